Background: an optimization exercise with open tools, aiming at small area. Do not read the settings as production practice.
RTL that was checked went through simulation tests only; none was proved equivalent to the original.
The runs stand in the order in which they began. Some may have run side by side, so a run need not build on the results above it, and the first need not be the original design.
The series may have gaps, and a smaller design here may also do less where the tests do not look.
The RTL of runs 1 to 4 was laid out without a check of its function.
No driver is modelled on the clock port, so clocking that relies on it looks cheaper here than on a real chip.
Power is estimated from default activity; no workload was simulated.

==> flow/design.v <==
module sseg_driver(
    input [2:0] k,
    input [3:0] money,    
    input [3:0] change,   
    output [0:7] AN,
    output reg [6:0] sseg,
    output DP
    );
    reg [2:0] dig;
    always @(*) begin
        case (k)
            3'd0: dig = money[0] ? 3'd5 : 3'd0;
            3'd1: dig = money[3:1];
            3'd4: dig = change[0] ? 3'd5 : 3'd0;
            3'd5: dig = change[3:1];
            default: dig = 3'd0;
        endcase
        case (dig)  
            3'd1: sseg = 7'b1111001;
            3'd2: sseg = 7'b0100100;
            3'd3: sseg = 7'b0110000;
            3'd4: sseg = 7'b0011001;
            3'd5: sseg = 7'b0010010;
            default: sseg = 7'b1000000;
        endcase
    end
    assign AN = ~(8'b1000_0000 >> k) | 8'b0001_0001;
    assign DP = 1'b1;
endmodule
module rgb_driver(
    input clk,
    input reset_n,
    input [1:0] t4,
    input dispense,
    output reg red_LED, green_LED,
    output blue_LED
    );
    reg [5:0] r;
    wire end49 = (r[4:2] == 3'b101) & r[0];
    wire tick = (t4 == 2'd3) & end49;
    always @(posedge clk) begin
        r <= (~reset_n | end49) ? 6'd1 : {~r[4:0], r[5] ^ r[4]};
        if (~reset_n) begin
            red_LED <= 1'b0;
            green_LED <= 1'b0;
        end else if (tick) begin
            red_LED <= ~dispense;
            green_LED <= dispense;
        end
    end
    assign blue_LED = 1'b0;
endmodule
module debouncer_delayed(
    input clk, reset_n,
    input noisy,
    output reg debounced,
    output reg p_edge
    );
    localparam [14:0] K = 15'd9823;
    localparam [14:0] T = 15'd24189;
    localparam [14:0] M = 15'b000101111111111;
    reg [14:0] c;
    wire eq   = ~(noisy ^ debounced);
    wire done = ((c ^ T) & M) == 15'd0;
    wire clr  = ~reset_n | eq | done;
    always @(posedge clk) begin
        c <= clr ? K : {~c[13:0], c[14] ^ c[13]};
        debounced <= reset_n & (debounced ^ (done & ~eq));
        p_edge <= reset_n & ~debounced & done & noisy;
    end
endmodule
module button(
    input clk, reset_n,
    input noisy,
    output debounced,
    output p_edge
    );
    debouncer_delayed DD0(
        .clk(clk),
        .reset_n(reset_n),
        .noisy(noisy),
        .debounced(debounced),
        .p_edge(p_edge)
    );
endmodule
module money_counter(
    input clk,
    input reset_n,
    input clr,
    input c5, c10, c25,
    output [3:0] money,
    output [3:0] change
    );
    reg [3:0] m;
    wire one = (c5 | c10 | c25) & ~(c5 & c10) & ~(c5 & c25) & ~(c10 & c25);
    wire [3:0] inc = c5 ? 4'd1 : c10 ? 4'd2 : 4'd5;
    always @(posedge clk) begin
        if (~reset_n | clr)
            m <= 4'd0;
        else if (one & (m < 4'd5))
            m <= m + inc;
    end
    assign money  = clr ? 4'd0 : m;
    assign change = (money >= 4'd5) ? money - 4'd5 : 4'd0;
endmodule
module vending_machine_fsm(
    input clk,
    input reset_n,
    input [3:0] x,    
    output r5, r10, r20, dispense
    );
    reg [3:0] s;
    wire p5 = x[3], p10 = x[2], p25 = x[1], it = x[0];
    wire one = (p5 | p10 | p25) & ~(p5 & p10) & ~(p5 & p25) & ~(p10 & p25);
    wire [3:0] inc = p5 ? 4'd1 : p10 ? 4'd2 : 4'd5;
    always @(posedge clk) begin
        if (~reset_n)
            s <= 4'd0;
        else if (s < 4'd5) begin
            if (one & ~it)
                s <= s + inc;
        end else if (~p5 & ~p10 & ~p25 & it)
            s <= 4'd0;
    end
    assign dispense = s >= 4'd5;
    assign r5  = (s == 4'd6) | (s == 4'd8);
    assign r10 = (s == 4'd7) | (s == 4'd8);
    assign r20 = (s == 4'd9);
endmodule
module vending_machine_controller(
    input clk,
    input reset_n,
    input c5, c10, c25, item_taken,
    output [6:0]sseg,
    output [0:7]AN,
    output DP,
    output r5, r10, r20,
    output rgb_red, rgb_green, rgb_blue
    );
    wire c5_pedge, c10_pedge, c25_pedge, item_level;
    wire dispense;
    wire [3:0] money, change;
    reg [10:0] t;
    button B0(.clk(clk), .reset_n(reset_n), .noisy(c5),  .debounced(), .p_edge(c5_pedge));
    button B1(.clk(clk), .reset_n(reset_n), .noisy(c10), .debounced(), .p_edge(c10_pedge));
    button B2(.clk(clk), .reset_n(reset_n), .noisy(c25), .debounced(), .p_edge(c25_pedge));
    button B3(.clk(clk), .reset_n(reset_n), .noisy(item_taken), .debounced(item_level), .p_edge());
    vending_machine_fsm VMF0(
        .clk(clk),
        .reset_n(reset_n),
        .x({c5_pedge, c10_pedge, c25_pedge, item_level}),
        .r5(r5), .r10(r10), .r20(r20),
        .dispense(dispense)
    );
    money_counter MC0(
        .clk(clk),
        .reset_n(reset_n),
        .clr(item_level & dispense),
        .c5(c5_pedge), .c10(c10_pedge), .c25(c25_pedge),
        .money(money),
        .change(change)
    );
    always @(posedge clk)
        t <= reset_n ? t + 11'd1 : 11'd0;
    sseg_driver SSD0(
        .k(t[10:8]),
        .money(money),
        .change(change),
        .AN(AN),
        .sseg(sseg),
        .DP(DP)
    );
    rgb_driver RGB0(
        .clk(clk),
        .reset_n(reset_n),
        .t4(t[1:0]),
        .dispense(dispense),
        .red_LED(rgb_red),
        .green_LED(rgb_green),
        .blue_LED(rgb_blue)
    );
endmodule
==> flow/run.sh <==
#!/bin/bash
# synth_recipe.tcl (not shown) runs the flow's synth.tcl, then flattens the netlist and writes it again
# the make line also repeats each setting of config.mk as NAME=value (left out here)
make -C /OpenROAD-flow-scripts/flow DESIGN_CONFIG=/design/flow/config.mk WORK_HOME=/design/flow/orfs CLKGATE_MAP_FILE= SYNTH_SCRIPT=/design/flow/synth_recipe.tcl finish
==> flow/config.mk <==
export PLATFORM = sky130hd
export DESIGN_NAME = vending_machine_controller
export DESIGN_NICKNAME = vending_machine_controller
export VERILOG_FILES = /design/flow/design.v
export SDC_FILE = /design/flow/constraint.sdc
export NUM_CORES = 4
export LEC_CHECK = 0
export CAP_MARGIN = 20
export CORE_MARGIN = 2
export CORE_UTILIZATION = 40
export SLEW_MARGIN = 20
==> flow/constraint.sdc <==
create_clock -name core_clock -period 10.0 [get_ports {clk}]
set_input_delay 2.0000 -clock core_clock [delete_from_list [all_inputs] [get_ports {clk}]]
set_output_delay 2.0000 -clock core_clock [all_outputs]
set_load 0.01 [all_outputs]
==> notes.md, run 1 <==
status complete, no violations; Yosys warnings 6; diodes inserted 0; Worst-Skew Late Latency ~0.35 ns; HP Class flop to flop; clock sink count 94; Layout area overhead 13.3%; detailed-route via count 2454; required time of the critical path 8.00 ns; Post-Syn Area 3550 um^2; largest net degree at the start of global routing 22; clock slew at reported path FFs 0.09 ns; CP endpoint kind output pin; fmax 0.193 GHz; initial antenna violation count 0; Finish-stage setup viols 0; Yosys reg bits 94; Slew HR 48.4%; first-pass GRT wire length 9800 um; initial core utilization roughly 40%; Leak 1.56 nW; CP arrival 3.18 ns; # hold bufs at CTS 0; CORE AREA 8680 um^2; number of library cell types mapped by synthesis 52; Die H 98.2 um; CTS tree built; fin area ~4000 um^2; Pre-Repair DR Iteration Count 4; row count 34; Max H-tree Level 3; Mean Syn Cell Area 9.54 um^2; VDD IR-drop max 0.0756 mV; post-synthesis cell count 372; post-layout net count 406; DRT Wirelength 5780 um; Post-CTS Repair Setup Buffers 0; DRC Markers 0; die area slightly below 10000 um^2; max_cap viols 0; reg2reg setup slack a little over 8 ns; hold slack approximately 0.37 ns; RSZ-0062 raised after global routing false; WL/cell 11.5 um; routability cong. 0.830; post-cts repair resize count 0; Tcrit/Tclk final 51.8%; worst r2r src B0.DD0.p_edge$_DFF_P_; DP Wirelength slightly above 4000 um; DR iter-0 viols between 50 and 60; EDFF count, synth 0; Worst Max-Slew Pin Slew 0.771 ns; Main synth FF type dfxtp_1; Critical R2R Capture VMF0.s[3]$_SDFFE_PN0P_; CP Max Fanout 7; Seq/Total Area, Yosys 53.0%; fin. max-slew vios 0; Top Ports 28; Final ANT Viol Nets 0; die width 98.2 um; Synth async-reset ratio 0%; worst setup path startpoint VMF0.s[0]$_SDFFE_PN0P_; Worst setup SP type flop; vias in the first global route between 2000 and 2500; share of layout cells above drive strength 1 7.85%; pwr/cell area 163 nW/um^2; setup_tns 0 ns; WS Path Type flop to output pin; final hold vios 0; Placement Cell Area 3830 um^2; grt total ovfl 0; number of port buffers 23; CTS Buf Count 9; Max clock buf depth 2; Min Clock Period, post-route between 5 and 6 ns; GRT Overall Usage between 10% and 20%; CTS root buf clkbuf_8; Setup Skew 0.0128 ns; vias per inst 4.88; cell depth of the worst flop-to-flop path 7; critical path endpoint sseg[3]
## sequential cells by signal, summed over array words and instances (netlist names), 4 cells and up
register / count
B1.DD0.c: 15
B0.DD0.c: 15
VMF0.s: 4
t: 11
B2.DD0.c: 15
RGB0.r: 6
MC0.m: 4
B3.DD0.c: 15
## logic make-up (layout without fill, tap and decap cells)
kind of cell             count (synthesis)  after routing  synth area share [%]
XOR/XNOR                                21             21                  5.18
multiplexers                             8              8                  2.26
AO/OA/AOI/OAI                           41             41                  8.53
buffers and inverters                   24             45                  3.31
adder cells (fa/ha/maj)                 10             10                  3.95
flip-flops                              94             94                  53.0
other                                    2              4                 0.212
AND/OR/NAND/NOR                        172            172                  23.5
## area by class of cell
cell class,instances,area (um^2)
clock buffers,13,149
flip-flops and latches,94,1880
repair buffers,23,230
fillers,843,4660
inverters,6,22.5
well taps,108,135
clock inverters,3,43.8
multi-input cells,256,1560
## cells in the final DEF (no fill, tap or decap), types with 4 or more instances in the layout
cell type,count
ha_1,8
and3_1,8
o21ai_0,9
dfxtp_1,94
nand4b_1,8
nor2_1,55
inv_1,6
nand2_1,55
xor2_1,13
xnor2_1,8
conb_1,4
nand2b_1,4
a21oi_1,7
clkdlybuf4s50_1,23
nand3_1,14
clkbuf_8,10
nand4_1,4
mux2i_1,8
## cells in the mapped netlist, types with 3 or more instances
cell type / instances / share of area [%]
a21oi_1: 7 / 0.99
a31oi_1: 3 / 0.53
and3_1: 8 / 1.4
buf_2: 7 / 0.99
buf_4: 5 / 1.1
clkbuf_1: 6 / 0.63
dfxtp_1: 94 / 53
ha_1: 8 / 2.8
inv_1: 6 / 0.63
mux2i_1: 8 / 2.3
nand2_1: 55 / 5.8
nand2b_1: 4 / 0.71
nand3_1: 14 / 2.0
nand4_1: 4 / 0.71
nand4b_1: 8 / 2.0
nor2_1: 55 / 5.8
nor3_1: 3 / 0.42
nor4_1: 3 / 0.53
o21a_1: 3 / 0.63
o21ai_0: 9 / 1.3
or4_4: 3 / 0.95
xnor2_1: 8 / 2.0
xor2_1: 13 / 3.2
## layer usage
metal | share of wire [%] | track usage, %
met5 | 0 | 0
met4 | 1.5 | 6.43
met3 | 4.0 | 3.58
met2 | 44 | 19.2
met1 | 51 | 16.0
## how the worst min path moves through the flow
stage,cells past startpoint,slack (ns),end,start
5_1_grt,1,0.39,B1.DD0.c[13]$_SDFF_PP1_,B1.DD0.c[12]$_SDFF_PP0_
4_1_cts,1,0.37,B0.DD0.c[13]$_SDFF_PP1_,B0.DD0.c[12]$_SDFF_PP0_
2_1_floorplan,1,0.34,B0.DD0.c[13]$_SDFF_PP1_,B0.DD0.c[12]$_SDFF_PP0_
3_5_place_dp,1,0.35,B0.DD0.c[13]$_SDFF_PP1_,B0.DD0.c[12]$_SDFF_PP0_
3_3_place_gp,1,0.35,B1.DD0.c[13]$_SDFF_PP1_,B1.DD0.c[12]$_SDFF_PP0_
6_report,1,0.37,B1.DD0.c[13]$_SDFF_PP1_,B1.DD0.c[12]$_SDFF_PP0_
## stage by stage
step	power (W)	setup slack, ns	utilization, %	instances
finish	0.000657	4.82	46.3	503
global route	0.000689	4.66	46.3	503
CTS	0.000667	4.79	46.3	503
detailed placement	0.000422	5.19	44.1	487
global placement	0.000422	5.31	44.1	487
floorplan	0.000416	5.71	-	374
## worst max-delay path: stages (launching register included)
cell,delay (ns)
dfxtp_1,0.38
o21a_2,0.27
o21ai_2,0.24
and2_2,0.19
ha_1,0.25
and3_1,0.20
a31oi_2,0.14
or3_1,0.40
a21boi_1,0.19
clkdlybuf4s50_1,0.56
## power by group
| group | switching [W] | total [W] | internal (W) |
|---|---|---|---|
| registers | 0.00000623 | 0.000392 | 0.000386 |
| clock network | 0.000121 | 0.000244 | 0.000123 |
| logic | 0.0000130 | 0.0000211 | 0.00000813 |
==> inputs of run 2 (changes only) <==
--- a/flow/config.mk
+++ b/flow/config.mk
@@ -8,4 +8,7 @@
 export CAP_MARGIN = 20
 export CORE_MARGIN = 2
 export CORE_UTILIZATION = 40
+export CTS_BUF_LIST = sky130_fd_sc_hd__clkbuf_16
+export CTS_CLUSTER_DIAMETER = 500
+export CTS_CLUSTER_SIZE = 100
 export SLEW_MARGIN = 20
==> notes.md, run 2 <==
CTS root buf clkbuf_16; clock sink count 94; die width between 90 and 100 um; DRT Wirelength 5850 um; Top Ports 28; Max clock buf depth 2; post-synthesis cell count 372; Yosys reg bits 94; routability cong. about 0.83; DR iter-0 viols between 50 and 60; die area 9640 um^2; grt total ovfl 0; initial antenna violation count 0; Seq/Total Area, Yosys 53.0%; top post-synthesis cells by area dfxtp_1 53%, nand2_1 5.8%, nor2_1 5.8%, xor2_1 3.2%, ha_1 2.8%; met1 wire length 2960 um; vias per inst 4.87; setup_tns 0 ns; CP endpoint kind output pin; Max H-tree Level 3; post-layout net count 406; top-count cell post-synth dfxtp_1; GRT Overall Usage 12.6%; Post-Syn Area between 3000 and 4000 um^2; Synth area leader dfxtp_1; total power draw 0.000735 W; number of port buffers 23; Max Used Layer met4; CTS Buf Count 9; share of the synthesized area in the top cell type 53.0%; HP Class flop to flop; diodes inserted 0; VDD IR-drop max 0.101 mV; final hold vios 0; commonest cells in the netlist 94 x dfxtp_1, 55 x nand2_1, 55 x nor2_1, 14 x nand3_1, 13 x xor2_1; # hold bufs at CTS 0; clock slew at reported path FFs roughly 0.06 ns; Slew HR between 40% and 50%; Synth async-reset ratio 0%; Yosys warnings 6; pwr/cell area 179 nW/um^2; max_cap viols 0; final core occ 47.4%; Worst-Skew Late Latency 0.33 ns; Mean Syn Cell Area ~9.5 um^2; Min Clock Period, post-route 5.15 ns; CORE AREA 8680 um^2; commonest non-fill, non-tap cell in the layout dfxtp_1; Worst Max-Slew Pin Slew between 0.7 and 0.8 ns; worst setup path startpoint VMF0.s[0]$_SDFFE_PN0P_; share of layout cells above drive strength 1 7.59%; status complete, no violations; vias in the first global route roughly 2200; WS Path Type flop to output pin; CP Max Fanout 7; EDFF count, synth 0; required time of the critical path roughly 8.0 ns; power share of the clock group 43.8%; first-pass GRT wire length 9890 um; Internal Power slightly below 0.0006 W; Switching Power 0.000151 W; DRC Markers 0; Gate power share just under 3%; number of fill cells between 800 and 900; WL/cell roughly 12 um; worst r2r src B0.DD0.p_edge$_DFF_P_; sw frac between 20% and 30%; detailed-route via count 2451; initial core utilization roughly 40%; cell depth of the worst flop-to-flop path 7; Finish-stage setup viols 0; hold_sp B0.DD0.c[12]$_SDFF_PP0_; row count 34; largest net degree at the start of global routing 22; number of library cell types mapped by synthesis 52; Main synth FF type dfxtp_1; Pre-Repair DR Iteration Count 4; commonest non-fill, non-tap cells in the layout 94 x dfxtp_1, 55 x nor2_1, 55 x nand2_1; critical path endpoint sseg[3]; reg2reg setup slack 8.23 ns; routed wl met2 roughly 2600 um; Post-CTS Repair Setup Buffers 0; Setup Skew 0.00553 ns; DP Wirelength 4140 um; Leak around 1.6 nW; RSZ-0062 raised after global routing false; fmax roughly 0.19 GHz; met3 wire length 226 um; Layout area overhead 15.8%; CTS tree built; Tcrit/Tclk final between 50% and 60%; Critical R2R Capture VMF0.s[3]$_SDFFE_PN0P_; Worst setup SP type flop; CP arrival 3.15 ns; Final ANT Viol Nets 0; Die H 98.2 um; fin. max-slew vios 0; post-cts repair resize count 0; Flop pwr share between 50 and 60%
[run 2: cell counts after synthesis]
No cell type changed its count.
[run 2: worst max-delay path, cell delays in order, from the launching register on]
cell and delay, ns:
dfxtp_1 0.37, o21a_2 0.27, o21ai_2 0.25, and2_2 0.19, ha_1 0.25, and3_1 0.20
a31oi_2 0.14, or3_1 0.40, a21boi_1 0.19, clkdlybuf4s50_1 0.56
[run 2: how the worst min path moves through the flow]
| stage | end | slack [ns] | cells past startpoint |
|---|---|---|---|
| 2_1_floorplan | B0.DD0.c[13]$_SDFF_PP1_ | 0.34 | 1 |
| 6_report | B0.DD0.c[13]$_SDFF_PP1_ | 0.36 | 1 |
| 5_1_grt | B2.DD0.c[13]$_SDFF_PP1_ | 0.39 | 1 |
| 3_5_place_dp | B0.DD0.c[13]$_SDFF_PP1_ | 0.35 | 1 |
| 3_3_place_gp | B1.DD0.c[13]$_SDFF_PP1_ | 0.35 | 1 |
| 4_1_cts | B0.DD0.c[13]$_SDFF_PP1_ | 0.36 | 1 |
[run 2: layout make-up]
cell class                 count  area [um^2]  area share, %
timing repair buffer          23          230           5.60
clock buffer                   9          225           5.48
sequential                    94         1880           45.8
tap                          108          135           3.29
clock inverter                 7         58.8           1.43
inverter                       6         22.5          0.548
multi-input combinational    256         1560           37.9
[run 2: kinds of logic after synthesis]
group,synth area share (%)
buf+inv,3.31
xor+xnor,5.18
mux,2.26
fa+ha+maj,3.95
simple gates,23.5
other cells,0.212
flops,53.0
compound gates,8.53
[run 2: routing by layer]
metal	vias to the layer above	GRT usage [%]
li1	1284	-
met1	1116	16.1
met2	40	19.5
met3	11	4.01
met4	0	5.80
met5	-	0
[run 2: stage by stage]
step	hold slack, ns	area [um^2]	cells	setup WS, ns
final	0.362	4110	503	4.85
after global routing	0.389	4110	503	4.70
after CTS	0.363	4110	503	4.83
after detailed placement	0.349	3830	487	5.19
after global placement	0.346	3830	487	5.31
after floorplan	0.343	3560	374	5.71
[run 2: power by group through the flow]
stage / Sequential [W] / Combinational, W / Clock [W]
global route: 0.000394 / 0.0000242 / 0.000349
global placement: 0.000401 / 0.0000211 / 0
detailed placement: 0.000401 / 0.0000214 / 0
finish: 0.000393 / 0.0000211 / 0.000322
CTS: 0.000393 / 0.0000215 / 0.000329
floorplan: 0.000399 / 0.0000166 / 0
==> inputs of run 3 (changes only) <==
--- a/flow/config.mk
+++ b/flow/config.mk
@@ -8,7 +8,5 @@
 export CAP_MARGIN = 20
 export CORE_MARGIN = 2
 export CORE_UTILIZATION = 40
-export CTS_BUF_LIST = sky130_fd_sc_hd__clkbuf_16
-export CTS_CLUSTER_DIAMETER = 500
-export CTS_CLUSTER_SIZE = 100
+export CTS_BUF_LIST = sky130_fd_sc_hd__clkbuf_4 sky130_fd_sc_hd__clkbuf_8
 export SLEW_MARGIN = 20
==> notes.md, run 3 <==
status complete, no violations; initial core utilization 40.9%; CP arrival 3.18 ns; post-cts repair resize count 0; RSZ-0062 raised after global routing false; Main synth FF type dfxtp_1; Tcrit/Tclk final 51.8%; Min Clock Period, post-route 5.18 ns; Placement Cell Area 3830 um^2; first-pass GRT wire length 9800 um; Yosys warnings 6; final hold vios 0; Max clock buf depth 2; clock slew at reported path FFs 0.09 ns; grt total ovfl 0; share of layout cells above drive strength 1 8.61%; Slew HR a little under half; cell depth of the worst flop-to-flop path 7; Pre-Repair DR Iteration Count 4; Leak 1.57 nW; commonest cells in the netlist 94 x dfxtp_1, 55 x nand2_1, 55 x nor2_1, 14 x nand3_1, 13 x xor2_1; Synth area leader dfxtp_1; share of the synthesized area in the top cell type a little over half; Finish-stage setup viols 0; Critical R2R Capture VMF0.s[3]$_SDFFE_PN0P_; reg2reg setup slack between 8 and 9 ns; Mean Syn Cell Area 9.54 um^2; setup_tns 0 ns; Placement Setup Slack 5.19 ns; post-layout net count 406; required time of the critical path 8.00 ns; Top Ports 28; fin. max-slew vios 0; hold path depth 1; max incr delay on CP between 0.5 and 0.6 ns; Layout area overhead 13.6%; die width between 90 and 100 um; CP Max Fanout 7; number of library cell types mapped by synthesis 52; vias in the first global route 2216; post-synthesis cell count 372; DP Wirelength 4140 um; hold_sp B1.DD0.c[12]$_SDFF_PP0_; Final ANT Viol Nets 0; CTS Buf Count 9; DRC Markers 0; worst r2r src B0.DD0.p_edge$_DFF_P_; row count 34; Yosys reg bits 94; VDD IR-drop max 0.0756 mV; CTS root buf clkbuf_8; EDFF count, synth 0; Hold Crit Endpoint B1.DD0.c[13]$_SDFF_PP1_; Worst setup SP type flop; CP endpoint kind output pin; # hold bufs at CTS 0; die area around 9600 um^2; initial antenna violation count 0; fin area 4030 um^2; pwr/cell area between 150 and 200 nW/um^2; DRT Wirelength 5790 um; crit path cell chain o21a_2, o21ai_2, and2_2, ha_1, and3_1, a31oi_2, or3_1, a21boi_1, clkdlybuf4s50_1; GRT Overall Usage roughly 12%; WS Path Type flop to output pin; CORE AREA 8680 um^2; number of fill cells 839; Post-Syn Area around 3500 um^2; diodes inserted 0; commonest non-fill, non-tap cells in the layout 94 x dfxtp_1, 55 x nor2_1, 55 x nand2_1; vias per inst 4.86; WL/cell 11.5 um; CTS tree built; number of port buffers 23; Synth async-reset ratio 0%; HP Class flop to flop; DR iter-0 viols 56; top post-synthesis cells by area dfxtp_1 53%, nand2_1 5.8%, nor2_1 5.8%, xor2_1 3.2%, ha_1 2.8%; commonest non-fill, non-tap cell in the layout dfxtp_1; Seq/Total Area, Yosys approximately 53%; Worst-Skew Late Latency 0.35 ns; Die H between 90 and 100 um; detailed-route via count 2447; final core occ 46.4%; routability cong. 0.830; fmax between 0.15 and 0.2 GHz; Setup Skew 0.0114 ns; largest net degree at the start of global routing 22; Worst Max-Slew Pin Slew 0.785 ns; max_cap viols 0; clock sink count 94; slowest stage cell, crit path clkdlybuf4s50_1; Max H-tree Level 3; top-count cell post-synth dfxtp_1; Post-CTS Repair Setup Buffers 0; fin worst setup slack 4.82 ns
[run 3: report_power, final]
part | switching [W] | internal [W] | leakage (nW)
logic | 0.0000130 | 0.00000813 | 0.690
registers | 0.00000623 | 0.000386 | 0.769
clock network | 0.000120 | 0.000131 | 0.108
total | 0.000139 | 0.000525 | 1.57
[run 3: metal layers]
layer	track usage (%)	share of wire, %	up-vias
met5	0	0	-
met4	6.01	1.5	0
met3	3.58	4.0	9
met2	19.4	44	42
met1	16.0	51	1111
li1	-	-	1285
[run 3: through the flow]
step                      hold slack, ns  cells  total power, W
after floorplan                    0.343    374        0.000416
after global placement             0.346    487        0.000422
after detailed placement           0.349    487        0.000422
after CTS                          0.368    503        0.000675
after global routing               0.390    503        0.000697
final                              0.366    503        0.000664
[run 3: how the worst max path moves through the flow]
| stage | startpoint | endpoint | depth (start not counted) |
|---|---|---|---|
| after floorplan | VMF0.s[0]$_SDFFE_PN0P_ | sseg[3] | 9 |
| after global placement | VMF0.s[0]$_SDFFE_PN0P_ | sseg[0] | 9 |
| after detailed placement | VMF0.s[1]$_SDFFE_PN0P_ | sseg[3] | 9 |
| after CTS | VMF0.s[0]$_SDFFE_PN0P_ | sseg[3] | 9 |
| after global routing | VMF0.s[0]$_SDFFE_PN0P_ | sseg[0] | 9 |
| final | VMF0.s[0]$_SDFFE_PN0P_ | sseg[3] | 9 |
[run 3: worst max-delay path: cells and delay by family (launching register included)]
family	cells	cell delay (ns)
and+or+nand+nor	3	0.79
AOI/OAI and AO/OA	4	0.84
DFF	1	0.38
buffers and inverters	1	0.56
adders and majority gates	1	0.25
[run 3: final cells by class]
type | count | area [um^2] | area share (%)
Timing Repair Buffer | 23 | 230 | 5.71
Tap cell | 108 | 135 | 3.35
Multi-Input combinational cell | 256 | 1560 | 38.6
Sequential cell | 94 | 1880 | 46.7
Clock buffer | 13 | 160 | 3.97
Inverter | 6 | 22.5 | 0.559
Clock inverter | 3 | 43.8 | 1.09
[run 3: logic make-up after synthesis]
family,Yosys count,share of synthesized area (%)
AOI/OAI and AO/OA,41,8.53
xor gates and xnor gates,21,5.18
adders and majority gates,10,3.95
buffers and inverters,24,3.31
DFF,94,53.0
muxes,8,2.26
other,2,0.212
and+or+nand+nor,172,23.5
==> inputs of run 4 (changes only) <==
==> flow/flow/run.sh (new file) <==
#!/bin/bash
# Standard ORFS flow (standard.sh) with a few ORFS variables set:
# port buffers of the smallest buffer, no buffers left from synthesis, clock
# tree without dummy loads, and power recovery (downsizing) after global route.
set -euo pipefail
export BUFFER_PORTS_ARGS="-buffer_cell sky130_fd_sc_hd__buf_1"
export REMOVE_ABC_BUFFERS=1
export RECOVER_POWER=100
export CTS_ARGS="-sink_clustering_enable -repair_clock_nets -dont_use_dummy_load"
bash standard.sh > standard.log 2>&1
==> flow/standard.sh (new file) <==
#!/bin/bash
# synth_recipe.tcl (not shown) runs the flow's synth.tcl, then flattens the netlist and writes it again
# the make line also repeats each setting of config.mk as NAME=value (left out here)
make -C /OpenROAD-flow-scripts/flow DESIGN_CONFIG=/design/flow/config.mk WORK_HOME=/design/flow/orfs CLKGATE_MAP_FILE= SYNTH_SCRIPT=/design/flow/synth_recipe.tcl "${@:-finish}"
--- a/flow/config.mk
+++ b/flow/config.mk
@@ -8,5 +8,4 @@
 export CAP_MARGIN = 20
 export CORE_MARGIN = 2
 export CORE_UTILIZATION = 40
-export CTS_BUF_LIST = sky130_fd_sc_hd__clkbuf_4 sky130_fd_sc_hd__clkbuf_8
 export SLEW_MARGIN = 20
removed: flow/run.sh
==> notes.md, run 4 <==
max_cap viols 0; Max H-tree Level 3; Worst Max-Slew Pin Slew slightly below 0.9 ns; required time of the critical path 8.00 ns; Finish-stage setup viols 0; CP Max Fanout 7; initial core utilization 40.9%; post-layout net count around 400; number of library cell types mapped by synthesis 52; Layout area overhead 7.09%; max incr delay on CP 0.49 ns; Die H 98.2 um; slowest stage cell, crit path o21ai_0; Min Clock Period, post-route 5.09 ns; cell depth of the worst flop-to-flop path 4; non-filler instance count after layout 497; share of layout cells above drive strength 1 6.43%; CTS Buf Count 9; Synth async-reset ratio 0%; Main synth FF type dfxtp_1; top post-synthesis cells by area dfxtp_1 53%, nand2_1 5.8%, nor2_1 5.8%, xor2_1 3.2%, ha_1 2.8%; largest net degree at the start of global routing 22; CTS tree built; GRT Overall Usage 12.6%; placed cells slightly below 500; Final ANT Viol Nets 0; clock sink count 94; commonest non-fill, non-tap cell in the layout dfxtp_1; crit path cell chain o21a_2, o21ai_0, and2_2, ha_1, and3_1, a31oi_1, or3_1, a21boi_0, buf_1; routability cong. 0.787; diodes inserted 0; vias in the first global route 2239; commonest cells in the netlist 94 x dfxtp_1, 55 x nand2_1, 55 x nor2_1, 14 x nand3_1, 13 x xor2_1; hold path depth 1; Pre-Repair DR Iteration Count 4; Bufs and invs on worst path 1; status complete, no violations; final hold vios 0; EDFF count, synth 0; row count 34; Hold Crit Endpoint B1.DD0.c[13]$_SDFF_PP1_; Worst setup SP type flop; top-count cell post-synth dfxtp_1; DRC Markers 0; CTS root buf clkbuf_8; WS Path Type flop to output pin; Critical R2R Capture VMF0.s[3]$_SDFFE_PN0P_; Mean Syn Cell Area 9.54 um^2; # hold bufs at CTS 0; share of the synthesized area in the top cell type 53.0%; VDD IR-drop max about 0.05 mV; Max clock buf depth 2; post-synthesis cell count approximately 370; worst r2r src VMF0.s[1]$_SDFFE_PN0P_; DRT Wirelength between 5000 and 6000 um; Yosys reg bits 94; Slew HR 42.3%; Setup Skew 0.0168 ns; number of port buffers 23; CP arrival 3.09 ns; post-cts repair resize count 0; Synth area leader dfxtp_1; Seq/Total Area, Yosys 53.0%; pwr/cell area 158 nW/um^2; hold_sp B1.DD0.c[12]$_SDFF_PP0_; Post-CTS Repair Setup Buffers 0; first-pass GRT wire length 9960 um; Yosys warnings 6; fmax approximately 0.2 GHz; CORE AREA 8680 um^2; clock slew at reported path FFs 0.08 ns; Tcrit/Tclk final 50.9%; WL/cell 11.4 um; initial antenna violation count 0; cell family with most CP delay compound AO/OA/AOI/OAI gates; setup_tns 0 ns; total power draw 0.000599 W; commonest non-fill, non-tap cells in the layout 94 x dfxtp_1, 55 x nor2_1, 55 x nand2_1; reg2reg setup slack 8.22 ns; Top Ports 28; Worst-Skew Late Latency 0.34 ns; DP Wirelength around 4100 um; DR iter-0 viols 62; die area around 9600 um^2; detailed-route via count between 2000 and 2500; Leak 1.46 nW; HP Class flop to flop; fin. max-slew vios 0; grt total ovfl 0; Post-Syn Area 3550 um^2; RSZ-0062 raised after global routing false; die width 98.2 um; vias per inst 4.85; CP endpoint kind output pin
==> run 4: kinds of logic (layout without fill, tap and decap cells) <==
kind of cell | Yosys count | after routing | share of synthesized area, %
multiplexers | 8 | 8 | 2.26
AO/OA/AOI/OAI | 41 | 41 | 8.53
AND/OR/NAND/NOR | 172 | 172 | 23.5
other | 2 | 4 | 0.212
adder cells (fa/ha/maj) | 10 | 10 | 3.95
flip-flops | 94 | 94 | 53.0
buffers and inverters | 24 | 39 | 3.31
XOR/XNOR | 21 | 21 | 5.18
==> run 4: area by class of cell <==
type	count	area (um^2)
Fill cell	894	4880
Tap cell	108	135
Clock buffer	9	124
Inverter	6	22.5
Sequential cell	94	1880
Timing Repair Buffer	24	90.1
Multi-Input combinational cell	256	1550
==> run 4: how the worst max path moves through the flow <==
stage | startpoint | cells after the start | endpoint
floorplan | VMF0.s[0]$_SDFFE_PN0P_ | 8 | sseg[0]
global placement | VMF0.s[0]$_SDFFE_PN0P_ | 9 | sseg[3]
detailed placement | VMF0.s[0]$_SDFFE_PN0P_ | 9 | sseg[3]
CTS | VMF0.s[0]$_SDFFE_PN0P_ | 9 | sseg[3]
global route | VMF0.s[0]$_SDFFE_PN0P_ | 9 | sseg[0]
finish | VMF0.s[0]$_SDFFE_PN0P_ | 9 | sseg[3]
==> run 4: power by group <==
| group | internal, W | switching (W) | total (W) | leakage (nW) |
|---|---|---|---|---|
| logic | 0.00000679 | 0.0000130 | 0.0000198 | 0.630 |
| registers | 0.000386 | 0.00000609 | 0.000392 | 0.769 |
| clock network | 0.0000807 | 0.000106 | 0.000187 | 0.0647 |
==> run 4: per-stage QoR <==
stage	worst slack, ns	util (%)	hold WS (ns)	cell area, um^2
2_1_floorplan	5.78	-	0.343	3460
3_3_place_gp	5.70	42.5	0.346	3690
3_5_place_dp	5.64	42.5	0.353	3690
4_1_cts	5.24	43.9	0.370	3810
5_1_grt	4.54	43.8	0.387	3800
6_report	4.91	43.8	0.367	3800
==> run 4: metal layers <==
layer / track usage (%) / routed length [um] / part of all wire (%)
met2: 19.7 / 2520 / 44
met5: 0 / 0 / 0
met1: 16.5 / 2870 / 51
met3: 4.22 / 207 / 3.6
met4: 4.43 / 85 / 1.5
==> inputs of run 5 (changes only) <==
--- a/flow/design.v
+++ b/flow/design.v
@@ -1,18 +1,20 @@
 module sseg_driver(
     input [2:0] k,
-    input [3:0] money,    
-    input [3:0] change,   
+    input h,
+    input [2:0] v,
     output [0:7] AN,
     output reg [6:0] sseg,
     output DP
     );
     reg [2:0] dig;
+    wire odd = v[0] ^ v[1];                                   
+    wire [2:0] half = {v[2] & ~v[1], v[1], 1'b0} >> 1;       
     always @(*) begin
         case (k)
-            3'd0: dig = money[0] ? 3'd5 : 3'd0;
-            3'd1: dig = money[3:1];
-            3'd4: dig = change[0] ? 3'd5 : 3'd0;
-            3'd5: dig = change[3:1];
+            3'd0: dig = (h ^ odd) ? 3'd5 : 3'd0;
+            3'd1: dig = half + (h ? 3'd2 + odd : 3'd0);
+            3'd4: dig = (h & odd) ? 3'd5 : 3'd0;
+            3'd5: dig = h ? half : 3'd0;
             default: dig = 3'd0;
         endcase
         case (dig)  
@@ -88,20 +90,34 @@
     input reset_n,
     input clr,
     input c5, c10, c25,
-    output [3:0] money,
-    output [3:0] change
-    );
-    reg [3:0] m;
-    wire one = (c5 | c10 | c25) & ~(c5 & c10) & ~(c5 & c25) & ~(c10 & c25);
-    wire [3:0] inc = c5 ? 4'd1 : c10 ? 4'd2 : 4'd5;
-    always @(posedge clk) begin
-        if (~reset_n | clr)
-            m <= 4'd0;
-        else if (one & (m < 4'd5))
-            m <= m + inc;
-    end
-    assign money  = clr ? 4'd0 : m;
-    assign change = (money >= 4'd5) ? money - 4'd5 : 4'd0;
+    output h_out,
+    output [2:0] v_out
+    );
+    reg h;
+    reg [2:0] v;
+    wire none = ~c5 & ~c10 & ~c25;
+    wire one = ~none & ~(c5 & c10) & ~(c5 & c25) & ~(c10 & c25);
+    wire [2:0] v1 = {v[1], v[0], ~(v[2] | v[1])};
+    wire [2:0] v2 = {v[0], ~(v[2] | v[1]), ~(v[1] | v[0])};
+    wire o1 = v[2] & ~v[1];
+    wire o2 = v[2] & ~v[0];
+    always @(posedge clk) begin
+        if (~reset_n | clr) begin
+            h <= 1'b0;
+            v <= 3'b000;
+        end else if (one & ~h) begin
+            if (c5) begin
+                h <= o1;
+                v <= v1;
+            end else if (c10) begin
+                h <= o2;
+                v <= v2;
+            end else
+                h <= 1'b1;
+        end
+    end
+    assign h_out = h & ~clr;
+    assign v_out = clr ? 3'b000 : v;
 endmodule
 module vending_machine_fsm(
     input clk,
@@ -109,23 +125,39 @@
     input [3:0] x,    
     output r5, r10, r20, dispense
     );
-    reg [3:0] s;
+    reg d;
+    reg [2:0] v;
     wire p5 = x[3], p10 = x[2], p25 = x[1], it = x[0];
-    wire one = (p5 | p10 | p25) & ~(p5 & p10) & ~(p5 & p25) & ~(p10 & p25);
-    wire [3:0] inc = p5 ? 4'd1 : p10 ? 4'd2 : 4'd5;
-    always @(posedge clk) begin
-        if (~reset_n)
-            s <= 4'd0;
-        else if (s < 4'd5) begin
-            if (one & ~it)
-                s <= s + inc;
-        end else if (~p5 & ~p10 & ~p25 & it)
-            s <= 4'd0;
-    end
-    assign dispense = s >= 4'd5;
-    assign r5  = (s == 4'd6) | (s == 4'd8);
-    assign r10 = (s == 4'd7) | (s == 4'd8);
-    assign r20 = (s == 4'd9);
+    wire none = ~p5 & ~p10 & ~p25;
+    wire one = ~none & ~(p5 & p10) & ~(p5 & p25) & ~(p10 & p25);
+    wire [2:0] v1 = {v[1], v[0], ~(v[2] | v[1])};          
+    wire [2:0] v2 = {v[0], ~(v[2] | v[1]), ~(v[1] | v[0])};  
+    wire o1 = v[2] & ~v[1];    
+    wire o2 = v[2] & ~v[0];    
+    always @(posedge clk) begin
+        if (~reset_n) begin
+            d <= 1'b0;
+            v <= 3'b000;
+        end else if (~d) begin
+            if (one & ~it) begin
+                if (p5) begin
+                    d <= o1;
+                    v <= v1;
+                end else if (p10) begin
+                    d <= o2;
+                    v <= v2;
+                end else
+                    d <= 1'b1;
+            end
+        end else if (none & it) begin
+            d <= 1'b0;
+            v <= 3'b000;
+        end
+    end
+    assign dispense = d;
+    assign r5  = d & (v[0] ^ v[1]);
+    assign r10 = d & v[1];
+    assign r20 = d & v[2] & ~v[1];
 endmodule
 module vending_machine_controller(
     input clk,
@@ -139,7 +171,8 @@
     );
     wire c5_pedge, c10_pedge, c25_pedge, item_level;
     wire dispense;
-    wire [3:0] money, change;
+    wire mh;
+    wire [2:0] mv;
     reg [10:0] t;
     button B0(.clk(clk), .reset_n(reset_n), .noisy(c5),  .debounced(), .p_edge(c5_pedge));
     button B1(.clk(clk), .reset_n(reset_n), .noisy(c10), .debounced(), .p_edge(c10_pedge));
@@ -157,15 +190,15 @@
         .reset_n(reset_n),
         .clr(item_level & dispense),
         .c5(c5_pedge), .c10(c10_pedge), .c25(c25_pedge),
-        .money(money),
-        .change(change)
+        .h_out(mh),
+        .v_out(mv)
     );
     always @(posedge clk)
         t <= reset_n ? t + 11'd1 : 11'd0;
     sseg_driver SSD0(
         .k(t[10:8]),
-        .money(money),
-        .change(change),
+        .h(mh),
+        .v(mv),
         .AN(AN),
         .sseg(sseg),
         .DP(DP)
==> flow/flow/run.sh (replaced) <==
#!/bin/bash
# The standard ORFS flow (standard.sh) with these ORFS variables set:
#  - port buffers of the smallest buffer cell (buf_1),
#  - buffers left by synthesis removed at floorplan,
#  - every cell given its smallest drive strength after floorplan
#    (flow/downsize.tcl); the later repair steps size up where needed,
#  - clock tree without dummy loads, built from the buffers in CTS_BUFS.
# Each tool's output is in orfs/logs; make's output is in standard.log.
set -euo pipefail
here=$(cd "$(dirname "$0")" && pwd)
export BUFFER_PORTS_ARGS="-buffer_cell sky130_fd_sc_hd__buf_1"
export REMOVE_ABC_BUFFERS=1
export POST_FLOORPLAN_TCL="$here/downsize.tcl"
export CTS_ARGS="-sink_clustering_enable -repair_clock_nets -dont_use_dummy_load -buf_list {sky130_fd_sc_hd__clkbuf_4 sky130_fd_sc_hd__clkbuf_8}"
bash standard.sh > standard.log 2>&1
==> flow/flow/downsize.tcl (new file) <==
# Run after floorplan: give every cell the smallest drive strength of its
# family (same cell name but for the _N suffix), skipping don't-use cells.
# Synthesis sizes cells for speed; this design has timing to spare, and the
# later repair steps size up again wherever slew or capacitance need it.
proc ds_dont_use { name } {
  foreach p $::env(DONT_USE_CELLS) {
    if { [string match $p $name] } { return 1 }
  }
  return 0
}
array set ds_best {}
array set ds_area {}
foreach lc [get_lib_cells *] {
  set n [get_name $lc]
  if { ![regexp {^(sky130_fd_sc_hd__[a-z0-9]+)_([0-9]+)$} $n -> base drive] } { continue }
  if { [ds_dont_use $n] } { continue }
  set a [get_property $lc area]
  if { ![info exists ds_best($base)] || $a < $ds_area($base) } {
    set ds_best($base) $n
    set ds_area($base) $a
  }
}
set ds_count 0
foreach inst [get_cells *] {
  set lc [get_lib_cells -of_objects $inst]
  set n [get_name $lc]
  if { ![regexp {^(sky130_fd_sc_hd__[a-z0-9]+)_([0-9]+)$} $n -> base drive] } { continue }
  if { [string match "sky130_fd_sc_hd__df*" $n] } { continue }
  if { [info exists ds_best($base)] && $ds_best($base) ne $n && $ds_area($base) < [get_property $lc area] } {
    replace_cell $inst $ds_best($base)
    incr ds_count
  }
}
puts "downsize.tcl: resized $ds_count instances"
==> notes.md, run 5 <==
row count 34; number of port buffers 23; vias in the first global route 2283; post-layout net count 391; first-pass GRT wire length 10000 um; top post-synthesis cells by area dfxtp_1 54%, nand2_1 5.8%, nor2_1 4.1%, xor2_1 3.0%, mux2i_1 2.9%; DR iter-0 viols 63; met2 Resource Use GR 20.7%; Leak 1.42 nW; DRT Wirelength 5760 um; max_cap viols 0; slowest stage cell, crit path dfxtp_1; Max clock buf depth 2; Min Clock Period, post-route 5.03 ns; global route hottest layer met2; diodes inserted 0; required time of the critical path about 8 ns; Finish-stage setup viols 0; VDD IR-drop max 0.0838 mV; CP arrival 3.03 ns; CORE AREA 8590 um^2; CTS tree built; Placement Setup Slack 5.34 ns; commonest cells in the netlist 94 x dfxtp_1, 54 x nand2_1, 38 x nor2_1, 17 x nor3_1, 13 x a21oi_1; Synth area leader dfxtp_1; status complete, no violations; DP Wirelength approximately 4000 um; Layout area overhead 6.16%; post-synthesis cell count 363; Worst Max-Slew Pin Slew 0.781 ns; commonest non-fill, non-tap cells in the layout 94 x dfxtp_1, 54 x nand2_1, 38 x nor2_1; clock slew at reported path FFs 0.07 ns; WS Path Type flop to output pin; Placement Cell Area 3570 um^2; routability cong. about 0.84; vias per inst approximately 5; CP Max Fanout 10; fin area 3710 um^2; fmax 0.199 GHz; detailed-route via count 2427; CP endpoint kind output pin; hold slack 0.366 ns; clock sink count 94; die area approximately 9500 um^2; DRC Markers 0; crit path cell chain nand2_1, and2_1, ha_1, and3_1, fa_1, mux2_2, nand2_1, and3_1, a32o_1, buf_1; die width 97.5 um; EDFF count, synth 0; GR Layer Usage met1 16.1%; initial antenna violation count 0; Main synth FF type dfxtp_1; Final ANT Viol Nets 0; cell depth of the worst flop-to-flop path 4; WL/cell 11.8 um; fin. max-slew vios 0; CTS root buf clkbuf_8; Worst setup SP type flop; CTS Buf Count 9; Max H-tree Level 3; Slew HR 47.9%; Mean Syn Cell Area 9.62 um^2; Yosys reg bits 94; pwr/cell area between 150 and 200 nW/um^2; # hold bufs at CTS 0; RSZ-0062 raised after global routing false; Setup Skew roughly 0.023 ns; max incr delay on CP about 0.51 ns; Die H 97.5 um; share of layout cells above drive strength 1 about 3.7%; fin worst setup slack roughly 5.0 ns; placed cells 476; Post-Syn Area approximately 3500 um^2; Top Ports 28; GRT Overall Usage 12.8%; share of the synthesized area in the top cell type a little over half; setup_tns 0 ns; Synth async-reset ratio 0%; grt total ovfl 0; Tcrit/Tclk final 50.3%; Worst-Skew Late Latency 0.34 ns; non-filler instance count after layout 486; post-cts repair resize count 0; final hold vios 0; commonest non-fill, non-tap cell in the layout dfxtp_1; top-count cell post-synth dfxtp_1; Seq/Total Area, Yosys 53.9%; Post-CTS Repair Setup Buffers 0; met3 global-route usage approximately 3.5%; number of library cell types mapped by synthesis 47; HP Class flop to flop; largest net degree at the start of global routing 26; Pre-Repair DR Iteration Count 4; Yosys warnings 6; initial core utilization 40.7%; hold path depth 1
run 5: logic make-up (layout without fill, tap and decap cells):
kind of cell / Yosys count / count (layout) / synth area share [%]
AND/OR/NAND/NOR: 169 / 169 / 25.0
XOR/XNOR: 18 / 18 / 4.51
other: 2 / 4 / 0.215
flip-flops: 94 / 94 / 53.9
multiplexers: 11 / 11 / 3.19
buffers and inverters: 27 / 40 / 3.83
adder cells (fa/ha/maj): 5 / 5 / 2.01
AO/OA/AOI/OAI: 37 / 37 / 7.34
run 5: area by class of cell:
type	instances	area [um^2]
multi-input combinational	244	1450
inverter	7	26.3
clock buffer	9	124
sequential	94	1880
timing repair buffer	24	91.3
fill	858	4880
tap	108	135
run 5: metal layers:
layer | part of all wire [%] | vias up
met3 | 3.9 | 7
li1 | - | 1260
met2 | 46 | 42
met1 | 49 | 1118
met5 | 0 | -
met4 | 1.4 | 0
run 5: where the power goes:
group	internal, W	leakage [nW]	switching, W
clock network	0.0000808	0.0647	0.000109
registers	0.000386	0.769	0.00000737
logic	0.0000105	0.587	0.0000175
total	0.000478	1.42	0.000134
run 5: path summary, 6_finish.rpt:
kind         slack (ns)                   start                      to
max                4.97       VMF0.d$_SDFF_PN0_                 sseg[0]
min                0.37  B2.DD0.c[8]$_SDFF_PP0_  B2.DD0.c[9]$_SDFF_PP1_
max reg2reg        8.22   B0.DD0.p_edge$_DFF_P_   MC0.v[0]$_SDFFE_PP0P_
min reg2reg        0.37  B2.DD0.c[8]$_SDFF_PP0_  B2.DD0.c[9]$_SDFF_PP1_
run 5: metrics by stage:
step | power [W] | util, %
finish | 0.000612 | 43.2
CTS | 0.000623 | 43.0
global placement | 0.000430 | 41.5
detailed placement | 0.000430 | 41.5
floorplan | 0.000423 | -
global route | 0.000641 | 43.2
run 5: worst max-delay path: cells and delay by family, from the launching register on:
family / cells / cell delay [ns]
fa+ha+maj: 2 / 0.65
flops: 1 / 0.51
mux: 1 / 0.26
buf+inv: 1 / 0.15
simple gates: 5 / 0.98
compound gates: 1 / 0.14
==> inputs of run 6 (changes only) <==
--- a/flow/design.v
+++ b/flow/design.v
@@ -3,29 +3,18 @@
     input h,
     input [2:0] v,
     output [0:7] AN,
-    output reg [6:0] sseg,
+    output [6:0] sseg,
     output DP
     );
-    reg [2:0] dig;
-    wire odd = v[0] ^ v[1];                                   
-    wire [2:0] half = {v[2] & ~v[1], v[1], 1'b0} >> 1;       
-    always @(*) begin
-        case (k)
-            3'd0: dig = (h ^ odd) ? 3'd5 : 3'd0;
-            3'd1: dig = half + (h ? 3'd2 + odd : 3'd0);
-            3'd4: dig = (h & odd) ? 3'd5 : 3'd0;
-            3'd5: dig = h ? half : 3'd0;
-            default: dig = 3'd0;
-        endcase
-        case (dig)  
-            3'd1: sseg = 7'b1111001;
-            3'd2: sseg = 7'b0100100;
-            3'd3: sseg = 7'b0110000;
-            3'd4: sseg = 7'b0011001;
-            3'd5: sseg = 7'b0010010;
-            default: sseg = 7'b1000000;
-        endcase
-    end
+    wire odd = v[0] ^ v[1];                   
+    wire k0 = k == 3'd0, k1 = k == 3'd1, k4 = k == 3'd4, k5 = k == 3'd5;
+    wire d1 = (k1 & ~h | k5 & h) & v[1];                         
+    wire d2 = k1 & (~h & v[2] & ~v[1] | h & ~v[2] & ~v[0])       
+            | k5 & h & v[2] & ~v[1];                             
+    wire d3 = k1 & h & v[0] & ~v[2];                             
+    wire d4 = k1 & h & v[2];                                     
+    wire d5 = k0 & (h ^ odd) | k4 & h & odd;                     
+    assign sseg = {~(d2 | d3 | d4 | d5), d1 | d2 | d3, d1 | d3 | d4 | d5, d1 | d4, d2, d5, d1 | d4};
     assign AN = ~(8'b1000_0000 >> k) | 8'b0001_0001;
     assign DP = 1'b1;
 endmodule
@@ -128,31 +117,17 @@
     reg d;
     reg [2:0] v;
     wire p5 = x[3], p10 = x[2], p25 = x[1], it = x[0];
-    wire none = ~p5 & ~p10 & ~p25;
-    wire one = ~none & ~(p5 & p10) & ~(p5 & p25) & ~(p10 & p25);
-    wire [2:0] v1 = {v[1], v[0], ~(v[2] | v[1])};          
+    wire q   = ~d & ~it;                      
+    wire a5  = q & p5 & ~p10 & ~p25;
+    wire a10 = q & p10 & ~p5 & ~p25;
+    wire a25 = q & p25 & ~p5 & ~p10;
+    wire z   = d & it & ~p5 & ~p10 & ~p25;    
+    wire hold = ~a5 & ~a10;
+    wire [2:0] v1 = {v[1], v[0], ~(v[2] | v[1])};           
     wire [2:0] v2 = {v[0], ~(v[2] | v[1]), ~(v[1] | v[0])};  
-    wire o1 = v[2] & ~v[1];    
-    wire o2 = v[2] & ~v[0];    
     always @(posedge clk) begin
-        if (~reset_n) begin
-            d <= 1'b0;
-            v <= 3'b000;
-        end else if (~d) begin
-            if (one & ~it) begin
-                if (p5) begin
-                    d <= o1;
-                    v <= v1;
-                end else if (p10) begin
-                    d <= o2;
-                    v <= v2;
-                end else
-                    d <= 1'b1;
-            end
-        end else if (none & it) begin
-            d <= 1'b0;
-            v <= 3'b000;
-        end
+        v <= {3{reset_n & ~z}} & ({3{a5}} & v1 | {3{a10}} & v2 | {3{hold}} & v);
+        d <= reset_n & (d & ~z | a5 & v[2] & ~v[1] | a10 & v[2] & ~v[0] | a25);
     end
     assign dispense = d;
     assign r5  = d & (v[0] ^ v[1]);
==> flow/flow/run.sh (replaced) <==
#!/bin/bash
# The standard ORFS flow (standard.sh) with these changes:
#  - synthesis: the standard flow's synthesis script, but with abc running
#    flow/abc_deep.script (flow/abc_override.tcl),
#  - port buffers of the smallest buffer cell (buf_1),
#  - buffers left by synthesis removed at floorplan,
#  - every cell given its smallest drive strength after floorplan
#    (flow/downsize.tcl); the later repair steps size up where needed,
#  - clock tree without dummy loads.
# Each tool's output is in orfs/logs; make's output is in standard.log.
set -euo pipefail
here=$(cd "$(dirname "$0")" && pwd)
cat "$here/abc_override.tcl" synth_recipe.tcl > my_synth.tcl
sed "s#SYNTH_SCRIPT=[^ ]*#SYNTH_SCRIPT=$PWD/my_synth.tcl#" standard.sh > my_standard.sh
grep -q "SYNTH_SCRIPT=$PWD/my_synth.tcl" my_standard.sh
export FLOW_ABC_SCRIPT="$here/abc_deep.script"
export BUFFER_PORTS_ARGS="-buffer_cell sky130_fd_sc_hd__buf_1"
export REMOVE_ABC_BUFFERS=1
export POST_FLOORPLAN_TCL="$here/downsize.tcl"
export CTS_ARGS="-sink_clustering_enable -repair_clock_nets -dont_use_dummy_load -buf_list {sky130_fd_sc_hd__clkbuf_4 sky130_fd_sc_hd__clkbuf_8}"
bash my_standard.sh > standard.log 2>&1
==> flow/flow/abc_deep.script (new file) <==
strash
&get -n
&deepsyn -T 20
&dch -f
&nf -a -R 1000
&put
topo
==> flow/flow/abc_override.tcl (new file) <==
# Sourced before synth_recipe.tcl: every abc call of ORFS's synthesis runs
# flow/abc_deep.script (area-oriented: &deepsyn, then area mapping) in place
# of ORFS's speed script. Everything else in the synthesis is unchanged, so
# the registers and their names are those of the standard synthesis.
proc abc {args} {
  set i [lsearch -exact $args -script]
  if { $i >= 0 } {
    lset args [expr { $i + 1 }] $::env(FLOW_ABC_SCRIPT)
  }
  yosys abc {*}$args
}
==> notes.md, run 6 <==
status complete, no violations; initial core utilization 41.1%; CP Max Fanout 4; setup_tns 0 ns; DR iter-0 viols slightly above 70; clock slew at reported path FFs 0.06 ns; Seq/Total Area, Yosys 59.9%; Synth async-reset ratio 0%; pwr/cell area 176 nW/um^2; number of fill cells ~760; DRC Markers 0; die area 8580 um^2; cell depth of the worst flop-to-flop path 8; multi-input logic area 1170 um^2; VDD IR-drop max 0.0518 mV; Post-Syn Area 3140 um^2; commonest cells in the netlist 94 x dfxtp_1, 54 x nand2_1, 49 x nor2_1, 16 x a21oi_1, 13 x o21ai_0; GRT Overall Usage 12.8%; Mean Syn Cell Area 9.40 um^2; grt total ovfl 0; Max clock buf depth 2; Yosys warnings 5; DRT Wirelength between 4000 and 5000 um; detailed-route via count 2237; RSZ-0062 raised after global routing false; largest net degree at the start of global routing 31; fin. max-slew vios 0; row count 32; top-count cell post-synth dfxtp_1; WS Path Type flop to output pin; clock sink count 94; Hold Crit Endpoint B2.DD0.c[13]$_SDFF_PP1_; register area 1880 um^2; Min Clock Period, post-route 4.19 ns; commonest non-fill, non-tap cells in the layout 94 x dfxtp_1, 54 x nand2_1, 49 x nor2_1; post-cts repair resize count 0; Setup Skew 0.0232 ns; WL/cell 10.6 um; Die H slightly above 90 um; Max H-tree Level 3; total power draw 0.000606 W; first-pass GRT wire length 8710 um; Synth area leader dfxtp_1; # hold bufs at CTS 0; Slew HR 34.8%; HP Class flop to flop; post-layout net count approximately 370; vias per inst 4.82; hold path depth 1; die width 92.6 um; Pre-Repair DR Iteration Count 4; initial antenna violation count 0; Yosys reg bits 94; Final ANT Viol Nets 0; Placement Cell Area 3320 um^2; CP endpoint kind output pin; hold_sp B2.DD0.c[12]$_SDFF_PP0_; Worst setup SP type flop; fmax 0.239 GHz; Tcrit/Tclk final 41.9%; EDFF count, synth 0; Main synth FF type dfxtp_1; CP arrival 2.19 ns; CTS tree built; Finish-stage setup viols 0; CTS root buf clkbuf_8; Layout area overhead 9.56%; worst r2r src B0.DD0.p_edge$_DFF_P_; fin area 3440 um^2; number of port buffers 23; final hold vios 0; vias in the first global route 2010; Top Ports 28; reg2reg setup slack roughly 8.0 ns; DP Wirelength 3430 um; share of the synthesized area in the top cell type 59.9%; required time of the critical path roughly 8 ns; Critical R2R Capture VMF0.d$_DFF_P_; Worst Max-Slew Pin Slew 0.973 ns; commonest non-fill, non-tap cell in the layout dfxtp_1; Leak roughly 1.3 nW; post-synthesis cell count 334; share of layout cells above drive strength 1 2.76%; number of library cell types mapped by synthesis 33; routability cong. between 0.7 and 0.8; max_cap viols 0; top post-synthesis cells by area dfxtp_1 60%, nand2_1 6.5%, nor2_1 5.9%, a21oi_1 2.5%, o21ai_0 2.1%; Post-CTS Repair Setup Buffers 0; CORE AREA 7650 um^2; diodes inserted 0; CTS Buf Count 9; Worst-Skew Late Latency 0.35 ns
run 6: logic make-up after synthesis:
family / share of synthesized area (%)
and+or+nand+nor: 24.6
buffers and inverters: 2.99
DFF: 59.9
other: 0.239
adders and majority gates: 0.797
AOI/OAI and AO/OA: 9.12
muxes: 0.637
xor gates and xnor gates: 1.67
run 6: layout make-up:
| type | count | area share (%) |
|---|---|---|
| flip-flops and latches | 94 | 54.7 |
| multi-input cells | 224 | 34.1 |
| well taps | 102 | 3.71 |
| clock buffers | 9 | 3.60 |
| repair buffers | 24 | 2.73 |
| inverters | 11 | 1.20 |
run 6: how the worst max path moves through the flow:
stage / from / endpoint / slack [ns]
global route: MC0.h$_SDFFE_PP0P_ / sseg[6] / 5.61
floorplan: MC0.h$_SDFFE_PP0P_ / sseg[6] / 6.09
finish: MC0.h$_SDFFE_PP0P_ / sseg[6] / 5.81
CTS: MC0.h$_SDFFE_PP0P_ / sseg[6] / 5.81
detailed placement: MC0.h$_SDFFE_PP0P_ / sseg[6] / 6.16
global placement: MC0.h$_SDFFE_PP0P_ / sseg[6] / 6.28
run 6: metal layers:
metal	track usage (%)	wire, um	share of wire [%]
met5	0	0	0
met4	7.84	115	2.3
met3	2.93	211	4.3
met2	18.5	2150	44
met1	17.3	2460	50
run 6: where the power goes:
group / switching [W] / internal (W) / total, W
sequential: 0.00000749 / 0.000388 / 0.000395
clock: 0.000107 / 0.0000807 / 0.000188
combinational: 0.0000143 / 0.00000920 / 0.0000235
run 6: critical path, stage by stage (launching register included):
cell      delay, ns
dfxtp_1        0.37
clkinv_1       0.12
nor2_1         0.27
xor2_1         0.22
nor2_1         0.06
nor3_1         0.32
a211o_1        0.17
nor2b_1        0.05
nor3_1         0.12
buf_1          0.17
run 6: metrics by stage:
| step | hold WS (ns) | std cells | setup slack, ns | utilization (%) |
|---|---|---|---|---|
| 2_1_floorplan | 0.343 | 329 | 6.09 | - |
| 3_3_place_gp | 0.345 | 455 | 6.28 | 43.4 |
| 3_5_place_dp | 0.347 | 455 | 6.16 | 43.4 |
| 4_1_cts | 0.369 | 464 | 5.81 | 45.0 |
| 5_1_grt | 0.374 | 464 | 5.61 | 45.0 |
| 6_report | 0.365 | 464 | 5.81 | 45.0 |
==> inputs of run 7 (changes only) <==
--- a/flow/flow/abc_override.tcl
+++ b/flow/flow/abc_override.tcl
@@ -3,6 +3,7 @@
 # of ORFS's speed script. Everything else in the synthesis is unchanged, so
 # the registers and their names are those of the standard synthesis.
 proc abc {args} {
+  puts "abc_override.tcl: abc runs $::env(FLOW_ABC_SCRIPT)"
   set i [lsearch -exact $args -script]
   if { $i >= 0 } {
     lset args [expr { $i + 1 }] $::env(FLOW_ABC_SCRIPT)
==> notes.md, run 7 <==
setup_tns 0 ns; DP Wirelength 3430 um; CORE AREA 7650 um^2; Post-Syn Area 3140 um^2; Pre-Repair DR Iteration Count 4; Layout area overhead 9.56%; Synth async-reset ratio 0%; Finish-stage setup viols 0; max_cap viols 0; row count 32; routability cong. 0.763; non-filler instance count after layout about 460; Synth area leader dfxtp_1; Top Ports 28; first-pass GRT wire length 8710 um; DR iter-0 viols 72; slowest stage cell, crit path dfxtp_1; Max H-tree Level 3; GRT Overall Usage 12.8%; max incr delay on CP 0.37 ns; diodes inserted 0; commonest non-fill, non-tap cell in the layout dfxtp_1; Worst-Skew Late Latency roughly 0.35 ns; pwr/cell area approximately 180 nW/um^2; # hold bufs at CTS 0; share of layout cells above drive strength 1 2.76%; Mean Syn Cell Area between 9 and 10 um^2; Worst setup SP type flop; CP Max Fanout 4; top post-synthesis cells by area dfxtp_1 60%, nand2_1 6.5%, nor2_1 5.9%, a21oi_1 2.5%, o21ai_0 2.1%; initial antenna violation count 0; Yosys warnings 5; commonest non-fill, non-tap cells in the layout 94 x dfxtp_1, 54 x nand2_1, 49 x nor2_1; fmax 0.239 GHz; Main synth FF type dfxtp_1; post-cts repair resize count 0; DRC Markers 0; WL/cell roughly 11 um; WS Path Type flop to output pin; post-synthesis cell count 334; Post-CTS Repair Setup Buffers 0; EDFF count, synth 0; die area 8580 um^2; Tcrit/Tclk final 41.9%; RSZ-0062 raised after global routing false; CP arrival 2.19 ns; crit path cell chain clkinv_1, nor2_1, xor2_1, nor2_1, nor3_1, a211o_1, nor2b_1, nor3_1, buf_1; CTS root buf clkbuf_8; initial core utilization 41.1%; top-count cell post-synth dfxtp_1; Die H 92.6 um; clock slew at reported path FFs ~0.06 ns; Setup Skew approximately 0.023 ns; Min Clock Period, post-route 4.19 ns; DRT Wirelength 4940 um; clock sink count 94; grt total ovfl 0; fin. max-slew vios 0; CTS Buf Count 9; HP Class flop to flop; Max clock buf depth 2; Slew HR 34.8%; post-layout net count 372; Leak 1.31 nW; largest net degree at the start of global routing 31; die width 92.6 um; required time of the critical path 8.00 ns; placed cells 455; final hold vios 0; vias per inst around 4.8; number of port buffers 23; Final ANT Viol Nets 0; Seq/Total Area, Yosys about 60%; number of library cell types mapped by synthesis 33; CP endpoint kind output pin; Yosys reg bits 94; detailed-route via count 2237; commonest cells in the netlist 94 x dfxtp_1, 54 x nand2_1, 49 x nor2_1, 16 x a21oi_1, 13 x o21ai_0; status complete, no violations; CTS tree built; vias in the first global route 2010; VDD IR-drop max 0.0518 mV; Worst Max-Slew Pin Slew 0.973 ns; share of the synthesized area in the top cell type 59.9%
==> run 7: worst max-delay path: cells and delay by family, from the launching register on <==
family,cells,cell delay (ns)
compound gates,1,0.17
xor+xnor,1,0.22
buf+inv,2,0.29
flops,1,0.37
simple gates,5,0.82
==> run 7: area by class of cell <==
class                   count  area (um^2)
fillers                   755         4210
well taps                 102          128
inverters                  11         41.3
repair buffers             24         93.8
multi-input cells         224         1170
clock buffers               9          124
flip-flops and latches     94         1880
==> run 7: cells by family after synthesis <==
group	Yosys count	synth area share, %
AND/OR/NAND/NOR	163	24.6
flip-flops	94	59.9
XOR/XNOR	6	1.67
buffers and inverters	18	2.99
adder cells (fa/ha/maj)	2	0.797
multiplexers	2	0.637
AO/OA/AOI/OAI	47	9.12
other	2	0.239
==> run 7: routing by layer <==
metal  vias up  part of all wire, %  wire [um]  global-route usage (%)
met5         -                    0          0                       0
met4         0                  2.3        115                    7.84
met3        10                  4.3        211                    2.93
met2        46                   44       2150                    18.5
met1      1011                   50       2460                    17.3
li1       1170                    -          -                       -
==> run 7: per-stage QoR <==
step                hold WS, ns  worst slack [ns]  cell area [um^2]  util (%)  total power [W]
floorplan                 0.343              6.09              3100         -         0.000419
global placement          0.345              6.28              3320      43.4         0.000427
detailed placement        0.347              6.16              3320      43.4         0.000427
CTS                       0.369              5.81              3440      45.0         0.000615
global route              0.374              5.61              3440      45.0         0.000636
finish                    0.365              5.81              3440      45.0         0.000606
==> run 7: path summary, 6_finish.rpt <==
check,from,to,slack (ns),cells past startpoint
worst min register to register,B2.DD0.c[12]$_SDFF_PP0_,B2.DD0.c[13]$_SDFF_PP1_,0.36,1
worst max register to register,B0.DD0.p_edge$_DFF_P_,VMF0.d$_DFF_P_,8.00,8
worst max-delay path,MC0.h$_SDFFE_PP0P_,sseg[6],5.81,9
worst min-delay path,B2.DD0.c[12]$_SDFF_PP0_,B2.DD0.c[13]$_SDFF_PP1_,0.36,1
==> run 7: where the power goes <==
part	leakage [nW]	internal, W	switching (W)
registers	0.770	0.000388	0.00000749
logic	0.473	0.00000920	0.0000143
clock network	0.0647	0.0000807	0.000107
==> inputs of run 8 (changes only) <==
--- a/flow/design.v
+++ b/flow/design.v
@@ -21,14 +21,14 @@
 module rgb_driver(
     input clk,
     input reset_n,
-    input [1:0] t4,
+    input c4,
     input dispense,
     output reg red_LED, green_LED,
     output blue_LED
     );
     reg [5:0] r;
     wire end49 = (r[4:2] == 3'b101) & r[0];
-    wire tick = (t4 == 2'd3) & end49;
+    wire tick = c4 & end49;
     always @(posedge clk) begin
         r <= (~reset_n | end49) ? 6'd1 : {~r[4:0], r[5] ^ r[4]};
         if (~reset_n) begin
@@ -168,8 +168,12 @@
         .h_out(mh),
         .v_out(mv)
     );
-    always @(posedge clk)
-        t <= reset_n ? t + 11'd1 : 11'd0;
+    wire c4 = t[1] & ~t[0];                  
+    always @(posedge clk) begin
+        t[0] <= reset_n & ~t[1];
+        t[1] <= reset_n & t[0];
+        t[10:2] <= reset_n ? t[10:2] + c4 : 9'd0;
+    end
     sseg_driver SSD0(
         .k(t[10:8]),
         .h(mh),
@@ -181,7 +185,7 @@
     rgb_driver RGB0(
         .clk(clk),
         .reset_n(reset_n),
-        .t4(t[1:0]),
+        .c4(c4),
         .dispense(dispense),
         .red_LED(rgb_red),
         .green_LED(rgb_green),
--- a/flow/flow/run.sh
+++ b/flow/flow/run.sh
@@ -6,7 +6,8 @@
 #  - buffers left by synthesis removed at floorplan,
 #  - every cell given its smallest drive strength after floorplan
 #    (flow/downsize.tcl); the later repair steps size up where needed,
-#  - clock tree without dummy loads.
+#  - clock tree without dummy loads; after CTS, clock buffers that can be
+#    are made clkbuf_4 (flow/clkdown.tcl).
 # Each tool's output is in orfs/logs; make's output is in standard.log.
 set -euo pipefail
 here=$(cd "$(dirname "$0")" && pwd)
@@ -17,5 +18,6 @@
 export BUFFER_PORTS_ARGS="-buffer_cell sky130_fd_sc_hd__buf_1"
 export REMOVE_ABC_BUFFERS=1
 export POST_FLOORPLAN_TCL="$here/downsize.tcl"
+export POST_CTS_TCL="$here/clkdown.tcl"
 export CTS_ARGS="-sink_clustering_enable -repair_clock_nets -dont_use_dummy_load -buf_list {sky130_fd_sc_hd__clkbuf_4 sky130_fd_sc_hd__clkbuf_8}"
 bash my_standard.sh > standard.log 2>&1
==> flow/flow/clkdown.tcl (new file) <==
proc cd_worst_clk_slew { } {
  estimate_parasitics -placement
  set worst 0
  foreach p [get_pins -hierarchical */CLK] {
    set s [get_property $p slew_max]
    if { $s > $worst } { set worst $s }
  }
  return $worst
}
set cd_small sky130_fd_sc_hd__clkbuf_4
set cd_limit 0.110
set cd_count 0
foreach inst [[ord::get_db_block] getInsts] {
  set master [[$inst getMaster] getName]
  if { ![string match "sky130_fd_sc_hd__clkbuf_*" $master] } { continue }
  if { $master eq $cd_small || [$inst getName] eq "clkbuf_0_clk" } { continue }
  set name [$inst getName]
  replace_cell $name $cd_small
  if { [cd_worst_clk_slew] > $cd_limit } {
    replace_cell $name $master
  } else {
    incr cd_count
  }
}
puts "clkdown.tcl: $cd_count clock buffers now $cd_small, worst clock pin slew [cd_worst_clk_slew]"
==> notes.md, run 8 <==
status complete, no violations; register area 1880 um^2; commonest non-fill, non-tap cells in the layout 94 x dfxtp_1, 60 x nand2_1, 40 x nor2_1; WL/cell 10.8 um; HP Class flop to flop; most frequent CP cell xnor2_1; Setup Skew 0.0266 ns; row count 32; Min Clock Period, post-route 4.31 ns; top-count cell post-synth dfxtp_1; Worst Max-Slew Pin Slew about 1.0 ns; setup_tns 0 ns; post-layout net count 368; number of library cell types mapped by synthesis 29; Worst setup SP type flop; DR iter-0 viols roughly 110; share of layout cells above drive strength 1 2.80%; Layout area overhead 9.05%; crit path cell chain clkinv_1, nand2_1, xnor2_1, xnor2_1, nor4_1, a211o_1, nor2b_1, nor3_1, buf_1; hold slack about 0.37 ns; Main synth FF type dfxtp_1; Synth area leader dfxtp_1; multi-input logic area 1160 um^2; pwr/cell area 172 nW/um^2; grt total ovfl 0; share of the synthesized area in the top cell type 60.5%; vias per inst 4.73; commonest non-fill, non-tap cell in the layout dfxtp_1; WS Path Type flop to output pin; Pre-Repair DR Iteration Count 4; clock sink count 94; RSZ-0062 raised after global routing false; final hold vios 0; vias in the first global route between 1500 and 2000; Post-Syn Area 3110 um^2; max_cap viols 0; Placement Cell Area 3290 um^2; Tcrit/Tclk final 43.1%; largest net degree at the start of global routing 31; DRC Markers 0; Final ANT Viol Nets 0; Seq/Total Area, Yosys a little over 60%; Leak around 1.3 nW; Worst-Skew Late Latency approximately 0.36 ns; CP Max Fanout 8; initial antenna violation count 0; CP arrival ~2.3 ns; CTS tree built; CORE AREA 7650 um^2; fmax about 0.23 GHz; CP endpoint kind output pin; fin. max-slew vios 0; Slew HR between 30% and 40%; DRT Wirelength between 4000 and 5000 um; DP Wirelength around 3400 um; number of port buffers 23; fin area around 3400 um^2; GRT Overall Usage 12.8%; Die H 92.2 um; clock slew at reported path FFs 0.10 ns; number of fill cells 768; Top Ports 28; die area 8500 um^2; VDD IR-drop max 0.0858 mV; Finish-stage setup viols 0; detailed-route via count 2171; slowest stage cell, crit path nor4_1; Yosys warnings 5; routability cong. 0.719; Yosys reg bits 94; Mean Syn Cell Area 9.45 um^2; first-pass GRT wire length 8480 um; top post-synthesis cells by area dfxtp_1 60%, nand2_1 7.2%, nor2_1 4.8%, o21ai_0 4.0%, a21oi_1 2.4%; die width 92.2 um; commonest cells in the netlist 94 x dfxtp_1, 60 x nand2_1, 40 x nor2_1, 25 x o21ai_0, 15 x a21oi_1; required time of the critical path around 8.0 ns; max incr delay on CP roughly 0.42 ns; initial core utilization 40.7%; diodes inserted 0; EDFF count, synth 0; post-synthesis cell count ~330; Synth async-reset ratio 0%
==> run 8: cell count changes after synthesis, sizes merged, moves of 3 or more <==
cell,before,now
o21ai,13,25
nor2,49,40
nand2,54,60
clkinv,11,7
a22oi,3,0
and3,5,2
==> run 8: per-stage QoR <==
stage	power [W]	util, %	instances	setup WS (ns)
floorplan	0.000412	-	324	5.96
global placement	0.000419	43.0	450	6.19
detailed placement	0.000419	43.0	450	6.07
global route	0.000612	44.4	459	5.40
finish	0.000584	44.4	459	5.69
==> run 8: layout make-up <==
type,instances,share of cell area (%)
clock buffer,9,3.10
inverter,7,0.775
multi-input combinational,223,34.1
sequential,94,55.5
tap,102,3.76
timing repair buffer,24,2.77
==> run 8: worst paths after layout <==
path / start / to / slack [ns] / depth (start not counted)
setup / recovery: t[10]$_SDFF_PN0_ / sseg[6] / 5.69 / 9
hold / removal: B3.DD0.c[12]$_SDFF_PP0_ / B3.DD0.c[13]$_SDFF_PP1_ / 0.37 / 1
setup reg to reg: t[1]$_DFF_P_ / t[10]$_SDFF_PN0_ / 8.26 / 8
hold reg to reg: B3.DD0.c[12]$_SDFF_PP0_ / B3.DD0.c[13]$_SDFF_PP1_ / 0.37 / 1
==> run 8: worst max-delay path, delay by kind of cell, from the launching register on <==
| family | cells | cell delay, ns |
|---|---|---|
| compound gates | 1 | 0.18 |
| xor+xnor | 2 | 0.23 |
| buf+inv | 2 | 0.37 |
| flops | 1 | 0.38 |
| simple gates | 4 | 0.79 |
==> run 8: metal layers <==
metal  part of all wire [%]  global-route usage (%)
met1                     49                    15.7
met2                     45                    19.5
met3                    4.0                    5.18
met4                    1.9                    5.97
met5                      0                       0
==> run 8: kinds of logic after synthesis <==
group	Yosys count	share of synthesized area [%]
buffers and inverters	14	2.53
other	2	0.241
AO/OA/AOI/OAI	54	10.0
multiplexers	3	0.965
adder cells (fa/ha/maj)	3	1.21
flip-flops	94	60.5
XOR/XNOR	7	1.97
AND/OR/NAND/NOR	152	22.6
==> run 8: power breakdown <==
| part | switching (W) | internal (W) | total, W | leakage, nW |
|---|---|---|---|---|
| Sequential | 0.00000546 | 0.000386 | 0.000391 | 0.769 |
| Clock | 0.000106 | 0.0000681 | 0.000174 | 0.0569 |
| Combinational | 0.0000117 | 0.00000718 | 0.0000189 | 0.448 |
| Total | 0.000123 | 0.000461 | 0.000584 | 1.27 |
==> inputs of run 9 (changes only) <==
--- a/flow/flow/run.sh
+++ b/flow/flow/run.sh
@@ -6,8 +6,8 @@
 #  - buffers left by synthesis removed at floorplan,
 #  - every cell given its smallest drive strength after floorplan
 #    (flow/downsize.tcl); the later repair steps size up where needed,
-#  - clock tree without dummy loads; after CTS, clock buffers that can be
-#    are made clkbuf_4 (flow/clkdown.tcl).
+#  - clock tree without dummy loads; after CTS, clock buffers are made
+#    smaller where the clock slew allows (flow/clkdown.tcl).
 # Each tool's output is in orfs/logs; make's output is in standard.log.
 set -euo pipefail
 here=$(cd "$(dirname "$0")" && pwd)
==> flow/flow/abc_deep.script (replaced) <==
strash
&get -n
&deepsyn -T 60
&dch -f
&nf -a -R 1000
&put
topo
==> flow/flow/clkdown.tcl (replaced) <==
proc cd_worst_clk_slew { } {
  estimate_parasitics -placement
  set worst 0
  foreach p [get_pins -hierarchical */CLK] {
    set s [get_property $p slew_max]
    if { $s > $worst } { set worst $s }
  }
  return $worst
}
set cd_limit 0.110
set cd_count 0
foreach inst [[ord::get_db_block] getInsts] {
  set master [[$inst getMaster] getName]
  if { ![string match "sky130_fd_sc_hd__clkbuf_*" $master] } { continue }
  set name [$inst getName]
  foreach small {sky130_fd_sc_hd__clkbuf_2 sky130_fd_sc_hd__clkbuf_4} {
    if { $small eq $master } { break }
    replace_cell $name $small
    if { [cd_worst_clk_slew] > $cd_limit } {
      replace_cell $name $master
    } else {
      incr cd_count
      break
    }
  }
}
puts "clkdown.tcl: $cd_count clock buffers made smaller, worst clock pin slew [cd_worst_clk_slew]"
==> notes.md, run 9 <==
Seq/Total Area, Yosys 60.9%; post-synthesis cell count 326; WL/cell 11.0 um; die width between 90 and 100 um; CP endpoint kind output pin; diodes inserted 0; row count 32; initial core utilization 40.6%; Leak 1.27 nW; Placement Setup Slack 5.83 ns; first-pass GRT wire length 8790 um; Yosys warnings 5; RSZ-0062 raised after global routing false; slowest stage cell, crit path dfxtp_1; placed cells between 400 and 500; Synth area leader dfxtp_1; grt total ovfl 0; Min Clock Period, post-route 4.26 ns; number of library cell types mapped by synthesis 31; DP Wirelength 3510 um; HP Class flop to flop; clock slew at reported path FFs 0.10 ns; Finish-stage setup viols 0; non-filler instance count after layout 455; clock sink count 94; commonest cells in the netlist 94 x dfxtp_1, 55 x nand2_1, 47 x nor2_1, 17 x a21oi_1, 16 x nor3_1; number of port buffers 23; GRT Overall Usage 12.9%; vias in the first global route 1980; initial antenna violation count 0; Placement Cell Area about 3300 um^2; Main synth FF type dfxtp_1; fmax 0.235 GHz; final hold vios 0; number of fill cells 762; commonest non-fill, non-tap cell in the layout dfxtp_1; DRT Wirelength 5000 um; DR iter-0 viols 86; status complete, no violations; detailed-route via count 2185; Synth async-reset ratio 0%; die area 8450 um^2; CP Max Fanout 7; Post-Syn Area 3090 um^2; required time of the critical path around 8.0 ns; EDFF count, synth 0; Layout area overhead 8.58%; CORE AREA 7610 um^2; Mean Syn Cell Area 9.48 um^2; routability cong. 0.747; Top Ports 28; DRC Markers 0; largest net degree at the start of global routing 20; Worst Max-Slew Pin Slew around 1.0 ns; Die H 91.9 um; total power draw 0.000575 W; setup_tns 0 ns; Worst setup SP type flop; top-count cell post-synth dfxtp_1; pwr/cell area 171 nW/um^2; vias per inst 4.80; Setup Skew a little over 0.03 ns; Worst-Skew Late Latency just under 0.5 ns; fin area around 3400 um^2; max_cap viols 0; fin. max-slew vios 0; Yosys reg bits 94; CTS tree built; share of layout cells above drive strength 1 2.55%; commonest non-fill, non-tap cells in the layout 94 x dfxtp_1, 55 x nand2_1, 47 x nor2_1; fin worst setup slack 5.74 ns; VDD IR-drop max 0.0749 mV; post-layout net count 364; CP arrival 2.26 ns; Tcrit/Tclk final approximately 43%; crit path cell chain clkinv_1, o21ai_0, clkinv_1, nand2_1, nor2_1, a211o_1, nor2b_1, nor3_1, buf_1; share of the synthesized area in the top cell type 60.9%; max incr delay on CP 0.44 ns; Final ANT Viol Nets 0; Pre-Repair DR Iteration Count 4; top post-synthesis cells by area dfxtp_1 61%, nand2_1 6.7%, nor2_1 5.7%, a21oi_1 2.8%, nor3_1 2.6%; Slew HR ~31%; most frequent CP cell clkinv_1; WS Path Type flop to output pin
[run 9: path summary, 6_finish.rpt]
kind / startpoint / endpoint / slack (ns) / cells after the start
worst max register to register: B2.DD0.c[7]$_SDFF_PP0_ / B2.DD0.c[10]$_SDFF_PP1_ / 8.30 / 5
worst min register to register: B1.DD0.c[12]$_SDFF_PP0_ / B1.DD0.c[13]$_SDFF_PP1_ / 0.35 / 1
worst max-delay path: t[10]$_SDFF_PN0_ / sseg[6] / 5.74 / 9
worst min-delay path: B1.DD0.c[12]$_SDFF_PP0_ / B1.DD0.c[13]$_SDFF_PP1_ / 0.35 / 1
[run 9: worst max-delay path, delay by kind of cell (launching register included)]
kind / cells / cell delay (ns)
AND/OR/NAND/NOR: 4 / 0.39
flip-flops: 1 / 0.44
AO/OA/AOI/OAI: 2 / 0.55
buffers and inverters: 3 / 0.40
[run 9: cell type report]
| cell class | instances | area (um^2) | area share (%) |
|---|---|---|---|
| Clock buffer | 9 | 96.3 | 2.87 |
| Inverter | 8 | 30.0 | 0.895 |
| Multi-Input combinational cell | 219 | 1130 | 33.8 |
| Sequential cell | 94 | 1880 | 56.1 |
| Tap cell | 102 | 128 | 3.80 |
| Timing Repair Buffer | 23 | 86.3 | 2.57 |
[run 9: cell families (layout without fill, tap and decap cells)]
| kind of cell | after synthesis | after routing | synth area share, % |
|---|---|---|---|
| xor+xnor | 7 | 7 | 1.98 |
| simple gates | 155 | 155 | 22.7 |
| mux | 5 | 5 | 1.62 |
| flops | 94 | 94 | 60.9 |
| compound gates | 45 | 45 | 8.66 |
| fa+ha+maj | 3 | 3 | 1.21 |
| buf+inv | 15 | 40 | 2.67 |
| other cells | 2 | 4 | 0.243 |
[run 9: metal layers]
layer | GRT usage [%] | wire, um | part of all wire (%)
met1 | 17.7 | 2620 | 52
met2 | 19.0 | 2120 | 42
met3 | 2.55 | 176 | 3.5
met4 | 7.46 | 77 | 1.5
met5 | 0 | 0 | 0
[run 9: where the power goes]
part | internal, W | switching [W] | total, W
registers | 0.000386 | 0.00000534 | 0.000391
clock network | 0.0000604 | 0.000106 | 0.000166
logic | 0.00000628 | 0.0000116 | 0.0000179
total | 0.000452 | 0.000123 | 0.000575
[run 9: stage by stage]
step                      hold slack (ns)  utilization (%)
after global placement              0.346             42.9
final                               0.350             44.1
after floorplan                     0.343                -
after global routing                0.366             44.1
after detailed placement            0.348             42.9
==> inputs of run 10 (changes only) <==
--- a/flow/flow/run.sh
+++ b/flow/flow/run.sh
@@ -3,7 +3,8 @@
 #  - synthesis: the standard flow's synthesis script, but with abc running
 #    flow/abc_deep.script (flow/abc_override.tcl),
 #  - port buffers of the smallest buffer cell (buf_1),
-#  - buffers left by synthesis removed at floorplan,
+#  - buffers left by synthesis removed at floorplan, and the tie cells kept
+#    as synthesis made them (one per constant value),
 #  - every cell given its smallest drive strength after floorplan
 #    (flow/downsize.tcl); the later repair steps size up where needed,
 #  - clock tree without dummy loads; after CTS, clock buffers are made
@@ -17,6 +18,7 @@
 export FLOW_ABC_SCRIPT="$here/abc_deep.script"
 export BUFFER_PORTS_ARGS="-buffer_cell sky130_fd_sc_hd__buf_1"
 export REMOVE_ABC_BUFFERS=1
+export SKIP_REPAIR_TIE_FANOUT=1
 export POST_FLOORPLAN_TCL="$here/downsize.tcl"
 export POST_CTS_TCL="$here/clkdown.tcl"
 export CTS_ARGS="-sink_clustering_enable -repair_clock_nets -dont_use_dummy_load -buf_list {sky130_fd_sc_hd__clkbuf_4 sky130_fd_sc_hd__clkbuf_8}"
==> notes.md, run 10 <==
pwr/cell area around 170 nW/um^2; Seq/Total Area, Yosys roughly 61%; CTS tree built; Worst setup SP type flop; CORE AREA roughly 7600 um^2; Top Ports 28; commonest non-fill, non-tap cells in the layout 94 x dfxtp_1, 55 x nand2_1, 47 x nor2_1; diodes inserted 0; vias in the first global route ~2000; top post-synthesis cells by area dfxtp_1 61%, nand2_1 6.7%, nor2_1 5.7%, a21oi_1 2.8%, nor3_1 2.6%; CP arrival 2.28 ns; Main synth FF type dfxtp_1; Setup Skew ~0.032 ns; WS Path Type flop to output pin; CP Max Fanout 7; number of library cell types mapped by synthesis 31; Yosys warnings 5; share of the synthesized area in the top cell type between 60% and 70%; row count 32; required time of the critical path roughly 8 ns; max_cap viols 0; Final ANT Viol Nets 0; Slew HR 33.7%; EDFF count, synth 0; top-count cell post-synth dfxtp_1; number of port buffers 23; Yosys reg bits 94; DRT Wirelength approximately 5000 um; Bufs and invs on worst path 3; clock slew at reported path FFs 0.10 ns; VDD IR-drop max 0.0777 mV; Min Clock Period, post-route 4.28 ns; Pre-Repair DR Iteration Count 4; first-pass GRT wire length 8800 um; fin area 3360 um^2; fmax 0.234 GHz; WL/cell 10.9 um; commonest cells in the netlist 94 x dfxtp_1, 55 x nand2_1, 47 x nor2_1, 17 x a21oi_1, 16 x nor3_1; post-layout net count ~360; Worst-Skew Late Latency about 0.51 ns; DRC Markers 0; share of layout cells above drive strength 1 2.85%; Placement Cell Area 3250 um^2; setup_tns 0 ns; reg2reg setup slack 8.31 ns; Post-Syn Area between 3000 and 4000 um^2; Leak 1.27 nW; Worst Max-Slew Pin Slew 0.989 ns; DP Wirelength ~3500 um; cell family with most CP delay compound AO/OA/AOI/OAI gates; Finish-stage setup viols 0; detailed-route via count 2199; HP Class flop to flop; DR iter-0 viols 69; Tcrit/Tclk final 42.8%; status complete, no violations; die width 91.9 um; most frequent CP cell clkinv_1; post-synthesis cell count between 300 and 400; initial antenna violation count 0; Mean Syn Cell Area between 9 and 10 um^2; total power draw 0.000577 W; largest net degree at the start of global routing 20; clock sink count 94; slowest stage cell, crit path dfxtp_1; commonest non-fill, non-tap cell in the layout dfxtp_1; crit path cell chain clkinv_1, o21ai_0, clkinv_1, nand2_1, nor2_1, a211o_1, nor2b_1, nor3_1, buf_1; die area roughly 8400 um^2; initial core utilization 40.6%; Synth async-reset ratio 0%; Die H 91.9 um; CP endpoint kind output pin; fin. max-slew vios 0; final hold vios 0; max incr delay on CP approximately 0.44 ns; grt total ovfl 0; Synth area leader dfxtp_1; GRT Overall Usage 13.1%; number of fill cells 777; vias per inst 4.85; routability cong. 0.739; hold slack 0.360 ns; Layout area overhead 8.70%; RSZ-0062 raised after global routing false
[run 10: worst paths after layout]
kind | start | to | depth (start not counted)
max | t[10]$_SDFF_PN0_ | sseg[6] | 9
min reg2reg | B3.DD0.c[0]$_SDFF_PP1_ | B3.DD0.c[1]$_SDFF_PP1_ | 1
min | B3.DD0.c[0]$_SDFF_PP1_ | B3.DD0.c[1]$_SDFF_PP1_ | 1
max reg2reg | t[1]$_DFF_P_ | t[10]$_SDFF_PN0_ | 7
[run 10: power by group]
part	internal, W	switching (W)
combinational	0.00000633	0.0000119
sequential	0.000386	0.00000537
clock	0.0000644	0.000103
total	0.000456	0.000120
[run 10: kinds of logic (layout without fill, tap and decap cells)]
| group | count (synthesis) | after routing | share of synthesized area [%] |
|---|---|---|---|
| AO/OA/AOI/OAI | 45 | 45 | 8.66 |
| XOR/XNOR | 7 | 7 | 1.98 |
| adder cells (fa/ha/maj) | 3 | 3 | 1.21 |
| buffers and inverters | 15 | 40 | 2.67 |
| flip-flops | 94 | 94 | 60.9 |
| multiplexers | 5 | 5 | 1.62 |
| other | 2 | 2 | 0.243 |
| AND/OR/NAND/NOR | 155 | 155 | 22.7 |
[run 10: layout make-up]
cell class / instances / area (um^2) / share of cell area, %
sequential: 94 / 1880 / 56.0
tap: 102 / 128 / 3.80
inverter: 8 / 30.0 / 0.894
clock buffer: 9 / 103 / 3.05
multi-input combinational: 217 / 1130 / 33.7
timing repair buffer: 23 / 86.3 / 2.57
[run 10: routing by layer]
| layer | vias to the layer above | share of wire (%) | track usage [%] |
|---|---|---|---|
| met4 | 0 | 1.6 | 7.09 |
| met3 | 7 | 3.4 | 3.62 |
| met2 | 33 | 44 | 20.3 |
| li1 | 1154 | - | - |
| met1 | 1005 | 51 | 16.5 |
| met5 | - | 0 | 0 |
[run 10: stage by stage]
stage | worst slack (ns) | util [%] | instances
after floorplan | 6.23 | - | 319
after global placement | 5.91 | 42.8 | 444
after detailed placement | 5.79 | 42.8 | 444
after global routing | 5.45 | 44.2 | 453
final | 5.72 | 44.2 | 453
==> inputs of run 11 (changes only) <==
--- a/flow/flow/run.sh
+++ b/flow/flow/run.sh
@@ -3,8 +3,7 @@
 #  - synthesis: the standard flow's synthesis script, but with abc running
 #    flow/abc_deep.script (flow/abc_override.tcl),
 #  - port buffers of the smallest buffer cell (buf_1),
-#  - buffers left by synthesis removed at floorplan, and the tie cells kept
-#    as synthesis made them (one per constant value),
+#  - buffers left by synthesis removed at floorplan,
 #  - every cell given its smallest drive strength after floorplan
 #    (flow/downsize.tcl); the later repair steps size up where needed,
 #  - clock tree without dummy loads; after CTS, clock buffers are made
@@ -18,7 +17,6 @@
 export FLOW_ABC_SCRIPT="$here/abc_deep.script"
 export BUFFER_PORTS_ARGS="-buffer_cell sky130_fd_sc_hd__buf_1"
 export REMOVE_ABC_BUFFERS=1
-export SKIP_REPAIR_TIE_FANOUT=1
 export POST_FLOORPLAN_TCL="$here/downsize.tcl"
 export POST_CTS_TCL="$here/clkdown.tcl"
 export CTS_ARGS="-sink_clustering_enable -repair_clock_nets -dont_use_dummy_load -buf_list {sky130_fd_sc_hd__clkbuf_4 sky130_fd_sc_hd__clkbuf_8}"
--- a/flow/flow/clkdown.tcl
+++ b/flow/flow/clkdown.tcl
@@ -7,7 +7,7 @@
   }
   return $worst
 }
-set cd_limit 0.110
+set cd_limit 0.120
 set cd_count 0
 foreach inst [[ord::get_db_block] getInsts] {
   set master [[$inst getMaster] getName]
==> notes.md, run 11 <==
fmax 0.236 GHz; EDFF count, synth 0; largest family of logic cells by synthesized area simple AND/OR/NAND/NOR gates; CP Max Fanout 7; Min Clock Period, post-route ~4.2 ns; share of the synthesized area in the top cell type 60.9%; commonest non-fill, non-tap cell in the layout dfxtp_1; HP Class flop to flop; number of cells on the critical path 9; Worst Max-Slew Pin Slew ~1.0 ns; placed cells 446; routability cong. between 0.7 and 0.8; Layout area overhead 8.38%; initial core utilization between 40 and 50%; Post-Synth Simple-Gate Area 22.7%; WS Path Type flop to output pin; Tcrit/Tclk final a little over two fifths; required time of the critical path 8.00 ns; Slew HR a little under a third; most frequent CP cell clkinv_1; Switching Power 0.000122 W; DRT Wirelength 5000 um; adder-cell area share of the yosys netlist 1.21%; commonest non-fill, non-tap cells in the layout 94 x dfxtp_1, 55 x nand2_1, 47 x nor2_1; commonest cells in the netlist 94 x dfxtp_1, 55 x nand2_1, 47 x nor2_1, 17 x a21oi_1, 16 x nor3_1; diodes inserted 0; Synth area leader dfxtp_1; Final ANT Viol Nets 0; first-pass GRT wire length around 8800 um; final core occ 44.0%; Worst setup SP type flop; Bufs and invs on worst path 3; top post-synthesis cells by area dfxtp_1 61%, nand2_1 6.7%, nor2_1 5.7%, a21oi_1 2.8%, nor3_1 2.6%; Yosys reg bits 94; VDD IR-drop max ~0.075 mV; Die H 91.9 um; pwr/cell area 170 nW/um^2; DP Wirelength 3510 um; Synth Area in XOR/XNOR 1.98%; cell depth of the worst flop-to-flop path 5; share of layout cells above drive strength 1 2.55%; CP arrival 2.25 ns; Flop pwr share about 69%; mux contribution to synthesized area 1.62%; Finish-stage setup viols 0; final hold vios 0; clock sink count 94; clock slew at reported path FFs 0.10 ns; top-count cell post-synth dfxtp_1; status complete, no violations; post-synthesis cell count 326; Post-Syn Area 3090 um^2; fin. max-slew vios 0; Main synth FF type dfxtp_1; Gate power share 3.1%; vias in the first global route just under 2000; Mean Syn Cell Area roughly 9.5 um^2; max_cap viols 0; cell family with most CP delay compound AO/OA/AOI/OAI gates; DRC Markers 0; fin worst setup slack 5.75 ns; Synth async-reset ratio 0%; power share of the clock group 28.3%; non-filler instance count after layout around 460; Worst-Skew Late Latency 0.48 ns; Internal Power about 0.00045 W; DR iter-0 viols 86; detailed-route via count 2187; die area 8450 um^2; Pre-Repair DR Iteration Count 4; max incr delay on CP 0.44 ns; slowest stage cell, crit path dfxtp_1; CTS tree built; initial antenna violation count 0; vias per inst around 4.8; Yosys warnings 5; Top Ports 28; Placement Cell Area 3260 um^2; RSZ-0062 raised after global routing false; CP endpoint kind output pin; fin area 3350 um^2; number of port buffers 23; CORE AREA 7610 um^2; setup_tns 0 ns; reg2reg setup slack 8.30 ns; post-synthesis compound-gate area fraction 8.66%; Leak 1.27 nW; largest net degree at the start of global routing 20; Seq/Total Area, Yosys 60.9%; Placement Setup Slack about 6 ns; sw frac a little over a fifth; hold path depth 1; row count 32; die width ~90 um; grt total ovfl 0; post-layout net count 364; GRT Overall Usage 12.9%; crit path cell chain clkinv_1, o21ai_0, clkinv_1, nand2_1, nor2_1, a211o_1, nor2b_1, nor3_1, buf_1; WL/cell 11.0 um; number of library cell types mapped by synthesis 31; Setup Skew about 0.023 ns
==> run 11: cell count changes in the layout (fill, tap and decap cells not counted) <==
| cell | delta |
|---|---|
| a211oi_2 | -1 |
| clkbuf_8 | -2 |
| a211oi_1 | +1 |
| conb_1 | +2 |
| clkbuf_4 | +2 |
==> run 11: area by class of cell <==
cell class / count / area, um^2
Clock buffer: 9 / 90.1
Multi-Input combinational cell: 219 / 1130
Sequential cell: 94 / 1880
Fill cell: 764 / 4260
Tap cell: 102 / 128
Inverter: 8 / 30.0
Timing Repair Buffer: 23 / 86.3
==> run 11: power groups by stage <==
| stage | logic, W | clock network (W) | registers (W) |
|---|---|---|---|
| 3_5_place_dp | 0.0000186 | 0 | 0.000400 |
| 2_1_floorplan | 0.0000132 | 0 | 0.000399 |
| 3_3_place_gp | 0.0000180 | 0 | 0.000400 |
| 5_1_grt | 0.0000213 | 0.000184 | 0.000393 |
| 6_report | 0.0000179 | 0.000161 | 0.000391 |
==> run 11: path summary, 6_finish.rpt <==
check                           from                 endpoint
max                 t[10]$_SDFF_PN0_                  sseg[6]
min          B1.DD0.c[12]$_SDFF_PP0_  B1.DD0.c[13]$_SDFF_PP1_
max reg2reg   B2.DD0.c[7]$_SDFF_PP0_  B2.DD0.c[10]$_SDFF_PP1_
min reg2reg  B1.DD0.c[12]$_SDFF_PP0_  B1.DD0.c[13]$_SDFF_PP1_
==> run 11: per-layer routing <==
| metal | wire length (um) | up-vias | track usage (%) |
|---|---|---|---|
| met5 | 0 | - | 0 |
| met4 | 77 | 0 | 7.46 |
| met3 | 176 | 7 | 2.55 |
| met2 | 2120 | 35 | 19.0 |
| met1 | 2620 | 993 | 17.7 |
| li1 | - | 1152 | - |
==> run 11: kinds of logic (layout without fill, tap and decap cells) <==
logic type | after synthesis | count (layout)
buffers and inverters | 15 | 40
AND/OR/NAND/NOR | 155 | 155
adder cells (fa/ha/maj) | 3 | 3
AO/OA/AOI/OAI | 45 | 45
XOR/XNOR | 7 | 7
other | 2 | 4
multiplexers | 5 | 5
flip-flops | 94 | 94
==> run 11: stage by stage <==
step | hold WS [ns] | total power, W
floorplan | 0.343 | 0.000412
global placement | 0.346 | 0.000418
detailed placement | 0.348 | 0.000418
global route | 0.366 | 0.000598
finish | 0.350 | 0.000570

==> static timing again, ports no longer ideal <==
In the flow no input, the clock included, has a driving cell. The finished layouts below were timed again as built, in two steps. Step 1, drivers: a clkbuf_16 drives clk and a buf_2 each remaining input, both assumed. Step 2 times the ports against the registers' clock, not the clock port: input delays grow and output delays shrink by t, the midpoint of the rising clock arrivals with the driver on. Slacks: no drivers / after step 1 / after step 2; pairs: no drivers / after step 1.
run | t (ns) | slack for setup (ns) | cell pins on the clock port's net
run 1 | 0.378 | 4.815 / 4.785 / 5.163 | 1
run 2 | 0.361 | 4.850 / 4.815 / 5.176 | 1
run 3 | 0.377 | 4.820 / 4.789 / 5.166 | 1
run 4 | 0.363 | 4.909 / 4.879 / 5.243 | 1
run 5 | 0.362 | 4.967 / 4.936 / 5.299 | 1
run 6 | 0.366 | 5.809 / 5.781 / 6.147 | 1
run 7 | 0.366 | 5.809 / 5.781 / 6.147 | 1
run 8 | 0.378 | 5.688 / 5.659 / 6.037 | 1
run 9 | 0.496 | 5.744 / 5.719 / 5.927 | 1
run 10 | 0.518 | 5.723 / 5.695 / 5.872 | 1
run 11 | 0.491 | 5.755 / 5.730 / 5.923 | 1
After both steps setup and hold are still met in every run listed.
